This design comes from an exercise in tuning for small area, a short achievable clock period and few clock cycles per item on the open sky130 flow, not from production work.
The RTL was checked by simulation tests, not by an equivalence proof against the original design.
Order is by start time. A run may have started before the one above it ended, and the first run may already hold edits.
Not every run is shown, and edits may drop behaviour that the tests do not exercise.
No activity file was given, so power comes from the tool's default toggle rates.

==> flow/design.v <==
module subleq_status(
	input clk,
	input rst_n,
	input run,
	output s00_idle,   
	output s01_rop0,   
	output s02_rop1,   
	output s03_rop2,   
	output s04_rmd0,   
	output s05_rmd1,   
	output s06_exec,   
	output s07_wbmd    
	);
reg [2:0] status_cntr;
always @ ( posedge clk or negedge rst_n ) begin
	if (~rst_n)
		status_cntr <= 3'd0;
	else if ((status_cntr == 3'd0)&&run)
		status_cntr <= 3'd1;
	else if (status_cntr == 3'd7)
		status_cntr <= 3'd0;
	else if (status_cntr >= 3'd1)
		status_cntr <= status_cntr + 3'd1;
end
function [7:0] status_decoder;
input [2:0] status_cntr;
begin
	case(status_cntr)
		3'd0 : status_decoder = 8'b0000_0001;
		3'd1 : status_decoder = 8'b0000_0010;
		3'd2 : status_decoder = 8'b0000_0100;
		3'd3 : status_decoder = 8'b0000_1000;
		3'd4 : status_decoder = 8'b0001_0000;
		3'd5 : status_decoder = 8'b0010_0000;
		3'd6 : status_decoder = 8'b0100_0000;
		3'd7 : status_decoder = 8'b1000_0000;
		default : status_decoder = 8'd0;
	endcase
end
endfunction
wire [7:0] decode_bits;
assign decode_bits = status_decoder( status_cntr );
assign s00_idle = decode_bits[0];   
assign s01_rop0 = decode_bits[1];   
assign s02_rop1 = decode_bits[2];   
assign s03_rop2 = decode_bits[3];   
assign s04_rmd0 = decode_bits[4];   
assign s05_rmd1 = decode_bits[5];   
assign s06_exec = decode_bits[6];   
assign s07_wbmd = decode_bits[7];    
endmodule
module subleq_ram(
	input clk,
	input [7:0] ram_radr,
	output [7:0] ram_rdata,
	input [7:0] ram_wadr,
	input [7:0] ram_wdata,
	input ram_wen
	);
reg[7:0] ram[0:255];
reg[7:0] radr;
always @ (posedge clk) begin
	if (ram_wen)
		ram[ram_wadr] <= ram_wdata;
	radr <= ram_radr;
end
assign ram_rdata = ram[radr];
endmodule
module led_io(
	input clk,
	input rst_n,
	input [7:0] ram_wadr,
	input [7:0] ram_wdata,
	input ram_wen,
    output [2:0] led  
	);
reg red;
reg green;
reg blue;
always @ (posedge clk or negedge rst_n) begin
	if (~rst_n)
		red <= 1'b0;
	else if ((ram_wadr == 8'hfd)&&(ram_wen))
		red <= (ram_wdata == 8'hff);
end
always @ (posedge clk or negedge rst_n) begin
	if (~rst_n)
		green <= 1'b0;
	else if ((ram_wadr == 8'hfe)&&(ram_wen))
		green <= (ram_wdata == 8'hff);
end
always @ (posedge clk or negedge rst_n) begin
	if (~rst_n)
		blue <= 1'b0;
	else if ((ram_wadr == 8'hff)&&(ram_wen))
		blue <= (ram_wdata == 8'hff);
end
assign led = { ~red, ~blue, ~green };
endmodule
module subleq_regs_exec(
	input clk,
	input rst_n,
	input s00_idle,   
	input s01_rop0,   
	input s02_rop1,   
	input s03_rop2,   
	input s04_rmd0,   
	input s05_rmd1,   
	input s06_exec,   
	input s07_wbmd,   
	output run,
	output [7:0] ram_radr,
	input [7:0] ram_rdata,
	output [7:0] ram_wadr,
	output [7:0] ram_wdata,
	output ram_wen,
	input [7:0] write_adr_dat,
	input cpu_start,
	input write_address_set,
	input write_data_en,
	input read_start_set,
	input read_end_set,
	input read_stop,
	output rdata_snd_start,
	output [23:0] rdata_snd,
	input flushing_wq,
	output dump_running,
	input start_trush,
	output trush_running,
	input start_step,
	output wire cpu_running,
	input quit_cmd,
	input dump_cpu,
	output cpust_start,
	output [55:0] cpust_snd
	);
reg [7:0] pc;
wire inc_pc;
wire ld_pc;
wire [7:0] ld_value_pc;
always @ (posedge clk or negedge rst_n) begin
	if (~rst_n)
		pc <= 8'd0;
	else if (start_trush)
		pc <= 8'd0;
	else if (cpu_start)
		pc <= write_adr_dat;
	else if (ld_pc)
		pc <= ld_value_pc;
	else if (inc_pc)
		pc <= pc + 8'd1;
end
reg [7:0] idx0;
reg [7:0] idx1;
always @ (posedge clk or negedge rst_n) begin
	if (~rst_n)
		idx0 <= 8'd0;
	else if (s02_rop1)
		idx0 <= ram_rdata;
end
always @ (posedge clk or negedge rst_n) begin
	if (~rst_n)
		idx1 <= 8'd0;
	else if (s03_rop2)
		idx1 <= ram_rdata;
end
reg [7:0] jmpa;
always @ (posedge clk or negedge rst_n) begin
	if (~rst_n)
		jmpa <= 8'd0;
	else if (s04_rmd0)
		jmpa <= ram_rdata;
end
reg [7:0] data0;
wire [7:0] data1;  
always @ (posedge clk or negedge rst_n) begin
	if (~rst_n)
		data0 <= 8'd0;
	else if (s05_rmd1)
		data0 <= ram_rdata;
end
assign data1 = ram_rdata;
wire [8:0] sub;
wire [8:0] pre_accm;
reg [8:0] accm;
assign sub = { data0[7], data0 } - { data1[7], data1 };
assign pre_accm = ((sub[8] == 0)&&(sub[7] == 1)) ? 9'h07f :
                  ((sub[8] == 1)&&(sub[7] == 0)) ? 9'h180 : sub;
always @ (posedge clk or negedge rst_n) begin
	if (~rst_n)
		accm <= 9'd0;
	else if (s06_exec)
		accm <= pre_accm;
end
reg [8:0] cmd_read_adr;
assign ram_radr = dump_running ? cmd_read_adr :
				  s01_rop0 ? pc :
                  s02_rop1 ? pc :
				  s03_rop2 ? pc :
				  s04_rmd0 ? idx0 :
				  s05_rmd1 ? idx1 : 8'd0;
reg [7:0] cmd_wadr_cntr;
wire [7:0] trush_adr;
assign ram_wadr = trush_running ? trush_adr :
                  write_data_en ? cmd_wadr_cntr : idx0;
assign ram_wdata = trush_running ? 8'd0 :
                   write_data_en ? write_adr_dat : accm[7:0];
assign ram_wen = trush_running | write_data_en | s07_wbmd;
assign ld_value_pc = jmpa;
assign ld_pc = ((accm[8] == 1)|(accm[7:0] == 8'd0)) & s07_wbmd;
assign inc_pc = s01_rop0 | s02_rop1 | s03_rop2;
reg cpu_run_state;
reg step_reserve;
reg cupst_snd_wait;
wire rdata_snd_wait;
always @ (posedge clk or negedge rst_n) begin
	if (~rst_n)
		cpu_run_state <= 1'b0;
	else if (quit_cmd)
		cpu_run_state <= 1'b0;	
	else if (cpu_start)
		cpu_run_state <= 1'b1;
end
assign cpu_running = cpu_run_state & ~(rdata_snd_wait | cupst_snd_wait);
wire step_idle_nodump = s00_idle & ~dump_cpu;
wire step_start_cond = step_idle_nodump & ~(rdata_snd_wait | cupst_snd_wait);
always @ (posedge clk or negedge rst_n) begin
	if (~rst_n)
		step_reserve <= 1'b0;
	else if (step_start_cond)
		step_reserve <= 1'b0;	
	else if (~step_idle_nodump & start_step)
		step_reserve <= 1'b1;
end
wire step_run = step_start_cond & (step_reserve | start_step);
assign run = cpu_running | step_run;
always @ (posedge clk or negedge rst_n) begin
	if (~rst_n)
		cmd_wadr_cntr <= 8'd0;
	else if (write_address_set)
		cmd_wadr_cntr <= write_adr_dat;
	else if (write_data_en)
		cmd_wadr_cntr <= cmd_wadr_cntr + 8'd1;
end
reg [7:0] cmd_read_end;
wire dump_end;
wire radr_cntup;
always @ (posedge clk or negedge rst_n) begin
	if (~rst_n)
		cmd_read_adr <= 9'd0;
	else if (read_start_set)
		cmd_read_adr <= write_adr_dat;
	else if (radr_cntup)
		cmd_read_adr <= cmd_read_adr + 9'd1;
end
always @ (posedge clk or negedge rst_n) begin
	if (~rst_n)
		cmd_read_end <= 8'd0;
	else if (read_end_set)
		cmd_read_end <= write_adr_dat;
end
assign dump_end = (cmd_read_adr >= { 1'b0, cmd_read_end });
reg [2:0] status_dump;
wire [2:0] next_status_dump;
function [2:0] dump_status;
input [2:0] status_dump;
input read_end_set;
input read_stop;
input flushing_wq;
input dump_end;
begin
	case(status_dump)
		3'd0 :
			if (read_end_set)
				dump_status = 3'd1;
			else
				dump_status = 3'd0;
		3'd1 :
			if (read_stop)
				dump_status = 3'd0;
			else
				dump_status = 3'd2;
		3'd2 :
			if (read_stop)
				dump_status = 3'd0;
			else
				dump_status = 3'd3;
		3'd3 :
			if (read_stop)
				dump_status = 3'd0;
			else
				dump_status = 3'd4;
		3'd4 :
			if (read_stop)
				dump_status = 3'd0;
			else if (flushing_wq & dump_end)
				dump_status = 3'd0;
			else if (flushing_wq & ~dump_end)
				dump_status = 3'd1;
			else
				dump_status = 3'd4;
		default : dump_status = 3'd0;
	endcase
end
endfunction
assign next_status_dump = dump_status(
							status_dump,
							read_end_set,
							read_stop,
							flushing_wq,
							dump_end);
always @ (posedge clk or negedge rst_n) begin
	if (~rst_n)
		status_dump <= 3'd0;
	else
		status_dump <= next_status_dump;
end
assign radr_cntup = (status_dump == 3'd1)|(status_dump == 3'd2)|(status_dump == 3'd3);
assign dump_running = (status_dump != 3'd0);
assign rdata_snd_wait = (status_dump == 3'd4);
wire en_1st_data = (status_dump == 3'd2);
wire en_2nd_data = (status_dump == 3'd3);
reg en_3rd_data;
reg [7:0] data_1st;
reg [7:0] data_2nd;
reg [7:0] data_3rd;
always @ (posedge clk or negedge rst_n) begin
	if (~rst_n)
		en_3rd_data <= 1'b0;
	else
		en_3rd_data <= en_2nd_data;
end
always @ (posedge clk or negedge rst_n) begin
	if (~rst_n)
		data_1st <= 8'd0;
	else if (en_1st_data)
		data_1st <= ram_rdata;
end
always @ (posedge clk or negedge rst_n) begin
	if (~rst_n)
		data_2nd <= 8'd0;
	else if (en_2nd_data)
		data_2nd <= ram_rdata;
end
always @ (posedge clk or negedge rst_n) begin
	if (~rst_n)
		data_3rd <= 8'd0;
	else if (en_3rd_data)
		data_3rd <= ram_rdata;
end
assign rdata_snd = { data_1st, data_2nd, data_3rd };
reg [8:0] trash_cntr;
always @ (posedge clk or negedge rst_n) begin
	if (~rst_n)
		trash_cntr <= 9'd0;
	else if (start_trush)
		trash_cntr <= 9'h100;
	else if (trash_cntr[8])
		trash_cntr <= trash_cntr + 9'd1;
end
assign trush_adr = trash_cntr[7:0];
assign trush_running = trash_cntr[8];
reg [7:0] sample_pc;
reg [7:0] sample_data1;
always @ (posedge clk or negedge rst_n) begin
	if (~rst_n)
		sample_pc <= 8'd0;
	else if (s01_rop0)
		sample_pc <= pc;
end
always @ (posedge clk or negedge rst_n) begin
	if (~rst_n)
		sample_data1 <= 8'd0;
	else if (s06_exec)
		sample_data1 <= data1;
end
assign cpust_snd = {  sample_pc, idx0, idx1, jmpa, data0, sample_data1, accm[7:0] } ;
always @ (posedge clk or negedge rst_n) begin
	if (~rst_n)
		cupst_snd_wait <= 1'b0;
	else if (flushing_wq)
		cupst_snd_wait <= 1'b0;
	else if (s07_wbmd)
		cupst_snd_wait <= 1'b1;
end
reg cpust_snd_wait_dly;
always @ (posedge clk or negedge rst_n) begin
	if (~rst_n)
		cpust_snd_wait_dly <= 1'b0;
	else
		cpust_snd_wait_dly <= cupst_snd_wait;
end
assign cpust_start = cupst_snd_wait & ~cpust_snd_wait_dly;
reg rdata_snd_wait_dly;
always @ (posedge clk or negedge rst_n) begin
	if (~rst_n)
		rdata_snd_wait_dly <= 1'b0;
	else
		rdata_snd_wait_dly <= rdata_snd_wait;
end
assign rdata_snd_start = rdata_snd_wait & ~rdata_snd_wait_dly;
endmodule
module subleq_core(
	input clk,
	input rst_n,
	input [7:0] write_adr_dat,
	input cpu_start,
	input write_address_set,
	input write_data_en,
	input read_start_set,
	input read_end_set,
	input read_stop,
	input start_trush,
	input start_step,
	input quit_cmd,
	input flushing_wq,
	output cpust_start,
	output [55:0] cpust_snd,
	output rdata_snd_start,
	output [23:0] rdata_snd,
	output trush_running,
	output [2:0] led
	);
wire [7:0] ram_radr;
wire [7:0] ram_rdata;
wire [7:0] ram_wadr;
wire [7:0] ram_wdata;
wire ram_wen;
wire run;
wire s00_idle;
wire s01_rop0;
wire s02_rop1;
wire s03_rop2;
wire s04_rmd0;
wire s05_rmd1;
wire s06_exec;
wire s07_wbmd;
wire dump_running;
wire cpu_running;
led_io led_io (
	.clk(clk),
	.rst_n(rst_n),
	.ram_wadr(ram_wadr),
	.ram_wdata(ram_wdata),
	.ram_wen(ram_wen),
	.led(led)
	);
subleq_ram subleq_ram (
	.clk(clk),
	.ram_radr(ram_radr),
	.ram_rdata(ram_rdata),
	.ram_wadr(ram_wadr),
	.ram_wdata(ram_wdata),
	.ram_wen(ram_wen)
	);
subleq_regs_exec subleq_regs_exec (
	.clk(clk),
	.rst_n(rst_n),
	.s00_idle(s00_idle),
	.s01_rop0(s01_rop0),
	.s02_rop1(s02_rop1),
	.s03_rop2(s03_rop2),
	.s04_rmd0(s04_rmd0),
	.s05_rmd1(s05_rmd1),
	.s06_exec(s06_exec),
	.s07_wbmd(s07_wbmd),
	.run(run),
	.ram_radr(ram_radr),
	.ram_rdata(ram_rdata),
	.ram_wadr(ram_wadr),
	.ram_wdata(ram_wdata),
	.ram_wen(ram_wen),
	.write_adr_dat(write_adr_dat),
	.cpu_start(cpu_start),
	.write_address_set(write_address_set),
	.write_data_en(write_data_en),
	.read_start_set(read_start_set),
	.read_end_set(read_end_set),
	.read_stop(read_stop),
	.rdata_snd_start(rdata_snd_start),
	.rdata_snd(rdata_snd),
	.flushing_wq(flushing_wq),
	.dump_running(dump_running),
	.start_trush(start_trush),
	.trush_running(trush_running),
	.start_step(start_step),
	.cpu_running(cpu_running),
	.quit_cmd(quit_cmd),
	.dump_cpu(1'b0),
	.cpust_start(cpust_start),
	.cpust_snd(cpust_snd)
	);
subleq_status subleq_status (
	.clk(clk),
	.rst_n(rst_n),
	.run(run),
	.s00_idle(s00_idle),
	.s01_rop0(s01_rop0),
	.s02_rop1(s02_rop1),
	.s03_rop2(s03_rop2),
	.s04_rmd0(s04_rmd0),
	.s05_rmd1(s05_rmd1),
	.s06_exec(s06_exec),
	.s07_wbmd(s07_wbmd)
	);
endmodule
==> flow/run.sh <==
#!/bin/bash
# synth_recipe.tcl (not shown) runs the flow's synth.tcl, then flattens the netlist and writes it again
# the make line also repeats each setting of config.mk as NAME=value (left out here)
make -C /OpenROAD-flow-scripts/flow DESIGN_CONFIG=/design/flow/config.mk WORK_HOME=/design/flow/orfs CLKGATE_MAP_FILE= SYNTH_SCRIPT=/design/flow/synth_recipe.tcl finish
==> flow/config.mk <==
export PLATFORM = sky130hd
export DESIGN_NAME = subleq_core
export DESIGN_NICKNAME = subleq_core
export VERILOG_FILES = /design/flow/design.v
export SDC_FILE = /design/flow/constraint.sdc
export NUM_CORES = 4
export LEC_CHECK = 0
export CAP_MARGIN = 20
export CORE_MARGIN = 2
export CORE_UTILIZATION = 40
export SLEW_MARGIN = 20
==> flow/constraint.sdc <==
create_clock -name core_clock -period 10.0 [get_ports {clk}]
set_input_delay 2.0000 -clock core_clock [delete_from_list [all_inputs] [get_ports {clk}]]
set_output_delay 2.0000 -clock core_clock [all_outputs]
set_load 0.01 [all_outputs]
==> flow_summary.yaml, run 1 <==
status:
  status: "finished clean"
pwr:
  leakagePower_nw: 34.03
  power_switching_share_pct: 33.33
  seqPwrFrac_pct: 39.8
  power.internal_mw: 17.58
  p_comb_share_pct: 29.7
  p_sw_mw: 8.788
  total_power_mw: 26.37
  powerDensity_nw_per_um2: 268.1
  vdd_drop_max_uv: 213.8
  power.share.clock_pct: 30.5
grt:
  overflow: 0
  grt_pass1_vias: 45700
  grt_pass1_wl_um: 354000
  antenna_found_initial: 14
  grtUsageTotal_pct: 22.41
  grt_max_degree: 161
synthesis:
  synthesis.area_um2: 87180
  synth_cells: 4574
  dominantRegCellSynth: "edfxtp_1"
  synth_nets: 4621
  synth_area_leaders: "edfxtp_1 (71%), mux4_2 (11%), dfrtp_1 (4.0%), mux2i_1 (2.4%), nor2_1 (1.6%)"
  async_reset_ff_share_pct: 6.290
  synth_top_area_cell: "edfxtp_1"
  synth_edf_count: 2048
  ys_warn_count: 4
  netlist.area_leader.share_pct: 70.54
  ys_seq_area_share_pct: 74.69
  ys_types: 84
  avgSynthCellArea_um2: 19.06
  ys_seq_elements: 2194
critical_path:
  end_kind: "flip-flop"
  crit_path_top_delay_cell: "a31oi_1"
  crit_fanout: 30
  crit_chain: "buf_4 -> inv_2 -> nor2_2 -> buf_4 -> and2_1 -> a22oi_1 -> a31oi_1 -> a311o_1 -> o311a_2 -> ha_1 -> inv_1 -> fa_1 -> nand2_1 -> nand2_1 -> a21oi_1 -> o21ba_2 -> o21ai_0 -> a41oi_1 -> o21ai_0 -> a22o_1"
  critPathKind: "flip-flop to flip-flop"
  cp_num_buf_inv: 4
  critPathLaunchType: "flip-flop"
  critical_path.top_delay_family: "compound AO/OA/AOI/OAI gates"
  slowest_delay_ns: 0.62
  worstPathRequired_ns: 10.73
  crit_arrival_ns: 7.47
die:
  initial_core_util_pct: 40.18
  die_y_um: 470.9
  die-area_um2: 221700
  num_io_pins: 106
  die_w_um: 470.9
  core_um2: 217000
  fp-row-count: 171
drt:
  wl_per_cell_um: 32.41
  wirelength_um: 252100
  vias_per_cell: 5.965
  drt_pass1_iterations: 5
  drtIter0Drc: 5889
  vias: 46400
  drc: 0
  ant_nets: 0
cts:
  cts_hold_buffers: 0
  cts_max_level: 4
  cts_tree: "done"
  cts_buffers: 217
  cts-root-buf: "clkbuf_16"
  post_cts_buffers: 0
  clock_path_buffers: 3
  cts.repair.resized: 0
  cts_sinks: 2194
  clk_pin_slew_ns: 0.06
  insertion_delay_ns: 0.90
hold_path:
  hp-class: "flip-flop to flip-flop"
sta:
  worstMarginPinSlew_ns: 1.179
  finalHoldViolCount: 0
  fin_crit_sh_pct: 67.36
  fmax_ghz: 0.1485
  skew_ns: 0.07006
  tns_ns: 0
  slew_headroom_pct: 21.31
  hold_ws_ns: 0.4252
  slew_viol_final: 0
  fin_ws_ns: 3.264
  finalSetupViolCount: 0
  rsz0062_at_grt: "false"
  min_period_ns: 6.736
cells_and_area:
  multiInputGateArea_um2: 20400
  seqCellArea_um2: 65140
  drive_gt1_share_pct: 19.30
  fin_cells: 7778
  nFillCells: 18370
  area_delta_synth_final_pct: 12.81
  fin_util_pct: 45.33
  nets: 4791
  stdcell_area_um2: 98350
placement:
  place_congestion: 0.8976
  dp_worst_setup_slack_ns: 3.473
  io_buffers: 105
  place_area_um2: 91340
  dp_cells: 7379
  dp_hpwl_um: 158100
run:
  cap_viol_max_count: 0
==> sequential cells by signal, summed over array words and instances, names as in the netlist, 3 cells and up, named ones only <==
name	count
subleq_regs_exec.sample_data1	8
subleq_ram.ram	2048
subleq_regs_exec.data_3rd	8
subleq_status.status_cntr	3
subleq_regs_exec.idx0	8
subleq_regs_exec.status_dump	3
subleq_regs_exec.pc	8
subleq_regs_exec.accm	9
subleq_regs_exec.jmpa	8
subleq_regs_exec.idx1	8
subleq_regs_exec.cmd_read_adr	9
subleq_regs_exec.cmd_wadr_cntr	8
subleq_regs_exec.trash_cntr	9
subleq_regs_exec.sample_pc	8
subleq_regs_exec.data_2nd	8
subleq_regs_exec.data0	8
subleq_regs_exec.data_1st	8
subleq_regs_exec.cmd_read_end	8
==> cells by family after synthesis <==
group,Yosys count,synth area share [%]
simple gates,803,4.037
compound gates,517,4.041
xor+xnor,32,0.3215
fa+ha+maj,27,0.3961
mux,699,14.43
flops,2194,74.69
buf+inv,302,2.085
==> power groups by stage <==
stage | Clock (mW) | Sequential [mW] | Combinational [mW]
finish | 8.05 | 10.5 | 7.83
global route | 8.47 | 10.5 | 8.10
CTS | 8.14 | 10.5 | 7.79
detailed placement | 0 | 10.7 | 7.76
global placement | 0 | 10.7 | 7.76
floorplan | 0 | 10.5 | 4.88
==> cell usage after synthesis, types with 33 or more instances <==
master	number
dfrtp_1	138
nand3_1	60
a22oi_1	92
o22ai_1	49
mux2i_1	213
clkbuf_1	102
nor3_1	42
buf_6	33
inv_1	36
buf_2	62
mux4_2	438
edfxtp_1	2048
nand2_1	194
a21oi_1	76
nor2_1	370
o21ai_0	84
mux2_2	42
==> final timing paths <==
check / endpoint / slack (ns) / start / cells after the start
max: subleq_regs_exec.accm[3]$_DFFE_PN0P_ / 3.26 / flip-flop / 20
min: subleq_regs_exec.cpust_snd_wait_dly$_DFF_PN0_ / 0.43 / subleq_regs_exec.cupst_snd_wait$_DFFE_PN0P_ / 0
max reg2reg: subleq_regs_exec.accm[3]$_DFFE_PN0P_ / 3.26 / flip-flop / 20
min reg2reg: subleq_regs_exec.cpust_snd_wait_dly$_DFF_PN0_ / 0.43 / subleq_regs_exec.cupst_snd_wait$_DFFE_PN0P_ / 0
max in group asynchronous: subleq_regs_exec.data_3rd[7]$_DFFE_PN0P_ / 7.41 / rst_n / 2
min in group asynchronous: led_io.green$_DFFE_PN0P_ / 1.10 / rst_n / 1
==> metal layers <==
metal / vias up / track usage [%] / routed length (um)
li1: 18870 / - / -
met1: 24730 / 30.34 / 100900
met2: 2332 / 35.50 / 119800
met3: 457 / 4.812 / 21290
met4: 8 / 8.806 / 9964
met5: - / 0 / 55
==> cell usage in the layout (no fill, tap or decap), types with 42 or more instances in the layout <==
cell type	synthesis	final
edfxtp_1	2048	2048
mux4_2	438	438
nor2_1	370	360
clkbuf_16	0	217
mux2i_1	213	213
nand2_1	194	194
dfrtp_1	138	137
clkdlybuf4s50_1	0	104
a22oi_1	92	92
buf_4	28	92
o21ai_0	84	84
a21oi_1	76	76
clkbuf_1	102	53
o22ai_1	49	49
nand3_1	60	48
clkinv_1	1	47
mux2_2	42	42
==> worst reg2reg max path, cell delays in order, from the launching register on <==
cell	delay [ns]
dfxtp_4	0.52
buf_4	0.51
inv_2	0.44
nor2_2	0.34
buf_4	0.46
and2_1	0.25
a22oi_1	0.11
a31oi_1	0.62
a311o_1	0.45
o311a_2	0.53
ha_1	0.27
inv_1	0.05
fa_1	0.41
nand2_1	0.09
nand2_1	0.05
a21oi_1	0.22
o21ba_2	0.17
o21ai_0	0.15
a41oi_1	0.54
o21ai_0	0.18
a22o_1	0.23
==> final cells by class <==
type	count	area share [%]
Tap cell	2854	3.631
Antenna cell	6	0.01527
Timing Repair Buffer	214	2.126
Clock inverter	117	1.294
Inverter	39	0.1501
Sequential cell	2194	66.23
Clock buffer	276	5.808
Multi-Input combinational cell	2078	20.75
Testbench counts, summed over its fixed seeds: cycles 239,992, instrs 24,000.
==> run 2: changes to the inputs <==
==> flow/design.v (replaced) <==
module subleq_status(
	input [7:0] da,
	input [7:0] db,
	output [7:0] r,
	output le0        
	);
wire [8:0] d = { da[7], da } - { db[7], db };
assign le0 = d[8] | (da == db);
assign r = (d[8] ^ d[7]) ? { d[8], {7{~d[8]}} } : d[7:0];
endmodule
module subleq_ram(
	input clk,
	input [5:0] ba0,
	input [5:0] ba1,
	input [5:0] ba2,
	input [5:0] ba3,
	output [31:0] bq,        
	input [7:0] rb,
	output [7:0] rq,
	input [7:0] wa,
	input [7:0] wd,
	input we
	);
function [7:0] mux4;
input [31:0] d;
input [1:0] s;
begin
	case (s)
		2'd0 : mux4 = d[7:0];
		2'd1 : mux4 = d[15:8];
		2'd2 : mux4 = d[23:16];
		default : mux4 = d[31:24];
	endcase
end
endfunction
wire [2047:0] cells;     
wire [31:0] p2q;
genvar k, w, j;
generate
	for (k = 0; k < 4; k = k + 1) begin : bank
		for (w = 0; w < 64; w = w + 1) begin : word
			reg [7:0] q;
			always @ (posedge clk) begin
				if (we && (wa == {w[5:0], k[1:0]}))
					q <= wd;
			end
			assign cells[8*(64*k + w) +: 8] = q;
		end
		wire [511:0] bc = cells[512*k +: 512];
		wire [5:0] a1 = (k == 0) ? ba0 : (k == 1) ? ba1 : (k == 2) ? ba2 : ba3;
		wire [5:0] a2 = rb[7:2];
		wire [127:0] l1;
		wire [31:0] l2;
		wire [127:0] m1;
		wire [31:0] m2;
		for (j = 0; j < 16; j = j + 1) begin : t1
			assign l1[8*j +: 8] = mux4(bc[32*j +: 32], a1[1:0]);
			assign m1[8*j +: 8] = mux4(bc[32*j +: 32], a2[1:0]);
		end
		for (j = 0; j < 4; j = j + 1) begin : t2
			assign l2[8*j +: 8] = mux4(l1[32*j +: 32], a1[3:2]);
			assign m2[8*j +: 8] = mux4(m1[32*j +: 32], a2[3:2]);
		end
		assign bq[8*k +: 8] = mux4(l2, a1[5:4]);
		assign p2q[8*k +: 8] = mux4(m2, a2[5:4]);
	end
endgenerate
assign rq = mux4(p2q, rb[1:0]);
endmodule
module led_io(
	input clk,
	input rst_n,
	input [7:0] wa,
	input [7:0] wd,
	input we,
	input hw_en,
	input [2:0] hw_sel,    
	input [7:0] hw_d,
	output [2:0] led  
	);
reg red;
reg green;
reg blue;
wire hw_ff = (hw_d == 8'hff);
wire w_ff = (wd == 8'hff);
always @ (posedge clk or negedge rst_n) begin
	if (~rst_n)
		red <= 1'b0;
	else if (hw_en & hw_sel[0])
		red <= hw_ff;
	else if (we && (wa == 8'hfd))
		red <= w_ff;
end
always @ (posedge clk or negedge rst_n) begin
	if (~rst_n)
		green <= 1'b0;
	else if (hw_en & hw_sel[1])
		green <= hw_ff;
	else if (we && (wa == 8'hfe))
		green <= w_ff;
end
always @ (posedge clk or negedge rst_n) begin
	if (~rst_n)
		blue <= 1'b0;
	else if (hw_en & hw_sel[2])
		blue <= hw_ff;
	else if (we && (wa == 8'hff))
		blue <= w_ff;
end
assign led = { ~red, ~blue, ~green };
endmodule
module subleq_regs_exec(
	input clk,
	input rst_n,
	output reg [5:0] ba0,
	output reg [5:0] ba1,
	output reg [5:0] ba2,
	output reg [5:0] ba3,
	input [31:0] bq,
	output [7:0] rb,
	input [7:0] rq,
	output reg [7:0] wa,
	output reg [7:0] wd,
	output reg we,
	output hw_en,
	output [2:0] hw_sel,
	output [7:0] da,
	output [7:0] db,
	input [7:0] r,
	input le0,
	input [7:0] write_adr_dat,
	input cpu_start,
	input write_address_set,
	input write_data_en,
	input read_start_set,
	input read_end_set,
	input read_stop,
	input start_trush,
	input start_step,
	input quit_cmd,
	input flushing_wq,
	output reg cpust_start,
	output [55:0] cpust_snd,
	output reg rdata_snd_start,
	output [23:0] rdata_snd,
	output reg trush_running
	);
localparam S_IDLE  = 3'd0;
localparam S_PREP  = 3'd1;
localparam S_FA    = 3'd2;
localparam S_FB    = 3'd3;
localparam S_DPREP = 3'd4;
localparam S_DF    = 3'd5;
localparam S_DWAIT = 3'd6;
reg [2:0] st;
reg running;
reg tp;             
reg [7:0] pc;
reg [7:0] Ar, Br, Cr;       
reg [7:0] tpc, tB, tC;      
reg [7:0] dar, dbr;
reg dx;                     
reg [7:0] dend;
function [5:0] bank_word;   
input [7:0] p;
input [1:0] k;
begin
	bank_word = p[7:2] + { 5'd0, (k < p[1:0]) };
end
endfunction
function [7:0] sel4;
input [31:0] d;
input [1:0] s;
begin
	case (s)
		2'd0 : sel4 = d[7:0];
		2'd1 : sel4 = d[15:8];
		2'd2 : sel4 = d[23:16];
		default : sel4 = d[31:24];
	endcase
end
endfunction
wire [5:0] ba [0:3];
assign ba[0] = ba0;
assign ba[1] = ba1;
assign ba[2] = ba2;
assign ba[3] = ba3;
wire [31:0] fq;
genvar k;
generate
	for (k = 0; k < 4; k = k + 1) begin : fwd
		wire hit = we & (wa[1:0] == k) & (wa[7:2] == ba[k]);
		assign fq[8*k +: 8] = hit ? wd : bq[8*k +: 8];
	end
endgenerate
wire [1:0] rot = (st == S_DF) ? wa[1:0] : pc[1:0];
wire [7:0] fA = sel4(fq, rot);
wire [7:0] fB = sel4(fq, rot + 2'd1);
wire [7:0] fC = sel4(fq, rot + 2'd2);
assign da = sel4(fq, Ar[1:0]);
assign db = rq;
assign rb = Br;
wire [7:0] pc3 = pc + 8'd3;
wire [7:0] npc = le0 ? Cr : pc3;
wire in_fb = (st == S_FB);
wire commit = in_fb & (~tp | (flushing_wq & ~quit_cmd));
wire abort = in_fb & tp & quit_cmd;
wire cont = running & ~quit_cmd;
always @ (posedge clk or negedge rst_n) begin
	if (~rst_n)
		st <= S_IDLE;
	else case (st)
		S_IDLE :
			if (cpu_start | start_step)
				st <= S_PREP;
			else if (read_end_set)
				st <= S_DPREP;
		S_PREP :
			st <= (running & quit_cmd & tp) ? S_IDLE : S_FA;
		S_FA :
			st <= (running & quit_cmd & tp) ? S_IDLE : S_FB;
		S_FB :
			if (abort)
				st <= S_IDLE;
			else if (commit)
				st <= cont ? S_FA : S_IDLE;
		S_DPREP :
			st <= S_DF;
		S_DF :
			st <= S_DWAIT;
		S_DWAIT :
			if (read_stop)
				st <= S_IDLE;
			else if (flushing_wq)
				st <= (dnext >= { 1'b0, dend }) ? S_IDLE : S_DPREP;
		default :
			st <= S_IDLE;
	endcase
end
always @ (posedge clk or negedge rst_n) begin
	if (~rst_n)
		running <= 1'b0;
	else if (quit_cmd)
		running <= 1'b0;
	else if (cpu_start)
		running <= 1'b1;
end
always @ (posedge clk or negedge rst_n) begin
	if (~rst_n)
		tp <= 1'b0;
	else if (commit)
		tp <= 1'b1;
	else if (flushing_wq)
		tp <= 1'b0;
end
always @ (posedge clk or negedge rst_n) begin
	if (~rst_n) begin
		cpust_start <= 1'b0;
		rdata_snd_start <= 1'b0;
	end else begin
		cpust_start <= commit;
		rdata_snd_start <= (st == S_DF);
	end
end
always @ (posedge clk or negedge rst_n) begin
	if (~rst_n)
		pc <= 8'd0;
	else if (start_trush)
		pc <= 8'd0;
	else if (cpu_start)
		pc <= write_adr_dat;
	else if (commit)
		pc <= npc;
end
always @ (posedge clk) begin
	if ((st == S_PREP) | (st == S_DPREP)) begin
		ba0 <= bank_word((st == S_DPREP) ? wa : pc, 2'd0);
		ba1 <= bank_word((st == S_DPREP) ? wa : pc, 2'd1);
		ba2 <= bank_word((st == S_DPREP) ? wa : pc, 2'd2);
		ba3 <= bank_word((st == S_DPREP) ? wa : pc, 2'd3);
	end else if ((st == S_FA) | (st == S_DF)) begin
		ba0 <= fA[7:2];
		ba1 <= fA[7:2];
		ba2 <= fA[7:2];
		ba3 <= fA[7:2];
	end else if (commit) begin
		ba0 <= le0 ? bank_word(Cr, 2'd0) : bank_word(pc3, 2'd0);
		ba1 <= le0 ? bank_word(Cr, 2'd1) : bank_word(pc3, 2'd1);
		ba2 <= le0 ? bank_word(Cr, 2'd2) : bank_word(pc3, 2'd2);
		ba3 <= le0 ? bank_word(Cr, 2'd3) : bank_word(pc3, 2'd3);
	end
end
always @ (posedge clk) begin
	if ((st == S_FA) | (st == S_DF)) begin
		Ar <= fA;
		Br <= fB;
		Cr <= fC;
	end
end
always @ (posedge clk) begin
	if (commit) begin
		tpc <= pc;
		tB <= Br;
		tC <= Cr;
		dar <= da;
		dbr <= db;
	end
end
always @ (posedge clk or negedge rst_n) begin
	if (~rst_n) begin
		we <= 1'b0;
		trush_running <= 1'b0;
	end else begin
		we <= commit | write_data_en | start_trush | (trush_running & (wa != 8'hff));
		if (start_trush)
			trush_running <= 1'b1;
		else if (wa == 8'hff)
			trush_running <= 1'b0;
	end
end
always @ (posedge clk) begin
	if (commit)
		wa <= Ar;
	else if (start_trush)
		wa <= 8'd0;
	else if (write_address_set | read_start_set)
		wa <= write_adr_dat;
	else if ((st == S_DWAIT) & flushing_wq)
		wa <= wa + 8'd3;
	else if (we & ~tp)
		wa <= wa + 8'd1;
end
always @ (posedge clk) begin
	if (commit)
		wd <= r;
	else if (start_trush)
		wd <= 8'd0;
	else if (write_data_en)
		wd <= write_adr_dat;
end
wire [8:0] dnext = { dx, wa } + 9'd3;
always @ (posedge clk) begin
	if (read_start_set)
		dx <= 1'b0;
	else if ((st == S_DWAIT) & flushing_wq)
		dx <= dnext[8];
end
always @ (posedge clk) begin
	if (read_end_set)
		dend <= write_adr_dat;
end
assign hw_en = write_data_en;
assign hw_sel[0] = we ? (wa == 8'hfc) : (wa == 8'hfd);
assign hw_sel[1] = we ? (wa == 8'hfd) : (wa == 8'hfe);
assign hw_sel[2] = we ? (wa == 8'hfe) : (wa == 8'hff);
assign cpust_snd = { tpc, wa, tB, tC, dar, dbr, wd };
assign rdata_snd = { Ar, Br, Cr };
endmodule
module subleq_core(
	input clk,
	input rst_n,
	input [7:0] write_adr_dat,
	input cpu_start,
	input write_address_set,
	input write_data_en,
	input read_start_set,
	input read_end_set,
	input read_stop,
	input start_trush,
	input start_step,
	input quit_cmd,
	input flushing_wq,
	output cpust_start,
	output [55:0] cpust_snd,
	output rdata_snd_start,
	output [23:0] rdata_snd,
	output trush_running,
	output [2:0] led
	);
wire [5:0] ba0, ba1, ba2, ba3;
wire [31:0] bq;
wire [7:0] rb;
wire [7:0] rq;
wire [7:0] wa;
wire [7:0] wd;
wire we;
wire hw_en;
wire [2:0] hw_sel;
wire [7:0] da, db, r;
wire le0;
led_io led_io (
	.clk(clk),
	.rst_n(rst_n),
	.wa(wa),
	.wd(wd),
	.we(we),
	.hw_en(hw_en),
	.hw_sel(hw_sel),
	.hw_d(write_adr_dat),
	.led(led)
	);
subleq_ram subleq_ram (
	.clk(clk),
	.ba0(ba0),
	.ba1(ba1),
	.ba2(ba2),
	.ba3(ba3),
	.bq(bq),
	.rb(rb),
	.rq(rq),
	.wa(wa),
	.wd(wd),
	.we(we)
	);
subleq_status subleq_status (
	.da(da),
	.db(db),
	.r(r),
	.le0(le0)
	);
subleq_regs_exec subleq_regs_exec (
	.clk(clk),
	.rst_n(rst_n),
	.ba0(ba0),
	.ba1(ba1),
	.ba2(ba2),
	.ba3(ba3),
	.bq(bq),
	.rb(rb),
	.rq(rq),
	.wa(wa),
	.wd(wd),
	.we(we),
	.hw_en(hw_en),
	.hw_sel(hw_sel),
	.da(da),
	.db(db),
	.r(r),
	.le0(le0),
	.write_adr_dat(write_adr_dat),
	.cpu_start(cpu_start),
	.write_address_set(write_address_set),
	.write_data_en(write_data_en),
	.read_start_set(read_start_set),
	.read_end_set(read_end_set),
	.read_stop(read_stop),
	.start_trush(start_trush),
	.start_step(start_step),
	.quit_cmd(quit_cmd),
	.flushing_wq(flushing_wq),
	.cpust_start(cpust_start),
	.cpust_snd(cpust_snd),
	.rdata_snd_start(rdata_snd_start),
	.rdata_snd(rdata_snd),
	.trush_running(trush_running)
	);
endmodule
==> flow_summary.yaml, run 2 <==
cells_and_area:
  layout_commonest_cell: "edfxtp_1"
  stdcell_area_um2: 117900
  regMostFlops: "subleq_ram.bank.word.q"
  largest_register_ffs: 2048
  final_cell_mix: "edfxtp_1 (2160), mux4_2 (1092), nor2_1 (387), mux2i_1 (286), nand2_1 (242)"
  nets: 5924
  drive_gt1_share_pct: 28.87
  area_delta_synth_final_pct: 12.04
synthesis:
  synth_nets: 5816
  ys_seq_elements: 2181
  netlist.area_leader.share_pct: 61.64
  synth_top_area_cell: "edfxtp_1"
  async_reset_ff_share_pct: 0.9170
  synth_area_leaders: "edfxtp_1 (62%), mux4_2 (23%), mux2i_1 (2.7%), nor2_1 (1.5%), nand2_1 (0.87%)"
  synth_edf_count: 2160
  synthMostInstantiatedCell: "edfxtp_1"
  ys_types: 82
  dominantRegCellSynth: "edfxtp_1"
  avgSynthCellArea_um2: 18.30
  synth_cells: 5751
  ys_seq_area_share_pct: 62.14
  synthesis.area_um2: 105200
  synthTopCellsByCount: "edfxtp_1 (2160), mux4_2 (1092), nor2_1 (425)"
  ys_warn_count: 3
sta:
  tns_ns: 0
  finalHoldViolCount: 0
  finalSetupViolCount: 0
  worstMarginPinSlew_ns: 1.233
  fmax_ghz: 0.1365
  fin_ws_ns: 2.676
  fin_crit_sh_pct: 73.24
  rsz0062_at_grt: "false"
  slew_viol_final: 0
  min_period_ns: 7.324
  skew_ns: 0.04753
  slew_headroom_pct: 17.49
die:
  die-area_um2: 267200
  initial_core_util_pct: 40.16
  num_io_pins: 106
  core_um2: 262000
  fp-row-count: 188
  die_w_um: 516.9
  die_y_um: 516.9
cts:
  cts_buffers: 225
  clk_pin_slew_ns: 0.06
  post_cts_buffers: 0
  cts_tree: "done"
  cts.repair.resized: 0
  cts_hold_buffers: 0
  cts_sinks: 2181
  insertion_delay_ns: 0.90
  cts-root-buf: "clkbuf_16"
  clock_path_buffers: 3
  cts_max_level: 4
grt:
  overflow: 0
  grt_pass1_wl_um: 480700
  antenna_found_initial: 14
  grt_max_degree: 262
  grt_pass1_vias: 61490
  grtUsageTotal_pct: 25.47
drt:
  vias: 62250
  drt_pass1_iterations: 6
  drc: 0
  drtIter0Drc: 9296
  ant_nets: 0
  vias_per_cell: 6.497
  wl_per_cell_um: 35.73
  wirelength_um: 342300
critical_path:
  critPathKind: "flip-flop to flip-flop"
  worstPathRequired_ns: 10.63
  end_kind: "flip-flop"
  critPathLaunchType: "flip-flop"
  crit_arrival_ns: 7.95
  crit_fanout: 46
run:
  cap_viol_max_count: 0
placement:
  dp_worst_setup_slack_ns: 2.913
  io_buffers: 105
  place_area_um2: 110500
  dp_hpwl_um: 217800
  place_congestion: 0.9502
hold_path:
  hp-class: "flip-flop to flip-flop"
status:
  status: "finished clean"
[run 2: cell count changes after synthesis, sizes merged, moves of 32 or more]
cell and change:
clkbuf +91, nor2 +54, buf +75, nand2 +49, edfxtp +112, mux4 +652
xor2 +32, dfrtp -118, mux2i +73
[run 2: cell families (layout without fill, tap and decap cells)]
| family | Yosys count | count (layout) | synth area share (%) |
|---|---|---|---|
| flops | 2181 | 2181 | 62.14 |
| mux | 1433 | 1433 | 26.68 |
| simple gates | 942 | 942 | 3.981 |
| compound gates | 570 | 570 | 3.733 |
| buf+inv | 496 | 800 | 2.219 |
| xor+xnor | 84 | 84 | 0.6992 |
| fa+ha+maj | 45 | 45 | 0.5494 |
| other cells | 0 | 10 | 0 |
[run 2: layout make-up]
| class | count | area, um^2 |
|---|---|---|
| inverter | 67 | 251.5 |
| fill | 22360 | 144100 |
| multi-input combinational | 3074 | 37640 |
| tap | 3515 | 4398 |
| sequential | 2181 | 65380 |
| clock inverter | 152 | 1326 |
| timing repair buffer | 310 | 2998 |
| antenna | 10 | 25.02 |
| clock buffer | 271 | 5877 |
[run 2: worst paths after layout]
kind	start	endpoint	slack (ns)	cells after the start
worst max-delay path	subleq_regs_exec.ba2[0]$_DFFE_PP_	subleq_regs_exec.ba1[1]$_DFFE_PP_	2.68	16
worst min-delay path	subleq_regs_exec.running$_DFFE_PN0P_	subleq_regs_exec.running$_DFFE_PN0P_	0.53	2
worst max register to register	subleq_regs_exec.ba2[0]$_DFFE_PP_	subleq_regs_exec.ba1[1]$_DFFE_PP_	2.68	16
worst min register to register	subleq_regs_exec.running$_DFFE_PN0P_	subleq_regs_exec.running$_DFFE_PN0P_	0.53	2
max in group asynchronous	rst_n	led_io.blue$_DFFE_PN0P_	8.52	1
min in group asynchronous	rst_n	subleq_regs_exec.st[2]$_DFFE_PN0P_	1.08	1
[run 2: critical path: stages (launching register included)]
cell	delay [ns]
edfxtp_1	0.87
buf_12	0.41
mux4_2	0.57
mux4_2	0.62
a22o_1	0.28
nor4_1	0.91
a221oi_1	0.38
mux4_2	0.62
ha_1	0.39
nand4_1	0.13
o2111a_1	0.31
nor3_2	0.24
buf_4	0.28
buf_4	0.33
mux2_2	0.37
a21oi_1	0.14
o21ai_0	0.09
[run 2: metrics by stage]
stage                     util, %  std cells  hold slack (ns)
after floorplan                 -       5751           0.4765
final                       44.99       9580           0.5330
after detailed placement    42.17       9142           0.5132
after CTS                   44.92       9565           0.5293
after global placement      42.15       9140           0.5088
after global routing        44.99       9573           0.5709
[run 2: routing by layer]
layer | vias to the layer above | routed length (um) | track usage, % | share of wire (%)
met4 | 10 | 16210 | 10.93 | 4.7
met5 | - | 60 | 0 | 0.018
met3 | 633 | 34430 | 5.469 | 10
li1 | 24450 | - | - | -
met1 | 33340 | 134200 | 35.40 | 39
met2 | 3815 | 157400 | 38.84 | 46
Testbench counts for the RTL of run 2, summed over its fixed seeds: cycles 48,016, instrs 24,000.
Power of run 2 is not shown: the default activity estimate is doubtful for this run.
==> run 3: changes to the inputs <==
--- a/flow/design.v
+++ b/flow/design.v
@@ -10,62 +10,35 @@
 endmodule
 module subleq_ram(
 	input clk,
-	input [5:0] ba0,
-	input [5:0] ba1,
-	input [5:0] ba2,
-	input [5:0] ba3,
-	output [31:0] bq,        
-	input [7:0] rb,
-	output [7:0] rq,
+	input [39:0] ba,         
+	output [63:0] bq,        
 	input [7:0] wa,
 	input [7:0] wd,
 	input we
 	);
-function [7:0] mux4;
-input [31:0] d;
-input [1:0] s;
-begin
-	case (s)
-		2'd0 : mux4 = d[7:0];
-		2'd1 : mux4 = d[15:8];
-		2'd2 : mux4 = d[23:16];
-		default : mux4 = d[31:24];
-	endcase
-end
-endfunction
-wire [2047:0] cells;     
-wire [31:0] p2q;
-genvar k, w, j;
+genvar k, w;
 generate
-	for (k = 0; k < 4; k = k + 1) begin : bank
-		for (w = 0; w < 64; w = w + 1) begin : word
+	for (k = 0; k < 8; k = k + 1) begin : bank
+		wire [4:0] a = ba[5*k +: 5];
+		wire [255:0] cells;
+		for (w = 0; w < 32; w = w + 1) begin : word
 			reg [7:0] q;
 			always @ (posedge clk) begin
-				if (we && (wa == {w[5:0], k[1:0]}))
+				if (we && (wa == {w[4:0], k[2:0]}))
 					q <= wd;
 			end
-			assign cells[8*(64*k + w) +: 8] = q;
-		end
-		wire [511:0] bc = cells[512*k +: 512];
-		wire [5:0] a1 = (k == 0) ? ba0 : (k == 1) ? ba1 : (k == 2) ? ba2 : ba3;
-		wire [5:0] a2 = rb[7:2];
-		wire [127:0] l1;
-		wire [31:0] l2;
-		wire [127:0] m1;
-		wire [31:0] m2;
-		for (j = 0; j < 16; j = j + 1) begin : t1
-			assign l1[8*j +: 8] = mux4(bc[32*j +: 32], a1[1:0]);
-			assign m1[8*j +: 8] = mux4(bc[32*j +: 32], a2[1:0]);
+			assign cells[8*w +: 8] = q;
 		end
-		for (j = 0; j < 4; j = j + 1) begin : t2
-			assign l2[8*j +: 8] = mux4(l1[32*j +: 32], a1[3:2]);
-			assign m2[8*j +: 8] = mux4(m1[32*j +: 32], a2[3:2]);
+		reg [7:0] acc;
+		integer i;
+		always @ (*) begin
+			acc = 8'd0;
+			for (i = 0; i < 32; i = i + 1)
+				acc = acc | (cells[8*i +: 8] & {8{a == i}});
 		end
-		assign bq[8*k +: 8] = mux4(l2, a1[5:4]);
-		assign p2q[8*k +: 8] = mux4(m2, a2[5:4]);
+		assign bq[8*k +: 8] = acc;
 	end
 endgenerate
-assign rq = mux4(p2q, rb[1:0]);
 endmodule
 module led_io(
 	input clk,
@@ -112,13 +85,8 @@
 module subleq_regs_exec(
 	input clk,
 	input rst_n,
-	output reg [5:0] ba0,
-	output reg [5:0] ba1,
-	output reg [5:0] ba2,
-	output reg [5:0] ba3,
-	input [31:0] bq,
-	output [7:0] rb,
-	input [7:0] rq,
+	output reg [39:0] ba,
+	input [63:0] bq,
 	output reg [7:0] wa,
 	output reg [7:0] wd,
 	output reg we,
@@ -155,56 +123,59 @@
 reg [2:0] st;
 reg running;
 reg tp;             
+reg sec;            
 reg [7:0] pc;
 reg [7:0] Ar, Br, Cr;       
 reg [7:0] tpc, tB, tC;      
 reg [7:0] dar, dbr;
 reg dx;                     
 reg [7:0] dend;
-function [5:0] bank_word;   
+function [4:0] bank_word;   
 input [7:0] p;
-input [1:0] k;
+input [2:0] k;
 begin
-	bank_word = p[7:2] + { 5'd0, (k < p[1:0]) };
+	bank_word = p[7:3] + { 4'd0, (k < p[2:0]) };
 end
 endfunction
-function [7:0] sel4;
-input [31:0] d;
-input [1:0] s;
+function [7:0] sel8;
+input [63:0] d;
+input [2:0] s;
 begin
 	case (s)
-		2'd0 : sel4 = d[7:0];
-		2'd1 : sel4 = d[15:8];
-		2'd2 : sel4 = d[23:16];
-		default : sel4 = d[31:24];
+		3'd0 : sel8 = d[7:0];
+		3'd1 : sel8 = d[15:8];
+		3'd2 : sel8 = d[23:16];
+		3'd3 : sel8 = d[31:24];
+		3'd4 : sel8 = d[39:32];
+		3'd5 : sel8 = d[47:40];
+		3'd6 : sel8 = d[55:48];
+		default : sel8 = d[63:56];
 	endcase
 end
 endfunction
-wire [5:0] ba [0:3];
-assign ba[0] = ba0;
-assign ba[1] = ba1;
-assign ba[2] = ba2;
-assign ba[3] = ba3;
-wire [31:0] fq;
+wire [63:0] fq;
 genvar k;
 generate
-	for (k = 0; k < 4; k = k + 1) begin : fwd
-		wire hit = we & (wa[1:0] == k) & (wa[7:2] == ba[k]);
+	for (k = 0; k < 8; k = k + 1) begin : fwd
+		wire hit = we & (wa[2:0] == k) & (wa[7:3] == ba[5*k +: 5]);
 		assign fq[8*k +: 8] = hit ? wd : bq[8*k +: 8];
 	end
 endgenerate
-wire [1:0] rot = (st == S_DF) ? wa[1:0] : pc[1:0];
-wire [7:0] fA = sel4(fq, rot);
-wire [7:0] fB = sel4(fq, rot + 2'd1);
-wire [7:0] fC = sel4(fq, rot + 2'd2);
-assign da = sel4(fq, Ar[1:0]);
-assign db = rq;
-assign rb = Br;
+wire [2:0] rot = (st == S_DF) ? wa[2:0] : pc[2:0];
+wire [7:0] fA = sel8(fq, rot);
+wire [7:0] fB = sel8(fq, rot + 3'd1);
+wire [7:0] fC = sel8(fq, rot + 3'd2);
+wire conflict = (Ar[2:0] == Br[2:0]) & (Ar[7:3] != Br[7:3]);
+wire [7:0] rdA = sel8(fq, Ar[2:0]);
+assign da = sec ? dar : rdA;
+assign db = sel8(fq, Br[2:0]);
 wire [7:0] pc3 = pc + 8'd3;
 wire [7:0] npc = le0 ? Cr : pc3;
 wire in_fb = (st == S_FB);
-wire commit = in_fb & (~tp | (flushing_wq & ~quit_cmd));
-wire abort = in_fb & tp & quit_cmd;
+wire go = ~tp | (flushing_wq & ~quit_cmd);
+wire first = in_fb & conflict & ~sec & go;
+wire commit = in_fb & (~conflict | sec) & go;
+wire abort = tp & quit_cmd & running;
 wire cont = running & ~quit_cmd;
 always @ (posedge clk or negedge rst_n) begin
 	if (~rst_n)
@@ -216,9 +187,9 @@
 			else if (read_end_set)
 				st <= S_DPREP;
 		S_PREP :
-			st <= (running & quit_cmd & tp) ? S_IDLE : S_FA;
+			st <= abort ? S_IDLE : S_FA;
 		S_FA :
-			st <= (running & quit_cmd & tp) ? S_IDLE : S_FB;
+			st <= abort ? S_IDLE : S_FB;
 		S_FB :
 			if (abort)
 				st <= S_IDLE;
@@ -239,6 +210,12 @@
 end
 always @ (posedge clk or negedge rst_n) begin
 	if (~rst_n)
+		sec <= 1'b0;
+	else
+		sec <= first;
+end
+always @ (posedge clk or negedge rst_n) begin
+	if (~rst_n)
 		running <= 1'b0;
 	else if (quit_cmd)
 		running <= 1'b0;
@@ -272,22 +249,19 @@
 	else if (commit)
 		pc <= npc;
 end
+wire [7:0] src = (st == S_DPREP) ? wa : pc;
+integer j;
 always @ (posedge clk) begin
-	if ((st == S_PREP) | (st == S_DPREP)) begin
-		ba0 <= bank_word((st == S_DPREP) ? wa : pc, 2'd0);
-		ba1 <= bank_word((st == S_DPREP) ? wa : pc, 2'd1);
-		ba2 <= bank_word((st == S_DPREP) ? wa : pc, 2'd2);
-		ba3 <= bank_word((st == S_DPREP) ? wa : pc, 2'd3);
-	end else if ((st == S_FA) | (st == S_DF)) begin
-		ba0 <= fA[7:2];
-		ba1 <= fA[7:2];
-		ba2 <= fA[7:2];
-		ba3 <= fA[7:2];
-	end else if (commit) begin
-		ba0 <= le0 ? bank_word(Cr, 2'd0) : bank_word(pc3, 2'd0);
-		ba1 <= le0 ? bank_word(Cr, 2'd1) : bank_word(pc3, 2'd1);
-		ba2 <= le0 ? bank_word(Cr, 2'd2) : bank_word(pc3, 2'd2);
-		ba3 <= le0 ? bank_word(Cr, 2'd3) : bank_word(pc3, 2'd3);
+	for (j = 0; j < 8; j = j + 1) begin
+		if ((st == S_PREP) | (st == S_DPREP))
+			ba[5*j +: 5] <= bank_word(src, j);
+		else if ((st == S_FA) | (st == S_DF))
+			ba[5*j +: 5] <= (fA[2:0] == j) ? fA[7:3] : fB[7:3];
+		else if (first) begin
+			if (Br[2:0] == j)
+				ba[5*j +: 5] <= Br[7:3];
+		end else if (commit)
+			ba[5*j +: 5] <= le0 ? bank_word(Cr, j) : bank_word(pc3, j);
 	end
 end
 always @ (posedge clk) begin
@@ -302,10 +276,13 @@
 		tpc <= pc;
 		tB <= Br;
 		tC <= Cr;
-		dar <= da;
 		dbr <= db;
 	end
 end
+always @ (posedge clk) begin
+	if (first | commit)
+		dar <= da;
+end
 always @ (posedge clk or negedge rst_n) begin
 	if (~rst_n) begin
 		we <= 1'b0;
@@ -318,6 +295,7 @@
 			trush_running <= 1'b0;
 	end
 end
+wire [8:0] dnext = { dx, wa } + 9'd3;
 always @ (posedge clk) begin
 	if (commit)
 		wa <= Ar;
@@ -326,7 +304,7 @@
 	else if (write_address_set | read_start_set)
 		wa <= write_adr_dat;
 	else if ((st == S_DWAIT) & flushing_wq)
-		wa <= wa + 8'd3;
+		wa <= dnext[7:0];
 	else if (we & ~tp)
 		wa <= wa + 8'd1;
 end
@@ -338,7 +316,6 @@
 	else if (write_data_en)
 		wd <= write_adr_dat;
 end
-wire [8:0] dnext = { dx, wa } + 9'd3;
 always @ (posedge clk) begin
 	if (read_start_set)
 		dx <= 1'b0;
@@ -377,10 +354,8 @@
 	output trush_running,
 	output [2:0] led
 	);
-wire [5:0] ba0, ba1, ba2, ba3;
-wire [31:0] bq;
-wire [7:0] rb;
-wire [7:0] rq;
+wire [39:0] ba;
+wire [63:0] bq;
 wire [7:0] wa;
 wire [7:0] wd;
 wire we;
@@ -401,13 +376,8 @@
 	);
 subleq_ram subleq_ram (
 	.clk(clk),
-	.ba0(ba0),
-	.ba1(ba1),
-	.ba2(ba2),
-	.ba3(ba3),
+	.ba(ba),
 	.bq(bq),
-	.rb(rb),
-	.rq(rq),
 	.wa(wa),
 	.wd(wd),
 	.we(we)
@@ -421,13 +391,8 @@
 subleq_regs_exec subleq_regs_exec (
 	.clk(clk),
 	.rst_n(rst_n),
-	.ba0(ba0),
-	.ba1(ba1),
-	.ba2(ba2),
-	.ba3(ba3),
+	.ba(ba),
 	.bq(bq),
-	.rb(rb),
-	.rq(rq),
 	.wa(wa),
 	.wd(wd),
 	.we(we),
--- a/flow/config.mk
+++ b/flow/config.mk
@@ -8,4 +8,5 @@
 export CAP_MARGIN = 20
 export CORE_MARGIN = 2
 export CORE_UTILIZATION = 40
+export SETUP_SLACK_MARGIN = 4
 export SLEW_MARGIN = 20
==> flow_summary.yaml, run 3 <==
cts:
  clk_pin_slew_ns: 0.06
  cts-root-buf: "clkbuf_16"
  cts_sinks: 2198
  cts_buffers: 225
  clock_path_buffers: 3
  insertion_delay_ns: 0.94
  cts_hold_buffers: 0
  cts_tree: "done"
  cts_max_level: 4
placement:
  place_congestion: 1.001
  dp_cells: 10080
  dp_hpwl_um: 235900
  io_buffers: 105
sta:
  tns_ns: 0
  skew_ns: 0.1084
  finalHoldViolCount: 0
  rsz0062_at_grt: "false"
  fmax_ghz: 0.1660
  fin_crit_sh_pct: 60.24
  slew_headroom_pct: 8.802
  min_period_ns: 6.024
  finalSetupViolCount: 0
  hold_ws_ns: 0.5268
  slew_viol_final: 0
  worstMarginPinSlew_ns: 1.368
critical_path:
  rr_startpoint: "subleq_regs_exec.ba[21]$_DFFE_PP_"
  worstPathRequired_ns: 10.66
  end_kind: "flip-flop"
  rrSetupSlack_ns: 3.98
  crit_arrival_ns: 6.68
  critPathKind: "flip-flop to flip-flop"
  r2r_cells: 21
  r2r_end: "subleq_regs_exec.ba[30]$_DFFE_PP_"
  critPathLaunchType: "flip-flop"
  crit_fanout: 44
die:
  num_io_pins: 106
  die-area_um2: 243400
  initial_core_util_pct: 40.23
  die_w_um: 493.3
  die_y_um: 493.3
  core_um2: 238100
  fp-row-count: 179
cells_and_area:
  nFillCells: 20810
  largest_register_ffs: 2048
  layout_commonest_cell: "edfxtp_1"
  regMostFlops: "subleq_ram.bank.word.q"
  area_delta_synth_final_pct: 16.64
  nets: 7398
  fin_cells: 10680
  drive_gt1_share_pct: 16.94
  final_cell_mix: "edfxtp_1 (2176), nand3_1 (743), nor2_1 (424), buf_4 (380), nand2_1 (378)"
  reg.largest.list: "subleq_ram.bank.word.q (2048), subleq_regs_exec.ba (40)"
synthesis:
  avgSynthCellArea_um2: 13.60
  synthTopCellsByCount: "edfxtp_1 (2176), nand3_1 (753), nor2_1 (499)"
  synth_edf_count: 2176
  netlist.area_leader.share_pct: 68.22
  synthMostInstantiatedCell: "edfxtp_1"
  synth_cells: 7042
  async_reset_ff_share_pct: 0.9554
  synth_nets: 7130
  synth_area_leaders: "edfxtp_1 (68%), nand3_1 (3.9%), nor2_1 (2.0%), a22oi_1 (1.7%), mux2i_1 (1.5%)"
  dominantRegCellSynth: "edfxtp_1"
  ys_seq_area_share_pct: 68.79
  ys_types: 106
  ys_warn_count: 3
  ys_seq_elements: 2198
  synthesis.area_um2: 95780
  synth_top_area_cell: "edfxtp_1"
drt:
  vias: 69530
  wl_per_cell_um: 35.00
  drtIter0Drc: 11220
  wirelength_um: 373900
  vias_per_cell: 6.508
  ant_nets: 0
  drt_pass1_iterations: 6
  drc: 0
hold_path:
  hp-start: "subleq_regs_exec.dx$_SDFFE_PP0P_"
  worstHoldEndpoint: "subleq_regs_exec.dx$_SDFFE_PP0P_"
  hp-class: "flip-flop to flip-flop"
  hold_depth: 2
grt:
  grt_pass1_wl_um: 514600
  overflow: 0
  antenna_found_initial: 18
  grt_max_degree: 165
  grtUsageTotal_pct: 29.61
  grt_pass1_vias: 64740
status:
  status: "finished clean"
run:
  cap_viol_max_count: 0
run 3: cell count changes after synthesis, moves of 66 or more:
| cell | delta |
|---|---|
| a32oi_1 | +66 |
| mux2i_1 | -138 |
| and3_1 | +88 |
| clkbuf_1 | +108 |
| mux4_2 | -1076 |
| nand4_1 | +177 |
| a21oi_1 | +77 |
| a22oi_1 | +157 |
| nand2_1 | +141 |
| nor2_1 | +74 |
| nand3_1 | +714 |
| o21ai_0 | +84 |
run 3: stage by stage:
step	util [%]	cell area [um^2]	worst slack, ns
after detailed placement	42.51	101200	2.146
after global routing	46.92	111700	3.949
after CTS	46.35	110400	4.011
final	46.93	111700	3.976
after global placement	42.47	101100	1.438
after floorplan	-	95950	3.213
run 3: routing by layer:
metal  part of all wire, %  global-route usage [%]
met1                    38                   40.64
met2                    44                   44.24
met3                    12                   7.105
met4                   5.5                   14.13
met5                0.0029                       0
run 3: worst max-delay path: stages (launching register included):
cell       delay [ns]
edfxtp_1         0.51
buf_12           0.30
nor2_2           0.07
buf_4            0.27
a22o_1           0.28
a22o_1           0.21
nor4_1           0.64
a41o_2           0.47
inv_1            0.08
mux4_2           0.50
mux2i_4          0.33
ha_4             0.28
a21o_1           0.16
a21oi_1          0.15
o2111ai_2        0.15
o21a_4           0.18
o21ai_4          0.19
buf_6            0.20
nand2_1          0.06
nand3_1          0.08
a21oi_1          0.11
o21ai_4          0.47
run 3: cells by family (layout without fill, tap and decap cells):
kind of cell	count (synthesis)	in the layout	synth area share (%)
and+or+nand+nor	2522	2525	13.72
DFF	2198	2198	68.79
AOI/OAI and AO/OA	1239	1242	9.280
buffers and inverters	588	1043	2.652
muxes	290	290	3.412
xor gates and xnor gates	137	137	1.253
adders and majority gates	68	68	0.8961
other	0	14	0
run 3: layout make-up:
| class | count | area (um^2) | area share [%] |
|---|---|---|---|
| Clock inverter | 158 | 1704 | 1.525 |
| Tap cell | 3167 | 3963 | 3.547 |
| Antenna cell | 14 | 35.03 | 0.03136 |
| Inverter | 68 | 262.8 | 0.2352 |
| Sequential cell | 2198 | 65890 | 58.97 |
| Clock buffer | 262 | 5791 | 5.183 |
| Multi-Input combinational cell | 4262 | 29060 | 26.01 |
| Timing Repair Buffer | 555 | 5021 | 4.494 |
run 3: how the worst max path moves through the flow:
stage / start / endpoint / cells past startpoint
CTS: subleq_regs_exec.ba[21]$_DFFE_PP_ / subleq_regs_exec.ba[34]$_DFFE_PP_ / 25
finish: subleq_regs_exec.ba[21]$_DFFE_PP_ / subleq_regs_exec.ba[30]$_DFFE_PP_ / 21
floorplan: subleq_regs_exec.wd[5]$_DFFE_PP_ / subleq_regs_exec.ba[18]$_DFFE_PP_ / 20
detailed placement: subleq_regs_exec.ba[6]$_DFFE_PP_ / subleq_regs_exec.ba[30]$_DFFE_PP_ / 21
global route: subleq_regs_exec.ba[16]$_DFFE_PP_ / subleq_regs_exec.ba[30]$_DFFE_PP_ / 26
global placement: subleq_regs_exec.ba[18]$_DFFE_PP_ / subleq_regs_exec.ba[31]$_DFFE_PP_ / 22
run 3: timing repair:
action,CTS,global route
pin swaps,12,28
hold endpoints to repair,0,0
gates cloned,5,8
gates resized for setup,170,167
setup buffers,106,45
endpoints found under the setup margin,56,55
Testbench counts for the RTL of run 3, summed over its fixed seeds: cycles 49,696, instrs 24,000.
Power of run 3 is not shown: the default activity estimate is doubtful for this run.
==> run 4: changes to the inputs <==
--- a/flow/design.v
+++ b/flow/design.v
@@ -166,9 +166,19 @@
 wire [7:0] fB = sel8(fq, rot + 3'd1);
 wire [7:0] fC = sel8(fq, rot + 3'd2);
 wire conflict = (Ar[2:0] == Br[2:0]) & (Ar[7:3] != Br[7:3]);
-wire [7:0] rdA = sel8(fq, Ar[2:0]);
-assign da = sec ? dar : rdA;
-assign db = sel8(fq, Br[2:0]);
+reg [7:0] ohA, ohB;
+reg [7:0] rdA, rdB;
+integer m;
+always @ (*) begin
+	rdA = { 8{sec} } & dar;
+	rdB = 8'd0;
+	for (m = 0; m < 8; m = m + 1) begin
+		rdA = rdA | ({ 8{ohA[m]} } & bq[8*m +: 8]);
+		rdB = rdB | ({ 8{ohB[m]} } & bq[8*m +: 8]);
+	end
+end
+assign da = rdA;
+assign db = rdB;
 wire [7:0] pc3 = pc + 8'd3;
 wire [7:0] npc = le0 ? Cr : pc3;
 wire in_fb = (st == S_FB);
@@ -266,6 +276,13 @@
 end
 always @ (posedge clk) begin
 	if ((st == S_FA) | (st == S_DF)) begin
+		ohA <= 8'd1 << fA[2:0];
+		ohB <= 8'd1 << fB[2:0];
+	end else if (first)
+		ohA <= 8'd0;
+end
+always @ (posedge clk) begin
+	if ((st == S_FA) | (st == S_DF)) begin
 		Ar <= fA;
 		Br <= fB;
 		Cr <= fC;
--- a/flow/config.mk
+++ b/flow/config.mk
@@ -7,6 +7,6 @@
 export LEC_CHECK = 0
 export CAP_MARGIN = 20
 export CORE_MARGIN = 2
-export CORE_UTILIZATION = 40
-export SETUP_SLACK_MARGIN = 4
+export CORE_UTILIZATION = 45
+export SETUP_SLACK_MARGIN = 5
 export SLEW_MARGIN = 20
==> flow_summary.yaml, run 4 <==
drt:
  wirelength_um: 411600
  wl_per_cell_um: 38.66
  drt_pass1_iterations: 7
  drc: 0
  vias: 73300
  ant_nets: 0
  vias_per_cell: 6.886
  drtIter0Drc: 13200
sta:
  finalSetupViolCount: 0
  slew_headroom_pct: -5.973
  fin_crit_sh_pct: 58.80
  skew_ns: 0.05934
  tns_ns: 0
  fmax_ghz: 0.1701
  slew_viol_final: 9
  rsz0062_at_grt: "true"
  min_period_ns: 5.880
  worstMarginPinSlew_ns: 1.590
  finalHoldViolCount: 0
grt:
  grt_pass1_vias: 68400
  use_met1_pct: 50.31
  antenna_found_initial: 16
  grt_max_degree: 177
  grtUsageTotal_pct: 36.18
  busiest_layer: "met2"
  overflow: 0
  grt_pass1_wl_um: 565300
  use_met3_pct: 9.008
  grtUsageMet2_pct: 53.08
critical_path:
  crit_chain: "buf_8 -> buf_12 -> buf_4 -> nor2_2 -> buf_4 -> nand3_1 -> nand4_1 -> or4_1 -> or4_4 -> a22o_1 -> a221oi_2 -> nand3_2 -> fa_2 -> a21o_1 -> a21oi_4 -> o2111ai_2 -> o21a_2 -> buf_6 -> o21ai_4 -> nor2_1 -> a211oi_2 -> o21a_1 -> o21ai_1 -> o211ai_1"
  worstPathRequired_ns: 10.62
  crit_path_top_delay_cell: "o211ai_1"
  slowest_delay_ns: 0.59
  crit_fanout: 9
  end_kind: "flip-flop"
  r2r_cells: 24
  r2r_end: "subleq_regs_exec.ba[32]$_DFFE_PP_"
  critPathLaunchType: "flip-flop"
  rrSetupSlack_ns: 4.12
  crit_top_cell: "buf_4"
  critPathKind: "flip-flop to flip-flop"
  rr_startpoint: "subleq_regs_exec.ba[28]$_DFFE_PP_"
  crit_arrival_ns: 6.50
synthesis:
  synth_area_leaders: "edfxtp_1 (67%), mux2i_1 (2.7%), nor2_1 (2.1%), nand3_1 (2.0%), nand2_1 (1.3%)"
  synth_edf_count: 2192
  avgSynthCellArea_um2: 13.67
  synth_cells: 7180
  synth_nets: 7268
  ys_warn_count: 3
  async_reset_ff_share_pct: 0.9485
  ys_types: 104
  synthesis.area_um2: 98180
  netlist.area_leader.share_pct: 67.04
  synthTopCellsByCount: "edfxtp_1 (2192), nor2_1 (543), nand3_1 (394)"
  synthMostInstantiatedCell: "edfxtp_1"
  synth_top_area_cell: "edfxtp_1"
  ys_seq_elements: 2214
  ys_seq_area_share_pct: 67.60
  dominantRegCellSynth: "edfxtp_1"
die:
  initial_core_util_pct: 45.25
  num_io_pins: 106
  die_y_um: 471.1
  die_w_um: 471.1
  fp-row-count: 171
  core_um2: 217000
  die-area_um2: 221900
cts:
  cts_tree: "done"
  cts_max_level: 4
  cts_hold_buffers: 0
  clock_path_buffers: 3
  cts-root-buf: "clkbuf_16"
  clk_pin_slew_ns: 0.07
  insertion_delay_ns: 0.94
  cts_sinks: 2214
  cts_buffers: 228
status:
  status: "complete, but fails checks"
  so_faults: "max-capacitance violations, max-slew violations"
run:
  cap_viol_max_count: 1
cells_and_area:
  layout_commonest_cell: "edfxtp_1"
  regMostFlops: "subleq_ram.bank.word.q"
  reg.largest.list: "subleq_ram.bank.word.q (2048), subleq_regs_exec.ba (40)"
  nets: 7669
  area_delta_synth_final_pct: 18.30
  largest_register_ffs: 2048
  nFillCells: 17970
  final_cell_mix: "edfxtp_1 (2192), nor2_1 (482), buf_4 (422), nand3_1 (382), nand2_1 (320)"
  drive_gt1_share_pct: 18.96
hold_path:
  hold_depth: 2
  worstHoldEndpoint: "subleq_regs_exec.dx$_SDFFE_PP0P_"
  hp-class: "flip-flop to flip-flop"
  hp-start: "subleq_regs_exec.dx$_SDFFE_PP0P_"
placement:
  place_congestion: 1.015
  io_buffers: 105
  dp_hpwl_um: 258200
## run 4: cells by family (layout without fill, tap and decap cells)
| kind of cell | count (synthesis) | in the layout | synth area share [%] |
|---|---|---|---|
| AOI/OAI and AO/OA | 1436 | 1438 | 10.90 |
| xor gates and xnor gates | 134 | 134 | 1.195 |
| adders and majority gates | 68 | 68 | 0.8742 |
| buffers and inverters | 619 | 1217 | 2.757 |
| DFF | 2214 | 2214 | 67.60 |
| muxes | 374 | 374 | 3.999 |
| other | 0 | 11 | 0 |
| and+or+nand+nor | 2335 | 2335 | 12.67 |
## run 4: final cells by class
class	count	area, um^2	share of cell area (%)
Timing Repair Buffer	688	7208	6.206
Tap cell	2854	3571	3.075
Clock inverter	164	1559	1.342
Clock buffer	265	5844	5.032
Antenna cell	11	27.53	0.02370
Inverter	100	397.9	0.3426
Multi-Input combinational cell	4349	31170	26.84
Sequential cell	2214	66370	57.14
## run 4: how the worst max path moves through the flow
stage	start	end	slack (ns)
floorplan	subleq_regs_exec.wd[1]$_DFFE_PP_	subleq_regs_exec.ba[8]$_DFFE_PP_	3.74
global placement	subleq_regs_exec.ba[32]$_DFFE_PP_	subleq_regs_exec.ba[31]$_DFFE_PP_	2.07
detailed placement	subleq_regs_exec.ba[9]$_DFFE_PP_	subleq_regs_exec.ba[31]$_DFFE_PP_	2.43
CTS	subleq_regs_exec.ba[26]$_DFFE_PP_	subleq_regs_exec.ba[31]$_DFFE_PP_	4.38
global route	subleq_regs_exec.ba[20]$_DFFE_PP_	subleq_regs_exec.ba[12]$_DFFE_PP_	4.07
finish	subleq_regs_exec.ba[28]$_DFFE_PP_	subleq_regs_exec.ba[32]$_DFFE_PP_	4.12
## run 4: stage by stage
stage / hold slack [ns] / instance area, um^2 / utilization [%] / setup WS (ns) / cells
CTS: 0.5504 / 115000 / 52.99 / 4.379 / 10570
finish: 0.5520 / 116100 / 53.54 / 4.120 / 10650
floorplan: 0.4231 / 98380 / - / 3.738 / 7180
global route: 0.5970 / 116100 / 53.53 / 4.069 / 10640
detailed placement: 0.5311 / 103300 / 47.60 / 2.429 / 9917
global placement: 0.5148 / 103100 / 47.53 / 2.075 / 9908
## run 4: critical path: cells and delay by family, from the launching register on
| family | cells | cell delay [ns] |
|---|---|---|
| flops | 1 | 0.36 |
| fa+ha+maj | 1 | 0.42 |
| buf+inv | 5 | 0.83 |
| simple gates | 7 | 1.66 |
| compound gates | 11 | 2.27 |
## run 4: per-layer routing
metal | part of all wire, % | vias up
met5 | 0.018 | -
met4 | 5.8 | 10
met3 | 12 | 1035
met2 | 43 | 5695
met1 | 39 | 37220
li1 | - | 29340
## run 4: what timing repair did
item                                    4_1_cts  5_1_grt
gates resized for setup                     465      125
endpoints found under the setup margin       86       63
pin swaps                                   143       82
gates cloned                                 34        1
buffers inserted                            187       64
Testbench counts for the RTL of run 4, summed over its fixed seeds: cycles 49,696, instrs 24,000.
Power of run 4 is not shown: the default activity estimate is doubtful for this run.
==> run 5: changes to the inputs <==
--- a/flow/design.v
+++ b/flow/design.v
@@ -5,8 +5,20 @@
 	output le0        
 	);
 wire [8:0] d = { da[7], da } - { db[7], db };
-assign le0 = d[8] | (da == db);
 assign r = (d[8] ^ d[7]) ? { d[8], {7{~d[8]}} } : d[7:0];
+wire [7:0] ua = { ~da[7], da[6:0] };
+wire [7:0] ub = { ~db[7], db[6:0] };
+reg lt, eq;
+integer i;
+always @ (*) begin
+	lt = 1'b0;
+	eq = 1'b1;
+	for (i = 7; i >= 0; i = i - 1) begin
+		lt = lt | (eq & ~ua[i] & ub[i]);
+		eq = eq & ~(ua[i] ^ ub[i]);
+	end
+end
+assign le0 = lt | eq;
 endmodule
 module subleq_ram(
 	input clk,
==> flow_summary.yaml, run 5 <==
status:
  status: "finished clean"
synthesis:
  ys_types: 108
  synth_top_area_cell: "edfxtp_1"
  synthTopCellsByCount: "edfxtp_1 (2192), nor2_1 (506), nand3_1 (403)"
  async_reset_ff_share_pct: 0.9485
  ys_seq_elements: 2214
  synth_area_leaders: "edfxtp_1 (67%), mux2i_1 (2.4%), mux2_2 (2.1%), nand3_1 (2.1%), nor2_1 (1.9%)"
  ys_seq_area_share_pct: 67.85
  synth_edf_count: 2192
  synth_cells: 7056
  synthMostInstantiatedCell: "edfxtp_1"
  netlist.area_leader.share_pct: 67.29
  ys_warn_count: 4
  dominantRegCellSynth: "edfxtp_1"
  avgSynthCellArea_um2: 13.86
  synthesis.area_um2: 97820
  synth_nets: 7144
sta:
  slew_viol_final: 0
  finalHoldViolCount: 0
  tns_ns: 0
  slew_headroom_pct: 15.19
  min_period_ns: 5.615
  rsz0062_at_grt: "true"
  fmax_ghz: 0.1781
  worstMarginPinSlew_ns: 1.267
  finalSetupViolCount: 0
  skew_ns: 0.06501
  fin_crit_sh_pct: 56.15
cts:
  cts_buffers: 227
  cts_sinks: 2214
  cts_tree: "done"
  clk_pin_slew_ns: 0.06
  clock_path_buffers: 3
  cts-root-buf: "clkbuf_16"
  insertion_delay_ns: 0.93
  cts_max_level: 4
grt:
  grt_pass1_wl_um: 568500
  antenna_found_initial: 32
  overflow: 0
  grt_max_degree: 174
  grtUsageTotal_pct: 36.71
  grt_pass1_vias: 68390
cells_and_area:
  nets: 7663
  final_cell_mix: "edfxtp_1 (2192), buf_4 (507), nor2_1 (442), nand3_1 (379), nand2_1 (326)"
  regMostFlops: "subleq_ram.bank.word.q"
  drive_gt1_share_pct: 22.17
  layout_commonest_cell: "edfxtp_1"
  area_delta_synth_final_pct: 20.04
  reg.largest.list: "subleq_ram.bank.word.q (2048), subleq_regs_exec.ba (40)"
  largest_register_ffs: 2048
critical_path:
  r2r_cells: 24
  end_kind: "flip-flop"
  crit_chain: "buf_8 -> buf_16 -> buf_8 -> buf_4 -> nor2_1 -> a22oi_1 -> o22ai_1 -> a211oi_1 -> nand3_2 -> a222oi_1 -> nand3_2 -> ha_4 -> nand2_4 -> nor2_4 -> nand3_4 -> buf_6 -> a221oi_4 -> a211o_4 -> nor3_4 -> buf_6 -> buf_6 -> buf_6 -> a211oi_4 -> a2bb2oi_4"
  cp-startpoint: "subleq_regs_exec.ba[9]$_DFFE_PP_"
  slowest_delay_ns: 0.59
  crit_arrival_ns: 6.32
  critPathLaunchType: "flip-flop"
  rrSetupSlack_ns: 4.39
  worstPathRequired_ns: 10.71
  critPathKind: "flip-flop to flip-flop"
  crit_fanout: 7
  crit_path_top_delay_cell: "a222oi_1"
  crit_top_cell: "buf_6"
  rr_startpoint: "subleq_regs_exec.ba[9]$_DFFE_PP_"
  r2r_end: "subleq_regs_exec.ba[37]$_DFFE_PP_"
  crit_path_end: "subleq_regs_exec.ba[37]$_DFFE_PP_"
drt:
  route.met2.wl_um: 183800
  drtIter0Drc: 12180
  drt_pass1_iterations: 6
  wirelength_um: 419600
  wl_met1_um: 161500
  top_layer: "met5"
  ant_nets: 0
  vias: 73040
  wl_met3_um: 48760
  vias_per_cell: 6.869
  wl_per_cell_um: 39.46
  drc: 0
placement:
  dp_hpwl_um: 270700
  io_buffers: 105
  place_congestion: 0.9995
die:
  die_w_um: 470.2
  die-area_um2: 221100
  initial_core_util_pct: 45.18
  core_um2: 216500
  die_y_um: 470.2
  fp-row-count: 171
  num_io_pins: 106
hold_path:
  hp-class: "flip-flop to flip-flop"
run:
  cap_viol_max_count: 0
## run 5: changes by cell type after synthesis, sizes merged, moves of 16 or more
cell / delta
mux2: +79
a211oi: -37
nor2: -37
o211ai: -33
a22oi: +31
mux2i: -26
o32ai: -22
nand3b: -21
nor4: -20
buf: -17
o22ai: +16
## run 5: kinds of logic after synthesis
logic type      synth area share (%)
simple gates                   12.10
flops                          67.85
compound gates                 10.48
buf+inv                        2.585
mux                            4.891
xor+xnor                       1.218
fa+ha+maj                     0.8775
## run 5: how the worst min path moves through the flow
stage	startpoint	end	slack [ns]	cells past startpoint
after floorplan	subleq_regs_exec.pc[0]$_DFFE_PN0P_	subleq_regs_exec.tpc[0]$_DFFE_PP_	0.42	0
after global placement	subleq_regs_exec.dx$_SDFFE_PP0P_	subleq_regs_exec.dx$_SDFFE_PP0P_	0.48	2
after detailed placement	subleq_regs_exec.dx$_SDFFE_PP0P_	subleq_regs_exec.dx$_SDFFE_PP0P_	0.49	2
after CTS	subleq_regs_exec.dx$_SDFFE_PP0P_	subleq_regs_exec.dx$_SDFFE_PP0P_	0.50	2
after global routing	subleq_regs_exec.dx$_SDFFE_PP0P_	subleq_regs_exec.dx$_SDFFE_PP0P_	0.53	2
final	subleq_regs_exec.dx$_SDFFE_PP0P_	subleq_regs_exec.dx$_SDFFE_PP0P_	0.51	2
## run 5: repair_timing
item / CTS / global route
setup endpoints to repair: 94 / 64
gates resized for setup: 527 / 167
cloned: 23 / 8
hold buffers: 0 / 0
pin swaps: 182 / 116
setup buffers: 254 / 72
## run 5: layer usage
layer / up-vias / global-route usage [%]
met5: - / 0
li1: 29110 / -
met1: 37170 / 50.99
met2: 5746 / 54.32
met3: 996 / 7.973
met4: 18 / 18.89
## run 5: metrics by stage
| step | utilization [%] | hold slack [ns] | setup slack (ns) | std cells | area, um^2 |
|---|---|---|---|---|---|
| 6_report | 54.23 | 0.5075 | 4.385 | 10630 | 117400 |
| 5_1_grt | 54.22 | 0.5268 | 4.364 | 10630 | 117400 |
| 4_1_cts | 53.50 | 0.5018 | 4.569 | 10540 | 115800 |
| 3_5_place_dp | 47.60 | 0.4917 | 1.692 | 9840 | 103100 |
| 3_3_place_gp | 47.54 | 0.4823 | 1.681 | 9837 | 102900 |
| 2_1_floorplan | - | 0.4231 | 4.175 | 7056 | 97830 |
## run 5: worst max-delay path, delay by kind of cell (launching register included)
family	cells	cell delay, ns
and+or+nand+nor	7	1.08
DFF	1	0.38
AOI/OAI and AO/OA	8	2.44
adders and majority gates	1	0.33
buffers and inverters	8	1.18
## run 5: area by class of cell
type	count	area, um^2
diodes	12	30.03
repair buffers	795	8025
inverters	91	364.1
clock inverters	159	1804
fillers	17810	99100
multi-input cells	4246	31410
well taps	2854	3571
flip-flops and latches	2214	66370
clock buffers	263	5846
Testbench counts for the RTL of run 5, summed over its fixed seeds: cycles 49,696, instrs 24,000.
Power of run 5 is not shown: the default activity estimate is doubtful for this run.
==> run 6: changes to the inputs <==
==> flow/config.mk (replaced) <==
export PLATFORM = sky130hd
export DESIGN_NAME = subleq_core
export DESIGN_NICKNAME = subleq_core
export VERILOG_FILES = /design/flow/design.v
export SDC_FILE = /design/flow/constraint.sdc
export NUM_CORES = 4
export LEC_CHECK = 0
export CAP_MARGIN = 40
export CORE_MARGIN = 2
export CORE_UTILIZATION = 55
export CTS_CLUSTER_DIAMETER = 60
export CTS_CLUSTER_SIZE = 20
export SETUP_SLACK_MARGIN = 5
export SLEW_MARGIN = 40
==> flow_summary.yaml, run 6 <==
status:
  status: "finished clean"
grt:
  grtUsageTotal_pct: 42.75
  grt_pass1_wl_um: 540200
  overflow: 0
  grt_max_degree: 142
  antenna_found_initial: 15
  grt_pass1_vias: 67200
placement:
  dp_hpwl_um: 253900
  place_area_um2: 102900
  place_congestion: 1.035
  io_buffers: 105
synthesis:
  ys_seq_area_share_pct: 67.85
  synthMostInstantiatedCell: "edfxtp_1"
  synthTopCellsByCount: "edfxtp_1 (2192), nor2_1 (506), nand3_1 (403)"
  ys_types: 108
  synth_top_area_cell: "edfxtp_1"
  synthesis.area_um2: 97820
  ys_seq_elements: 2214
  ys_warn_count: 4
  synth_area_leaders: "edfxtp_1 (67%), mux2i_1 (2.4%), mux2_2 (2.1%), nand3_1 (2.1%), nor2_1 (1.9%)"
  synth_edf_count: 2192
  synth_nets: 7144
  netlist.area_leader.share_pct: 67.29
  avgSynthCellArea_um2: 13.86
  synth_cells: 7056
  async_reset_ff_share_pct: 0.9485
  dominantRegCellSynth: "edfxtp_1"
sta:
  hold_ws_ns: 0.5188
  skew_ns: 0.05649
  finalHoldViolCount: 0
  rsz0062_at_grt: "true"
  slew_viol_final: 0
  tns_ns: 0
  min_period_ns: 5.458
  worstMarginPinSlew_ns: 0.9439
  finalSetupViolCount: 0
  fmax_ghz: 0.1832
  fin_crit_sh_pct: 54.58
  slew_headroom_pct: 37.07
critical_path:
  crit_arrival_ns: 6.03
  crit_fanout: 9
  worstPathRequired_ns: 10.57
  critPathLaunchType: "flip-flop"
  rrSetupSlack_ns: 4.54
  critPathKind: "flip-flop to flip-flop"
  cp-startpoint: "subleq_regs_exec.ba[1]$_DFFE_PP_"
  rr_startpoint: "subleq_regs_exec.ba[1]$_DFFE_PP_"
  end_kind: "flip-flop"
cells_and_area:
  area_delta_synth_final_pct: 16.58
  reg.largest.list: "subleq_ram.bank.word.q (2048), subleq_regs_exec.ba (40)"
  final_cell_mix: "edfxtp_1 (2192), buf_4 (413), nand3_1 (380), nand2_1 (311), nor2_1 (292)"
  nets: 7488
  layout_commonest_cell: "edfxtp_1"
  drive_gt1_share_pct: 22.17
  stdcell_area_um2: 114000
  regMostFlops: "subleq_ram.bank.word.q"
  largest_register_ffs: 2048
cts:
  clock_path_buffers: 3
  cts_buffers: 161
  cts-root-buf: "clkbuf_16"
  insertion_delay_ns: 0.87
  cts_sinks: 2214
  cts_max_level: 4
  clk_pin_slew_ns: 0.08
  cts_hold_buffers: 0
  cts_tree: "done"
die:
  die_w_um: 425.7
  initial_core_util_pct: 55.42
  fp-row-count: 154
  core_um2: 176500
  num_io_pins: 106
  die_y_um: 425.7
  die-area_um2: 181200
hold_path:
  hp-start: "subleq_regs_exec.dx$_SDFFE_PP0P_"
  hp-class: "flip-flop to flip-flop"
drt:
  drc: 0
  vias: 72560
  vias_per_cell: 7.360
  wl_per_cell_um: 40.15
  ant_nets: 0
  wirelength_um: 395800
  drt_pass1_iterations: 9
  drtIter0Drc: 12780
run:
  cap_viol_max_count: 0
==> run 6: worst paths after layout <==
| check | end | depth (start not counted) |
|---|---|---|
| max | subleq_regs_exec.ba[35]$_DFFE_PP_ | 21 |
| max reg2reg | subleq_regs_exec.ba[35]$_DFFE_PP_ | 21 |
| min | subleq_regs_exec.dx$_SDFFE_PP0P_ | 2 |
| min in group asynchronous | led_io.blue$_DFFE_PN0P_ | 1 |
| max in group asynchronous | subleq_regs_exec.running$_DFFE_PN0P_ | 1 |
| min reg2reg | subleq_regs_exec.dx$_SDFFE_PP0P_ | 2 |
==> run 6: per-stage QoR <==
stage / instances / setup WS [ns] / util, %
floorplan: 7056 / 4.175 / -
global placement: 9273 / 1.824 / 57.76
detailed placement: 9289 / 2.267 / 58.28
CTS: 9790 / 4.621 / 63.73
global route: 9854 / 4.521 / 64.60
finish: 9858 / 4.542 / 64.61
==> run 6: critical path: stages, from the launching register on <==
cell,delay [ns]
edfxtp_1,0.56
buf_12,0.17
buf_4,0.19
nor2b_2,0.42
buf_4,0.29
a22o_1,0.18
a32oi_1,0.08
o221ai_2,0.59
o21ai_0,0.19
o21ai_1,0.31
or3_4,0.25
ha_4,0.21
nand2_4,0.05
and3_4,0.19
a221oi_4,0.07
a211oi_4,0.31
buf_12,0.17
nand3_4,0.09
buf_12,0.17
buf_6,0.12
mux2i_2,0.15
o32a_4,0.41
==> run 6: logic make-up after synthesis <==
| kind of cell | synth area share (%) |
|---|---|
| AND/OR/NAND/NOR | 12.10 |
| XOR/XNOR | 1.218 |
| buffers and inverters | 2.585 |
| AO/OA/AOI/OAI | 10.48 |
| adder cells (fa/ha/maj) | 0.8775 |
| flip-flops | 67.85 |
| multiplexers | 4.891 |
==> run 6: per-layer routing <==
metal | track usage (%) | vias up | wire [um]
met5 | 0 | - | 89
met4 | 23.94 | 14 | 28060
met3 | 11.00 | 1295 | 50880
met2 | 63.00 | 6199 | 171800
met1 | 58.05 | 36400 | 145000
li1 | - | 28650 | -
==> run 6: repair_timing <==
action                                  in CTS  in global routing
buffers inserted                           209                 49
gates resized for setup                    453                171
pin swaps                                  155                 98
endpoints found under the setup margin      77                 57
cloned                                      18                  9
==> run 6: cell type report <==
class | instances | area, um^2
tap | 2340 | 2928
clock inverter | 87 | 1154
clock buffer | 187 | 4274
timing repair buffer | 687 | 7038
multi-input combinational | 4245 | 31890
inverter | 91 | 364.1
sequential | 2214 | 66370
fill | 13140 | 62470
antenna | 7 | 17.52
Power of run 6 is not shown: the default activity estimate is doubtful for this run.
==> run 7: changes to the inputs <==
--- a/flow/config.mk
+++ b/flow/config.mk
@@ -10,5 +10,5 @@
 export CORE_UTILIZATION = 55
 export CTS_CLUSTER_DIAMETER = 60
 export CTS_CLUSTER_SIZE = 20
-export SETUP_SLACK_MARGIN = 5
+export SETUP_SLACK_MARGIN = 4.5
 export SLEW_MARGIN = 40
==> flow_summary.yaml, run 7 <==
status:
  status: "finished clean"
cts:
  cts_tree: "done"
  insertion_delay_ns: 0.88
  cts_sinks: 2214
  clk_pin_slew_ns: 0.07
  clock_path_buffers: 3
  cts_hold_buffers: 0
  cts_buffers: 160
  cts-root-buf: "clkbuf_16"
  cts_max_level: 4
synthesis:
  synthMostInstantiatedCell: "edfxtp_1"
  synthesis.area_um2: 97820
  ys_types: 108
  netlist.area_leader.share_pct: 67.29
  synthTopCellsByCount: "edfxtp_1 (2192), nor2_1 (506), nand3_1 (403)"
  ys_seq_elements: 2214
  avgSynthCellArea_um2: 13.86
  ys_seq_area_share_pct: 67.85
  synth_cells: 7056
  dominantRegCellSynth: "edfxtp_1"
  ys_warn_count: 4
  synth_edf_count: 2192
  async_reset_ff_share_pct: 0.9485
  synth_area_leaders: "edfxtp_1 (67%), mux2i_1 (2.4%), mux2_2 (2.1%), nand3_1 (2.1%), nor2_1 (1.9%)"
  synth_top_area_cell: "edfxtp_1"
  synth_nets: 7144
drt:
  drc: 0
  wl_per_cell_um: 39.92
  vias_per_cell: 7.298
  vias: 71990
  wirelength_um: 393800
  ant_nets: 0
  drt_pass1_iterations: 7
  drtIter0Drc: 12620
sta:
  min_period_ns: 5.643
  fin_crit_sh_pct: 56.43
  skew_ns: 0.04153
  finalSetupViolCount: 0
  fmax_ghz: 0.1772
  finalHoldViolCount: 0
  tns_ns: 0
  hold_ws_ns: 0.5062
  worstMarginPinSlew_ns: 0.9638
  slew_viol_final: 0
  slew_headroom_pct: 35.75
  rsz0062_at_grt: "true"
cells_and_area:
  fin_cells: 9864
  fin_util_pct: 64.47
  seqCellArea_um2: 66370
  nets: 7499
  nFillCells: 12960
  largest_register_ffs: 2048
  drive_gt1_share_pct: 21.65
  reg.largest.list: "subleq_ram.bank.word.q (2048), subleq_regs_exec.ba (40)"
  layout_commonest_cell: "edfxtp_1"
  multiInputGateArea_um2: 31760
  regMostFlops: "subleq_ram.bank.word.q"
  area_delta_synth_final_pct: 16.33
  final_cell_mix: "edfxtp_1 (2192), buf_4 (439), nand3_1 (384), nand2_1 (317), nor2_1 (308)"
grt:
  grtUsageTotal_pct: 42.72
  grt_max_degree: 157
  grt_pass1_vias: 66760
  overflow: 0
  grt_pass1_wl_um: 539000
  antenna_found_initial: 12
placement:
  io_buffers: 105
  dp_cells: 9315
  place_congestion: 1.039
  dp_hpwl_um: 255800
die:
  fp-row-count: 154
  die_w_um: 425.7
  initial_core_util_pct: 55.42
  core_um2: 176500
  die_y_um: 425.7
  die-area_um2: 181200
  num_io_pins: 106
hold_path:
  hp-class: "flip-flop to flip-flop"
  hold_depth: 2
critical_path:
  crit_fanout: 17
  critPathKind: "flip-flop to flip-flop"
  cp.depth: 27
  critical_path.top_delay_family: "simple AND/OR/NAND/NOR gates"
  end_kind: "flip-flop"
  r2r_cells: 27
  crit_path_top_delay_cell: "or4_4"
  crit_top_cell: "buf_12"
  critPathLaunchType: "flip-flop"
  slowest_delay_ns: 0.57
  crit_arrival_ns: 6.32
  cp_num_buf_inv: 10
  worstPathRequired_ns: 10.68
run:
  cap_viol_max_count: 0
## run 7: path summary, 6_finish.rpt
| path | endpoint | start | slack (ns) |
|---|---|---|---|
| worst min-delay path | subleq_regs_exec.dx$_SDFFE_PP0P_ | subleq_regs_exec.dx$_SDFFE_PP0P_ | 0.51 |
| worst min register to register | subleq_regs_exec.dx$_SDFFE_PP0P_ | subleq_regs_exec.dx$_SDFFE_PP0P_ | 0.51 |
| worst max-delay path | subleq_regs_exec.ba[28]$_DFFE_PP_ | subleq_regs_exec.ba[9]$_DFFE_PP_ | 4.36 |
| min in group asynchronous | led_io.green$_DFFE_PN0P_ | rst_n | 1.54 |
| max in group asynchronous | subleq_regs_exec.st[0]$_DFFE_PN0P_ | rst_n | 8.11 |
| worst max register to register | subleq_regs_exec.ba[28]$_DFFE_PP_ | subleq_regs_exec.ba[9]$_DFFE_PP_ | 4.36 |
## run 7: kinds of logic after synthesis
kind of cell	Yosys count	synth area share, %
AO/OA/AOI/OAI	1379	10.48
XOR/XNOR	136	1.218
adder cells (fa/ha/maj)	68	0.8775
buffers and inverters	597	2.585
flip-flops	2214	67.85
multiplexers	437	4.891
AND/OR/NAND/NOR	2225	12.10
## run 7: through the flow
| step | cell area [um^2] | worst slack [ns] |
|---|---|---|
| floorplan | 97830 | 4.175 |
| global placement | 102200 | 1.831 |
| detailed placement | 103100 | 2.290 |
| CTS | 112300 | 4.483 |
| global route | 113800 | 4.337 |
| finish | 113800 | 4.357 |
## run 7: area by class of cell
class	count	share of cell area, %
clock inverters	89	0.9247
diodes	9	0.01979
well taps	2340	2.573
clock buffers	177	3.743
flip-flops and latches	2214	58.33
inverters	91	0.3189
multi-input cells	4246	27.91
repair buffers	698	6.184
## run 7: tightest hold or removal path: cells and delay by family, from the launching register on
| family | cells | cell delay, ns |
|---|---|---|
| AOI/OAI and AO/OA | 2 | 0.13 |
| DFF | 1 | 0.32 |
## run 7: routing by layer
layer / track usage (%) / up-vias / share of wire (%)
li1: - / 28660 / -
met1: 58.10 / 35950 / 36
met2: 62.48 / 6210 / 43
met3: 11.63 / 1162 / 13
met4: 23.67 / 10 / 6.9
met5: 0 / - / 0.020
## run 7: repair_timing
action,CTS,global route
endpoints found under the hold margin,0,0
gates resized for setup,399,149
buffers inserted,193,53
pin swaps,92,82
setup endpoints to repair,56,51
cloned,18,6
Power of run 7 is not shown: the default activity estimate is doubtful for this run.
==> run 8: changes to the inputs <==
--- a/flow/config.mk
+++ b/flow/config.mk
@@ -7,8 +7,8 @@
 export LEC_CHECK = 0
 export CAP_MARGIN = 40
 export CORE_MARGIN = 2
-export CORE_UTILIZATION = 55
+export CORE_UTILIZATION = 60
 export CTS_CLUSTER_DIAMETER = 60
 export CTS_CLUSTER_SIZE = 20
-export SETUP_SLACK_MARGIN = 4.5
+export SETUP_SLACK_MARGIN = 5
 export SLEW_MARGIN = 40
==> flow_summary.yaml, run 8 <==
status:
  status: "finished clean"
critical_path:
  r2r_cells: 24
  crit_chain: "clkbuf_8 -> and3_1 -> o21ai_0 -> a21oi_1 -> nor4_1 -> o2111ai_2 -> buf_4 -> a221oi_1 -> nand3_1 -> ha_4 -> nand2_4 -> nor2_4 -> nand3_2 -> nor2_2 -> o31ai_1 -> o22ai_1 -> buf_4 -> nor2b_4 -> buf_12 -> nand3_4 -> buf_12 -> buf_6 -> mux2i_4 -> o21ai_2"
  r2r_end: "subleq_regs_exec.ba[19]$_DFFE_PP_"
  slowest_delay_ns: 0.57
  rr_startpoint: "subleq_regs_exec.ba[24]$_DFFE_PP_"
  crit_arrival_ns: 6.25
  worstPathRequired_ns: 10.62
  crit_fanout: 44
  cp-startpoint: "subleq_regs_exec.ba[24]$_DFFE_PP_"
  crit_path_top_delay_cell: "nor4_1"
  rrSetupSlack_ns: 4.37
  end_kind: "flip-flop"
  critPathKind: "flip-flop to flip-flop"
  cp_num_buf_inv: 6
  critical_path.top_delay_family: "simple AND/OR/NAND/NOR gates"
  critPathLaunchType: "flip-flop"
grt:
  grt_pass1_vias: 68220
  antenna_found_initial: 16
  grt_max_degree: 128
  overflow: 0
  grt_pass1_wl_um: 531900
  grtUsageTotal_pct: 45.46
placement:
  place_area_um2: 102500
  dp_cells: 9117
  dp_hpwl_um: 245200
  place_congestion: 1.032
  io_buffers: 105
synthesis:
  synthMostInstantiatedCell: "edfxtp_1"
  synth_top_area_cell: "edfxtp_1"
  synthTopCellsByCount: "edfxtp_1 (2192), nor2_1 (506), nand3_1 (403)"
  synth_nets: 7144
  synthesis.area_um2: 97820
  avgSynthCellArea_um2: 13.86
  dominantRegCellSynth: "edfxtp_1"
  ys_types: 108
  ys_warn_count: 4
  synth_area_leaders: "edfxtp_1 (67%), mux2i_1 (2.4%), mux2_2 (2.1%), nand3_1 (2.1%), nor2_1 (1.9%)"
  ys_seq_elements: 2214
  netlist.area_leader.share_pct: 67.29
  ys_seq_area_share_pct: 67.85
  synth_cells: 7056
  async_reset_ff_share_pct: 0.9485
  synth_edf_count: 2192
die:
  core_um2: 162400
  die_y_um: 407.8
  initial_core_util_pct: 60.23
  die_w_um: 407.8
  fp-row-count: 148
  die-area_um2: 166300
  num_io_pins: 106
run:
  cap_viol_max_count: 0
sta:
  min_period_ns: 5.635
  tns_ns: 0
  rsz0062_at_grt: "true"
  worstMarginPinSlew_ns: 1.136
  slew_headroom_pct: 22.30
  skew_ns: 0.03356
  fmax_ghz: 0.1775
  finalSetupViolCount: 0
  finalHoldViolCount: 0
  fin_crit_sh_pct: 56.35
  slew_viol_final: 0
cts:
  cts_max_level: 4
  insertion_delay_ns: 0.87
  cts_buffers: 159
  cts_sinks: 2214
  clk_pin_slew_ns: 0.08
  cts_hold_buffers: 0
  cts_tree: "done"
  clock_path_buffers: 3
  cts-root-buf: "clkbuf_16"
drt:
  wl_per_cell_um: 39.89
  ant_nets: 0
  drtIter0Drc: 14730
  wirelength_um: 386000
  vias: 73110
  vias_per_cell: 7.555
  drc: 0
  drt_pass1_iterations: 12
hold_path:
  hp-start: "subleq_regs_exec.dx$_SDFFE_PP0P_"
  worstHoldEndpoint: "subleq_regs_exec.dx$_SDFFE_PP0P_"
  hold_depth: 2
  hp-class: "flip-flop to flip-flop"
cells_and_area:
  largest_register_ffs: 2048
  fin_util_pct: 69.71
  stdcell_area_um2: 113200
  layout_commonest_cell: "edfxtp_1"
  nFillCells: 11170
  fin_cells: 9677
  final_cell_mix: "edfxtp_1 (2192), buf_4 (407), nand3_1 (386), nand2_1 (315), nor2_1 (293)"
  nets: 7474
  area_delta_synth_final_pct: 15.74
  reg.largest.list: "subleq_ram.bank.word.q (2048), subleq_regs_exec.ba (40)"
  drive_gt1_share_pct: 21.32
  regMostFlops: "subleq_ram.bank.word.q"
==> run 8: tightest hold or removal path: stages (launching register included) <==
cell and delay (ns):
dfxtp_1 0.33, o21ai_0 0.08, a21oi_1 0.07
==> run 8: cells by family (layout without fill, tap and decap cells) <==
| logic type | count (synthesis) | in the layout | synth area share, % |
|---|---|---|---|
| DFF | 2214 | 2214 | 67.85 |
| other | 0 | 8 | 0 |
| and+or+nand+nor | 2225 | 2225 | 12.10 |
| muxes | 437 | 437 | 4.891 |
| AOI/OAI and AO/OA | 1379 | 1379 | 10.48 |
| buffers and inverters | 597 | 1035 | 2.585 |
| adders and majority gates | 68 | 68 | 0.8775 |
| xor gates and xnor gates | 136 | 136 | 1.218 |
==> run 8: through the flow <==
step	hold WS, ns	setup WS [ns]
CTS	0.5235	4.595
global route	0.5938	4.452
finish	0.5378	4.365
global placement	0.4790	2.185
detailed placement	0.5126	2.766
floorplan	0.4231	4.175
==> run 8: worst max path at each step <==
stage	endpoint	slack (ns)	cells after the start
2_1_floorplan	subleq_regs_exec.ba[12]$_DFFE_PP_	4.17	7
3_3_place_gp	subleq_regs_exec.ba[3]$_DFFE_PP_	2.18	18
3_5_place_dp	subleq_regs_exec.ba[4]$_DFFE_PP_	2.77	22
4_1_cts	subleq_regs_exec.ba[3]$_DFFE_PP_	4.59	23
5_1_grt	subleq_regs_exec.ba[35]$_DFFE_PP_	4.45	25
6_report	subleq_regs_exec.ba[19]$_DFFE_PP_	4.37	24
==> run 8: cell type report <==
cell class | count | area (um^2) | share of cell area, %
tap | 2175 | 2721 | 2.404
sequential | 2214 | 66370 | 58.62
inverter | 91 | 357.8 | 0.3161
antenna | 8 | 20.02 | 0.01768
clock buffer | 176 | 4190 | 3.701
multi-input combinational | 4245 | 31460 | 27.79
timing repair buffer | 675 | 6953 | 6.142
clock inverter | 93 | 1137 | 1.005
==> run 8: per-layer routing <==
layer / vias to the layer above / global-route usage [%] / wire (um)
met2: 7145 / 64.19 / 161200
met5: - / 0 / 509
li1: 28610 / - / -
met1: 35840 / 61.78 / 135400
met4: 14 / 25.63 / 28400
met3: 1502 / 15.61 / 60530
==> run 8: timing repair <==
action                     in CTS  in global routing
setup endpoints to repair      71                 56
pin swaps                     155                 96
setup buffers                 209                 45
gates cloned                   22                  5
resized for setup             411                157
Power of run 8 is not shown: the default activity estimate is doubtful for this run.

-- separate check: timing with driven ports --
No port has a modelled driver above. Below, the same layouts with a new extraction and two added sets of constraints. Step 1, drivers: a clkbuf_16 drives clk and a buf_2 each remaining input, both assumed. Step 2 moves the port delays by t, midway between the first and last clock arrival at a register: inputs arrive t later, outputs are due t later. That takes back most of the time a late clock gives input paths. Three values: ideal, step 1, step 2; two values: the first two.
| run | shift t [ns] | slack for setup (ns) | hold slack, ns | slew at the worst register clock pin (ns) |
|---|---|---|---|---|
| run 1 | 0.944 | 3.264 / 3.264 / 3.264 | 0.425 / 0.425 / 0.425 | 0.07 / 0.07 |
| run 2 | 0.974 | 2.676 / 2.676 / 2.676 | 0.533 / 0.533 / 0.533 | 0.08 / 0.08 |
| run 3 | 0.990 | 3.976 / 3.976 / 3.702 | 0.527 / 0.527 / 0.527 | 0.07 / 0.07 |
| run 4 | 0.998 | 4.120 / 4.120 / 4.120 | 0.552 / 0.552 / 0.552 | 0.08 / 0.08 |
| run 5 | 0.992 | 4.385 / 4.385 / 3.889 | 0.507 / 0.507 / 0.507 | 0.07 / 0.07 |
| run 6 | 0.941 | 4.542 / 4.542 / 3.679 | 0.519 / 0.519 / 0.519 | 0.09 / 0.09 |
| run 7 | 0.958 | 4.357 / 4.357 / 3.910 | 0.506 / 0.506 / 0.506 | 0.09 / 0.09 |
| run 8 | 0.942 | 4.365 / 4.365 / 4.076 | 0.538 / 0.538 / 0.538 | 0.09 / 0.09 |
The setup slack of run 6, which loses most, moves by 0.000 ns with the drivers and by -0.863 ns with both steps.
